This design comes from an exercise in tuning for small area and a short achievable clock period on the open sky130 flow, not from production work.
RTL that was checked went through simulation tests only; none was proved equivalent to the original.
Runs are listed by start time; runs that overlapped did not see each other's results, and the first one shown may already differ from the original design.
Some runs may be left out. An edit can pass the tests and still lose a function that they never use.
For runs 2 to 5, 8 and 9, only the layout was checked, not whether the RTL still works.

===== design/flow/constraint.sdc =====
create_clock -name core_clock -period 380.0 [get_ports {clk}]
set_input_delay 76.0000 -clock core_clock [delete_from_list [all_inputs] [get_ports {clk}]]
set_output_delay 76.0000 -clock core_clock [all_outputs]
set_load 0.01 [all_outputs]

===== design/flow/config.mk =====
export PLATFORM = sky130hd
export DESIGN_NAME = alu_top
export DESIGN_NICKNAME = alu_top
export VERILOG_FILES = /design/flow/design.v
export SDC_FILE = /design/flow/constraint.sdc
export NUM_CORES = 8
export LEC_CHECK = 0
export CAP_MARGIN = 20
export CORE_MARGIN = 2
export CORE_UTILIZATION = 40
export SLEW_MARGIN = 20

===== design/flow/design.v =====
module alu  
#(parameter N=32)  
(
    input logic[N-1:0] operand1, operand2,
    input logic[3:0] operation,
    output logic[(2*N)-1:0] alu_out
);
    always@(operand1 or operand2 or operation) 
        begin
            case(operation)
                4'b0000: alu_out = operand1 + operand2;   
                4'b0001: alu_out = operand1 - operand2;   
                4'b0010: alu_out = operand1 * operand2;   
                4'b0011: alu_out = (operand2 != 0) ? (operand1 % operand2) : 1'bx;   
                4'b0100: alu_out = (operand2 != 0) ? (operand1 / operand2) : 1'bx;   
                4'b0101: alu_out = operand1 & operand2;   
                4'b0110: alu_out = operand1 | operand2;   
                4'b0111: alu_out = operand1 ^ operand2;   
                4'b1000: alu_out = operand1 && operand2;   
                4'b1001: alu_out = operand1 || operand2;   
                4'b1010: alu_out = operand1 << 1;   
                4'b1011: alu_out = operand1 >> 1;   
                4'b1100: alu_out = operand1 == operand2;   
                4'b1101: alu_out = operand1 != operand2;   
                4'b1110: alu_out = operand1 < operand2;   
                4'b1111: alu_out = operand1 > operand2;  
            endcase
        end
endmodule
module alu_top  
#(parameter N=32)  
    (  
    input logic clk, reset,
    input logic[N-1:0]operand1, operand2,
    input logic[3:0] select,
    output logic[(2*N)-1:0] result
    );
    logic[(2*N)-1:0] alu_out; 
    alu #(.N(N)) alu_inst(
        .operand1(operand1),
        .operand2(operand2),
        .operation(select),
        .alu_out(alu_out)
        );  
    always@(posedge clk or posedge reset) begin
        if(reset == 1) begin
        result <= 0;
    end
    else begin
        result <= alu_out;
    end
  end
endmodule 

===== design/flow/run.sh =====
#!/bin/bash
# synth_recipe.tcl (not shown) runs the flow's synth.tcl, then flattens the netlist and writes it again
# the make line also repeats each setting of config.mk as NAME=value (left out here)
make -C /OpenROAD-flow-scripts/flow DESIGN_CONFIG=/design/flow/config.mk WORK_HOME=/design/flow/orfs CLKGATE_MAP_FILE= SYNTH_SCRIPT=/design/flow/synth_recipe.tcl finish

==> results of run 1 <==
[cells in the mapped netlist, types with 53 or more instances]
library cell,instances,share of area
xor2_1,519,0.034
and2_1,125,0.0058
nor3_1,869,0.032
nand3_1,326,0.012
buf_4,79,0.0044
and4_1,57,0.0037
a21o_1,334,0.019
o21a_1,783,0.044
dfrtp_1,64,0.012
clkbuf_1,364,0.010
and3_1,122,0.0057
nand2b_1,141,0.0066
inv_1,1487,0.042
mux2_2,287,0.024
a21oi_1,1440,0.054
nor2_1,1798,0.050
or2_2,248,0.012
ha_1,1914,0.18
a221oi_1,76,0.0050
o21bai_1,129,0.0072
mux2i_1,86,0.0064
nand2_1,1868,0.052
nor4_1,101,0.0047
buf_6,95,0.0080
o221ai_1,53,0.0035
nor2b_1,145,0.0068
a31oi_1,138,0.0064
o31ai_1,348,0.020
xnor2_1,657,0.043
o21ai_0,562,0.021
fa_1,899,0.13
o21ai_1,78,0.0029
nand4_1,184,0.0086
a211oi_1,112,0.0063
or3_1,136,0.0064
o2111ai_1,57,0.0037
buf_1,100,0.0028
o211ai_1,134,0.0075
[metrics by stage]
step	setup TNS, ns	instance area (sq um)	hold slack (ns)	util
after CTS	0	142000	75.75	0.426
final	0	145000	75.75	0.435
after floorplan	0	134000	76.24	-
after global routing	-35.49	145000	75.76	0.435
after global placement	0	141000	76.18	0.424
after detailed placement	-143.77	141000	76.18	0.424
[kinds of logic (layout without fill, tap and decap cells)]
kind of cell | Yosys count | count (layout) | share of synthesized area
AND/OR/NAND/NOR | 6508 | 6516 | 0.235
XOR/XNOR | 1191 | 1191 | 0.0789
multiplexers | 421 | 421 | 0.0355
other | 1 | 60 | 0.0000280
AO/OA/AOI/OAI | 4977 | 4983 | 0.254
flip-flops | 64 | 64 | 0.0120
buffers and inverters | 2202 | 2349 | 0.0712
adder cells (fa/ha/maj) | 2820 | 2820 | 0.314
[final cells by class]
cell class	count	area [sq um]	area share
Timing Repair Buffer	836	6730	0.0464
Sequential cell	64	1600	0.0110
Clock inverter	7	128	0.000879
Antenna cell	28	70.1	0.000483
Multi-Input combinational cell	16000	125000	0.863
Clock buffer	9	225	0.00155
Inverter	1497	5690	0.0392
Tap cell	4387	5490	0.0378
[layer usage]
metal / part of all wire / global-route usage / wire length [microns]
met1: 0.40 / 0.416 / 235000
met2: 0.43 / 0.516 / 251000
met3: 0.087 / 0.0580 / 51300
met4: 0.083 / 0.221 / 48500
met5: 0.00029 / 0 / 172
[repair_timing]
item                                   CTS  global route
resized for setup                       18           438
gates cloned                             0            14
setup endpoints to repair               64            64
setup buffers                            2           142
endpoints found under the hold margin    0             0
pin swaps                                2            77
==> metrics.cfg, run 1 <==
[status]
status = finished clean

[synth]
avgSynthCellArea_sq_um = 7.37
ys_warn_count = 2
synth_flop_cell = dfrtp_1
ys_types = 186
ys_ff_latch = 64
synth-async-reset-ratio = 1.00
synth_cells = 18200
ys_seq_area_frac = 0.0120
netlist_area_sq_um = 134000
synth_edf_count = 0

[die]
rows = 212
dieHeight_microns = 583
dieArea_sq_um = 339000
initial_utilization = 0.402
io_pins = 134
fp.coreArea_sq_um = 333000
die_w_microns = 583

[setup_path]
worstSetupEndpoint = result[23]
path_depth = 1132
cp-end-kind = register
crit_buf_inv = 153
crit_top_cell = o21a_1
startpoint_type = input port
slowest_stage = clkdlybuf4s50_1
path_class = input port to register
crit_family = compound AO/OA/AOI/OAI gates
critPathLaunch = operand2[31]
cp_max_fo = 82
required_ns = 380.21
critPathMaxStageDelay_ns = 0.77
cp.arrival_ns = 360.07

[sta]
worst_pin_slew_ns = 1.34
min_period_over_period = 0.947
drv_slew = 0
relSlewSlack = 0.104
fin_ws_ns = 20.14
max_freq_mhz = 2.78
hold_viol = 0
setup_viol = 0
fin_crit_ns = 359.86

[routing]
dr.pass1.iters = 7
antenna_left = 0
vias = 141000
vias_per_cell = 6.20
wl_per_cell_microns = 25.7
post-route-drc-count = 0
drt_first_iter_violations = 14500
wl_microns = 587000

[final_layout]
syn_to_final_growth_pct = 8.39
finalNetCount = 21300
final_common_cell = ha_1
instances_no_fill = 22800
regMostFlops = result
largest_reg_flops = 64
fillerInstances = 34400
drive_gt1_frac = 0.111
biggestRegsByFlops = result x64
final_cell_mix = 1910 x ha_1, 1857 x nand2_1, 1771 x nor2_1

[placed_design]
dp.cells = 22600
numPortBuffers = 133
dp_hpwl_microns = 463000
pre_cts_ws_ns = -2.91
place_congestion = 1.07

[job]
cap_viol_max_count = 0

[clock_network]
root_buffer = clkbuf_16
hold_buffers = 0
clock_sinks = 64
cts_buffers = 9
tritoncts = done
htree_levels = 3
clock_path_buffers = 2
path_clk_slew_ns = 0.07

[global_routing]
grt_util_all_layers = 0.330
grt_pass1_wl_microns = 854000
grt_pass1_vias = 132000
grt_overflow_total = 0
grt_max_degree = 83
antenna_found_initial = 51

[worst_hold_path]
hold_path_class = input port to async pin

Power of run 1 is not shown: the default activity estimate is doubtful for this run.
## Run 2: large edit since run 1, in outline
design/flow/design.v: 53 -> 6204 lines; modules unchanged: 1
  alu: edited, 29 -> 6180 lines, shown in part
==> module alu, changes in run 2, first 45 of 6204 lines <==
@@ -1,4 +1,4 @@
-module alu  
-#(parameter N=32)  
+module alu
+#(parameter N=32)
 (
     input logic[N-1:0] operand1, operand2,
@@ -6,24 +6,6175 @@
     output logic[(2*N)-1:0] alu_out
 );
-    always@(operand1 or operand2 or operation) 
-        begin
-            case(operation)
-                4'b0000: alu_out = operand1 + operand2;   
-                4'b0001: alu_out = operand1 - operand2;   
-                4'b0010: alu_out = operand1 * operand2;   
-                4'b0011: alu_out = (operand2 != 0) ? (operand1 % operand2) : 1'bx;   
-                4'b0100: alu_out = (operand2 != 0) ? (operand1 / operand2) : 1'bx;   
-                4'b0101: alu_out = operand1 & operand2;   
-                4'b0110: alu_out = operand1 | operand2;   
-                4'b0111: alu_out = operand1 ^ operand2;   
-                4'b1000: alu_out = operand1 && operand2;   
-                4'b1001: alu_out = operand1 || operand2;   
-                4'b1010: alu_out = operand1 << 1;   
-                4'b1011: alu_out = operand1 >> 1;   
-                4'b1100: alu_out = operand1 == operand2;   
-                4'b1101: alu_out = operand1 != operand2;   
-                4'b1110: alu_out = operand1 < operand2;   
-                4'b1111: alu_out = operand1 > operand2;  
-            endcase
-        end
+  wire [31:0] a = operand1;
+  wire [31:0] b = operand2;
+  wire [3:0] op = operation;
+  wire op_add = (op == 4'd0);
+  wire op_sub = (op == 4'd1);
+  wire op_mul = (op == 4'd2);
+  wire op_div = (op == 4'd3) | (op == 4'd4);
+  wire op_cmp = (op == 4'd14) | (op == 4'd15);
+  wire inv = op_sub | op_div | op_cmp;
+  wire [31:0] bx = b ^ {32{inv}};
+  wire [31:0] r0 = a & {32{~op_mul}};
+  wire [31:0] bhz;
+  assign bhz[0] = 1'b1;
+  assign bhz[1] = bhz[0] & ~b[31];
==> metrics.cfg, run 2 <==
[status]
status = finished clean  ; unchanged

[clock_network]
clock_sinks = 64  ; unchanged
htree_levels = 3  ; unchanged
path_clk_slew_ns = 0.06  ; was 0.07 ns
post_cts_buffers = 0  ; was 2
tritoncts = done  ; unchanged
hold_buffers = 0  ; unchanged
cts_resized = 0  ; was 18
root_buffer = clkbuf_16  ; unchanged
cts_buffers = 9  ; unchanged
clock_path_buffers = 2  ; unchanged

[setup_path]
cp_max_fo = 42  ; was 82
slowest_stage = nor3_1  ; was clkdlybuf4s50_1
critPathLaunch = select[3]  ; was operand2[31]
worstSetupEndpoint = result[63]  ; was result[23]
cp.arrival_ns = 173.15  ; was 360.07 ns
critPathMaxStageDelay_ns = 1.00  ; was 0.77 ns
path_class = input port to register  ; unchanged
required_ns = 380.24  ; was 380.21 ns
path_depth = 325  ; was 1132
startpoint_type = input port  ; unchanged
crit_buf_inv = 23  ; was 153
crit_family = compound AO/OA/AOI/OAI gates  ; unchanged
cp-end-kind = register  ; unchanged

[routing]
antenna_left = 0  ; unchanged
vias = 51900  ; was 141000
vias_per_cell = 6.40  ; was 6.20
post-route-drc-count = 0  ; unchanged
drt_first_iter_violations = 6175  ; was 14500
dr.pass1.iters = 10  ; was 7
wl_per_cell_microns = 29.3  ; was 25.7 microns
wl_microns = 238000  ; was 587000 microns

[synth]
synth.most_common_cell = nor2_1  ; was ha_1
synth_cells = 6411  ; was 18200
ys_ff_latch = 64  ; unchanged
synth.largest_area_cell = fa_1  ; was ha_1
synth_area_leaders = fa_1 24%, ha_1 14%, nor2_1 5.4%  ; was ha_1 18%, fa_1 13%, a21oi_1 5.4%
synthSimpleGateAreaFrac = 0.187  ; was 0.235
synth_top_family_by_area = adder cells  ; unchanged
synth.cells.most_frequent = 712 x nor2_1, 711 x inv_1, 656 x nand2_1  ; was 1914 x ha_1, 1868 x nand2_1, 1798 x nor2_1
synth_flop_cell = dfrtp_1  ; unchanged
netlist_area_sq_um = 49100  ; was 134000 sq um
ys_seq_area_frac = 0.0326  ; was 0.0120
synth_edf_count = 0  ; unchanged
ys_types = 105  ; was 186
yosysTopAreaCellShare = 0.245  ; was 0.179
avgSynthCellArea_sq_um = 7.66  ; was 7.37 sq um
synth_compound_area_frac = 0.229  ; was 0.254
ys_warn_count = 2  ; unchanged
synth_fa_ha_area_frac = 0.386  ; was 0.314
synthXorXnorAreaFrac = 0.0664  ; was 0.0789
muxShareOfSynthArea = 0.0207  ; was 0.0355
synth-async-reset-ratio = 1.00  ; unchanged

[final_layout]
seqCellArea_sq_um = 1600  ; unchanged
biggestRegsByFlops = result x64  ; unchanged
regMostFlops = result  ; unchanged
drive_gt1_frac = 0.0636  ; was 0.111
fin_util = 0.439  ; was 0.435
multi_input_area_sq_um = 44000  ; was 125000 sq um
largest_reg_flops = 64  ; unchanged
final_cell_mix = 707 x inv_1, 698 x nor2_1, 656 x nand2_1  ; was 1910 x ha_1, 1857 x nand2_1, 1771 x nor2_1
final_common_cell = inv_1  ; was ha_1
finalNetCount = 7694  ; was 21300
syn_to_final_growth_pct = 8.78  ; was 8.39%
design_area_sq_um = 53400  ; was 145000 sq um
fillerInstances = 12500  ; was 34400

[placed_design]
dp_hpwl_microns = 184000  ; was 463000 microns
place_congestion = 1.09  ; was 1.07
numPortBuffers = 133  ; unchanged
placed_area_sq_um = 53100  ; was 141000 sq um

[sta]
worst_pin_slew_ns = 1.34  ; about the same
hold_viol = 0  ; unchanged
min_period_over_period = 0.455  ; was 0.947
max_freq_mhz = 5.78  ; was 2.78 MHz
relSlewSlack = 0.105  ; was 0.104
fin_crit_ns = 172.92  ; was 359.86 ns
drv_slew = 0  ; unchanged
rsz0062_at_grt = no
setup_viol = 0  ; unchanged
setup-tns-final_ns = 0  ; unchanged

[global_routing]
grt_util_all_layers = 0.371  ; was 0.330
grt_max_degree = 65  ; was 83
antenna_found_initial = 23  ; was 51
grt_pass1_vias = 51100  ; was 132000
grt_pass1_wl_microns = 344000  ; was 854000 microns
grt_overflow_total = 0  ; unchanged

[die]
dieArea_sq_um = 126000  ; was 339000 sq um
rows = 128  ; was 212
dieHeight_microns = 354  ; was 583 microns
io_pins = 134  ; unchanged
initial_utilization = 0.403  ; was 0.402
fp.coreArea_sq_um = 122000  ; was 333000 sq um
die_w_microns = 354  ; was 583 microns

[worst_hold_path]
hold_path_class = input port to async pin  ; unchanged

[job]
cap_viol_max_count = 0  ; unchanged

run 2: cell types whose count changed in the layout (fill, tap and decap cells not counted), sizes merged, moves of 314 or more:
cell,delta
o21a,-654
ha,-1360
buf,-545
xnor2,-419
inv,-763
nand2,-1220
xor2,-400
nor2,-1097
a21oi,-1053
o31ai,-314
nor3,-735
run 2: tightest hold or removal path, delay by kind of cell:
| family | cells | cell delay, ns |
|---|---|---|
| buffers and inverters | 3 | 1.09 |
run 2: metrics by stage:
step / std cells / hold slack, ns / setup slack, ns
after detailed placement: 8084 / 76.62 / 209.36
after CTS: 8099 / 76.22 / 209.47
after floorplan: 6411 / 76.12 / 224.19
after global placement: 8083 / 76.62 / 211.10
after global routing: 8099 / 76.28 / 201.47
final: 8106 / 76.18 / 207.09
run 2: how the worst min path moves through the flow:
stage	depth (start not counted)	end	slack [ns]	from
2_1_floorplan	2	result[32]	76.12	operand1[31]
3_3_place_gp	3	result[21]	76.62	reset
3_5_place_dp	3	result[21]	76.62	reset
4_1_cts	3	result[21]	76.22	reset
5_1_grt	3	result[21]	76.28	reset
6_report	3	result[21]	76.18	reset
run 2: kinds of logic (layout without fill, tap and decap cells):
logic type / count (synthesis) / after routing
DFF: 64 / 64
muxes: 96 / 96
buffers and inverters: 1008 / 1071
and+or+nand+nor: 2044 / 2044
adders and majority gates: 1155 / 1155
xor gates and xnor gates: 372 / 372
AOI/OAI and AO/OA: 1671 / 1671
other: 1 / 8
run 2: layout make-up:
class / instances / area share
clock inverters: 4 / 0.000586
clock buffers: 11 / 0.00455
flip-flops and latches: 64 / 0.0300
inverters: 731 / 0.0514
multi-input cells: 5339 / 0.823
diodes: 7 / 0.000328
repair buffers: 325 / 0.0518
well taps: 1625 / 0.0381
run 2: metal layers:
layer,up-vias,GRT usage,routed length [microns]
met5,-,0,324
met4,30,0.232,18900
met3,1027,0.112,30100
met2,3555,0.560,98900
met1,25000,0.463,89600
li1,22300,-,-
Power of run 2 is not shown: the default activity estimate is doubtful for this run.
## Run 3: large edit since run 2, in outline
design/flow/design.v: 6204 -> 5212 lines; modules unchanged: 1
  alu: edited, 6180 -> 5188 lines, shown in part
==> module alu, changes in run 3, first 51 of 11117 lines <==
@@ -54,6105 +54,5113 @@
   wire [31:0] q;
   wire [31:0] mc;
-  wire r31_p1 = r0[31] ^ bx[0];
+  wire r31_t1 = r0[31] | bx[0];
   wire r31_g2 = r0[31] & bx[0];
-  wire r31_g3 = r31_g2 | (r31_p1 & inv);
-  wire r31_s4 = r31_p1 ^ inv;
+  wire r31_g3 = r31_g2 | (r31_t1 & inv);
   wire co31 = r31_g3;
   wire sel31 = (co31 & dz[31]) | ma[31];
   assign q[31] = sel31;
   assign mc[31] = co31 & ma[31];
-  wire R31_5 = sel31 ? r31_s4 : r0[31];
-  wire r30_p6 = r0[30] ^ bx[0];
-  wire r30_p7 = R31_5 ^ bx[1];
-  wire r30_g8 = r0[30] & bx[0];
-  wire r30_g9 = R31_5 & bx[1];
-  wire r30_g10 = r30_g8 | (r30_p6 & inv);
-  wire r30_G11 = r30_g9 | (r30_p7 & r30_g10);
-  wire r30_P12 = r30_p7 & r30_p6;
-  wire r30_s13 = r30_p6 ^ inv;
-  wire r30_s14 = r30_p7 ^ r30_g10;
-  wire co30 = r30_G11;
+  wire R31_4 = r0[31] ^ (sel31 & (bx[0] ^ inv));
+  wire r30_t5 = r0[30] | bx[0];
+  wire r30_t6 = R31_4 | bx[1];
+  wire r30_g7 = r0[30] & bx[0];
+  wire r30_g8 = R31_4 & bx[1];
+  wire r30_g9 = r30_g7 | (r30_t5 & inv);
+  wire r30_G10 = r30_g8 | (r30_t6 & r30_g9);
+  wire r30_P11 = r30_t6 & r30_t5;
+  wire co30 = r30_G10;
   wire sel30 = (co30 & dz[30]) | ma[30];
   assign q[30] = sel30;
   assign mc[30] = co30 & ma[30];
-  wire R30_15 = sel30 ? r30_s13 : r0[30];
-  wire R30_16 = sel30 ? r30_s14 : R31_5;
-  wire r29_p17 = r0[29] ^ bx[0];
-  wire r29_p18 = R30_15 ^ bx[1];
-  wire r29_p19 = R30_16 ^ bx[2];
-  wire r29_g20 = r0[29] & bx[0];
-  wire r29_g21 = R30_15 & bx[1];
-  wire r29_g22 = R30_16 & bx[2];
-  wire r29_g23 = r29_g20 | (r29_p17 & inv);
-  wire r29_G24 = r29_g21 | (r29_p18 & r29_g23);
-  wire r29_P25 = r29_p18 & r29_p17;
-  wire r29_G26 = r29_g22 | (r29_p19 & r29_G24);
-  wire r29_P27 = r29_p19 & r29_P25;
-  wire r29_s28 = r29_p17 ^ inv;
-  wire r29_s29 = r29_p18 ^ r29_g23;
--- a/design/flow/config.mk
+++ b/design/flow/config.mk
@@ -6,4 +6,5 @@
 export NUM_CORES = 8
 export LEC_CHECK = 0
+export ABC_AREA = 1
 export CAP_MARGIN = 20
 export CORE_MARGIN = 2
==> metrics.cfg, run 3 <==
[status]
status = finished clean  ; unchanged

[clock_network]
clock_sinks = 64  ; unchanged
htree_levels = 3  ; unchanged
path_clk_slew_ns = 0.08  ; was 0.06 ns
root_buffer = clkbuf_16  ; unchanged
clock_path_buffers = 2  ; unchanged
cts_buffers = 9  ; unchanged
hold_buffers = 0  ; unchanged
cts_resized = 0  ; unchanged
post_cts_buffers = 0  ; unchanged
tritoncts = done  ; unchanged

[placed_design]
place_congestion = 1.07  ; was 1.09
dp_hpwl_microns = 175000  ; was 184000 microns
numPortBuffers = 133  ; unchanged

[final_layout]
largest_reg_flops = 64  ; unchanged
final_cell_mix = 2758 x nand2_1, 1376 x inv_1, 964 x nand3_1  ; was 707 x inv_1, 698 x nor2_1, 656 x nand2_1
syn_to_final_growth_pct = 2.59  ; was 8.78%
drive_gt1_frac = 0.133  ; was 0.0636
finalNetCount = 9714  ; was 7694
fin_util = 0.414  ; was 0.439
regMostFlops = result  ; unchanged
biggestRegsByFlops = result x64  ; unchanged
final_common_cell = nand2_1  ; was inv_1

[setup_path]
critPathMaxStageDelay_ns = 0.70  ; was 1.00 ns
cp_max_fo = 53  ; was 42
crit_buf_inv = 15  ; was 23
crit_top_cell = nand2_1
required_ns = 380.29  ; was 380.24 ns
cp-end-kind = register  ; unchanged
startpoint_type = input port  ; unchanged
slowest_stage = o21ai_0  ; was nor3_1
path_class = input port to register  ; unchanged
path_depth = 420  ; was 325
cp.arrival_ns = 130.93  ; was 173.15 ns
crit_family = simple AND/OR/NAND/NOR gates  ; was compound AO/OA/AOI/OAI gates

[routing]
vias = 58000  ; was 51900
vias_per_cell = 5.33  ; was 6.40
dr.pass1.iters = 8  ; was 10
wl_per_cell_microns = 20.7  ; was 29.3 microns
drt_first_iter_violations = 5005  ; was 6175
post-route-drc-count = 0  ; unchanged
wl_microns = 225000  ; was 238000 microns
antenna_left = 0  ; unchanged

[synth]
synth-async-reset-ratio = 1.00  ; unchanged
synth.most_common_cell = nand2_1  ; was nor2_1
synth.cells.most_frequent = 2758 x nand2_1, 1380 x inv_1, 964 x nand3_1  ; was 712 x nor2_1, 711 x inv_1, 656 x nand2_1
ys_ff_latch = 64  ; unchanged
synth_flop_cell = dfrtp_1  ; unchanged
ys_types = 83  ; was 105
avgSynthCellArea_sq_um = 6.09  ; was 7.66 sq um
ys_seq_area_frac = 0.0288  ; was 0.0326
ys_warn_count = 2  ; unchanged
synth.largest_area_cell = nand2_1  ; was fa_1
netlist_area_sq_um = 55600  ; was 49100 sq um
yosysTopAreaCellShare = 0.186  ; was 0.245
synth_edf_count = 0  ; unchanged
synth_cells = 9131  ; was 6411
synth_area_leaders = nand2_1 19%, fa_1 17%, inv_1 9.3%  ; was fa_1 24%, ha_1 14%, nor2_1 5.4%

[global_routing]
antenna_found_initial = 4  ; was 23
grt_overflow_total = 0  ; unchanged
grt_util_all_layers = 0.314  ; was 0.371
grt_pass1_wl_microns = 339000  ; was 344000 microns
grt_max_degree = 65  ; unchanged
grt_pass1_vias = 55400  ; was 51100

[sta]
relSlewSlack = 0.249  ; was 0.105
drv_slew = 0  ; unchanged
hold_viol = 0  ; unchanged
min_period_over_period = 0.344  ; was 0.455
setup-tns-final_ns = 0  ; unchanged
max_freq_mhz = 7.65  ; was 5.78 MHz
fin_crit_ns = 130.64  ; was 172.92 ns
rsz0062_at_grt = no  ; unchanged
setup_viol = 0  ; unchanged
worst_pin_slew_ns = 1.13  ; was 1.34 ns

[die]
io_pins = 134  ; unchanged
rows = 136  ; was 128
dieArea_sq_um = 142000  ; was 126000 sq um
fp.coreArea_sq_um = 138000  ; was 122000 sq um
initial_utilization = 0.404  ; was 0.403
die_w_microns = 377  ; was 354 microns
dieHeight_microns = 377  ; was 354 microns

[worst_hold_path]
hold_path_class = input port to async pin  ; unchanged

[job]
cap_viol_max_count = 0  ; unchanged

==> run 3: changes by cell type in the layout (fill, tap and decap cells not counted), moves of 129 or more <==
cell / previous run / this run
nand2_1: 656 / 2758
nand3_2: 2 / 165
xnor2_1: 222 / 31
nand2_2: 0 / 471
ha_1: 554 / 93
inv_1: 707 / 1376
a21oi_1: 393 / 173
xor2_1: 128 / 381
nand3_1: 118 / 964
fa_1: 600 / 471
a21o_1: 136 / 1
o21ai_0: 335 / 94
nor2_1: 698 / 897
==> run 3: cell families (layout without fill, tap and decap cells) <==
kind of cell | count (synthesis) | after routing | synth area share
other | 1 | 4 | 0.0000674
and+or+nand+nor | 5640 | 5640 | 0.467
buffers and inverters | 1909 | 1863 | 0.184
adders and majority gates | 564 | 564 | 0.190
AOI/OAI and AO/OA | 490 | 490 | 0.0533
DFF | 64 | 64 | 0.0288
xor gates and xnor gates | 463 | 463 | 0.0769
==> run 3: layout make-up <==
class                   instances  area, sq um
diodes                          3         7.51
clock inverters                 6         51.3
flip-flops and latches         64         1600
clock buffers                  10          239
fillers                     15000        80800
well taps                    1794         2240
multi-input cells            7158        44200
repair buffers                291         2510
inverters                    1556         6220
==> run 3: metal layers <==
| metal | routed length (microns) | vias to the layer above | GRT usage |
|---|---|---|---|
| met2 | 95600 | 2503 | 0.488 |
| met3 | 21800 | 640 | 0.0764 |
| li1 | - | 27700 | - |
| met5 | 39 | - | 0 |
| met4 | 16000 | 6 | 0.179 |
| met1 | 91800 | 27200 | 0.398 |
==> run 3: through the flow <==
step / cell area, sq um / hold slack (ns) / setup slack, ns / std cells
floorplan: 55600 / 76.15 / 264.84 / 9131
global placement: 56800 / 76.68 / 250.56 / 10900
detailed placement: 56800 / 76.69 / 249.50 / 10900
CTS: 57100 / 76.28 / 249.77 / 10900
global route: 57100 / 76.34 / 242.69 / 10900
finish: 57100 / 76.24 / 249.36 / 10900
==> run 3: how the worst max path moves through the flow <==
stage / from / endpoint / slack (ns)
after floorplan: select[0] / result[61] / 264.84
after global placement: select[0] / result[61] / 250.56
after detailed placement: select[3] / result[61] / 249.50
after CTS: select[3] / result[61] / 249.77
after global routing: select[0] / result[61] / 242.69
final: select[3] / result[61] / 249.36
==> run 3: tightest hold or removal path, cell delays in order <==
cell	delay, ns
clkdlybuf4s50_1	0.41
clkinv_2	0.04
buf_4	0.74
Power of run 3 is not shown: the default activity estimate is doubtful for this run.
==> run 4: changes to the inputs <==
--- a/design/flow/config.mk
+++ b/design/flow/config.mk
@@ -9,4 +9,5 @@
 export CAP_MARGIN = 20
 export CORE_MARGIN = 2
-export CORE_UTILIZATION = 40
+export CORE_UTILIZATION = 60
+export PLACE_DENSITY = 0.85
 export SLEW_MARGIN = 20
==> metrics.cfg, run 4 <==
[status]
status = finished clean  ; unchanged

[synth]
synthSimpleGateAreaFrac = 0.467  ; unchanged
synth_fa_ha_area_frac = 0.190  ; unchanged
synth_top_family_by_area = simple AND/OR/NAND/NOR gates  ; unchanged
synth-async-reset-ratio = 1.00  ; unchanged
ys_types = 83  ; unchanged
muxShareOfSynthArea = 0  ; unchanged
synth.cells.most_frequent = 2758 x nand2_1, 1380 x inv_1, 964 x nand3_1  ; unchanged
synth_edf_count = 0  ; unchanged
ys_seq_area_frac = 0.0288  ; unchanged
synth_compound_area_frac = 0.0533  ; unchanged
avgSynthCellArea_sq_um = 6.09  ; unchanged
synth_cells = 9131  ; unchanged
synth_area_leaders = nand2_1 19%, fa_1 17%, inv_1 9.3%  ; unchanged
ys_ff_latch = 64  ; unchanged
synthXorXnorAreaFrac = 0.0769  ; unchanged
ys_warn_count = 2  ; unchanged
synth.largest_area_cell = nand2_1  ; unchanged
netlist_area_sq_um = 55600  ; unchanged
synth.most_common_cell = nand2_1  ; unchanged
synth_flop_cell = dfrtp_1  ; unchanged
yosysTopAreaCellShare = 0.186  ; unchanged

[final_layout]
multi_input_area_sq_um = 44200  ; about the same
fillerInstances = 8938  ; was 15000
biggestRegsByFlops = result x64  ; unchanged
drive_gt1_frac = 0.133  ; about the same
regMostFlops = result  ; unchanged
syn_to_final_growth_pct = 1.37  ; was 2.59%
final_cell_mix = 2758 x nand2_1, 1377 x inv_1, 964 x nand3_1  ; was 2758 x nand2_1, 1376 x inv_1, 964 x nand3_1
design_area_sq_um = 56400  ; was 57100 sq um
largest_reg_flops = 64  ; unchanged
final_common_cell = nand2_1  ; unchanged
finalNetCount = 9712  ; was 9714
seqCellArea_sq_um = 1600  ; unchanged

[global_routing]
grt_util_all_layers = 0.464  ; was 0.314
grt_pass1_wl_microns = 333000  ; was 339000 microns
grt_max_degree = 65  ; unchanged
grt_overflow_total = 0  ; unchanged
antenna_found_initial = 9  ; was 4
grt_pass1_vias = 56800  ; was 55400

[worst_hold_path]
hold_path_class = input port to async pin  ; unchanged

[die]
die_w_microns = 309  ; was 377 microns
dieHeight_microns = 309  ; was 377 microns
fp.coreArea_sq_um = 91800  ; was 138000 sq um
initial_utilization = 0.606  ; was 0.404
io_pins = 134  ; unchanged
rows = 111  ; was 136
dieArea_sq_um = 95200  ; was 142000 sq um

[job]
cap_viol_max_count = 0  ; unchanged

[routing]
vias_per_cell = 5.81  ; was 5.33
vias = 60000  ; was 58000
antenna_left = 0  ; unchanged
dr.pass1.iters = 9  ; was 8
wl_microns = 221000  ; was 225000 microns
post-route-drc-count = 0  ; unchanged
wl_per_cell_microns = 21.4  ; was 20.7 microns
drt_first_iter_violations = 6396  ; was 5005

[placed_design]
numPortBuffers = 133  ; unchanged
placed_area_sq_um = 56100  ; was 56800 sq um
place_congestion = 1.10  ; was 1.07
dp_hpwl_microns = 170000  ; was 175000 microns

[sta]
drv_slew = 0  ; unchanged
relSlewSlack = 0.121  ; was 0.249
min_period_over_period = 0.347  ; was 0.344
worst_pin_slew_ns = 1.32  ; was 1.13 ns
hold_viol = 0  ; unchanged
fin_crit_ns = 131.96  ; was 130.64 ns
rsz0062_at_grt = no  ; unchanged
max_freq_mhz = 7.58  ; was 7.65 MHz
setup_viol = 0  ; unchanged
setup-tns-final_ns = 0  ; unchanged

[clock_network]
tritoncts = done  ; unchanged
hold_buffers = 0  ; unchanged
clock_path_buffers = 2  ; unchanged
path_clk_slew_ns = 0.06  ; was 0.08 ns
cts_resized = 0  ; unchanged
post_cts_buffers = 0  ; unchanged
clock_sinks = 64  ; unchanged
root_buffer = clkbuf_16  ; unchanged
htree_levels = 3  ; unchanged
cts_buffers = 9  ; unchanged

[setup_path]
critPathMaxStageDelay_ns = 0.89  ; was 0.70 ns
slowest_stage = nor2_4  ; was o21ai_0
cp-end-kind = register  ; unchanged
worstSetupEndpoint = result[61]  ; unchanged
required_ns = 380.29  ; about the same
cp.arrival_ns = 132.25  ; was 130.93 ns
critPathLaunch = select[3]  ; unchanged
startpoint_type = input port  ; unchanged
path_class = input port to register  ; unchanged
cp_max_fo = 53  ; unchanged
crit_buf_inv = 18  ; was 15
path_depth = 415  ; was 420
crit_top_cell = nand2_1  ; unchanged
crit_family = simple AND/OR/NAND/NOR gates  ; unchanged

-- run 4: cell count changes in the layout (fill, tap and decap cells not counted), sizes merged --
| cell | before | now |
|---|---|---|
| buf | 159 | 157 |
| bufinv | 3 | 4 |
| diode | 3 | 4 |
| clkinv | 62 | 60 |
| clkinvlp | 3 | 4 |
-- run 4: through the flow --
step	utilization	setup slack, ns	hold WS, ns	instances
finish	0.614	248.04	76.23	10300
global route	0.614	241.97	76.32	10300
CTS	0.614	249.90	76.25	10300
detailed placement	0.611	249.56	76.66	10300
global placement	0.611	251.41	76.64	10300
floorplan	-	264.84	76.15	9131
-- run 4: layer usage --
| layer | global-route usage | vias to the layer above | share of wire |
|---|---|---|---|
| met4 | 0.364 | 16 | 0.096 |
| met5 | 0.00253 | - | 0.00065 |
| met1 | 0.550 | 27700 | 0.36 |
| met3 | 0.157 | 1082 | 0.13 |
| met2 | 0.689 | 3563 | 0.41 |
| li1 | - | 27700 | - |
-- run 4: logic make-up after synthesis --
kind of cell               after synthesis
AOI/OAI and AO/OA                      490
xor gates and xnor gates               463
buffers and inverters                 1909
and+or+nand+nor                       5640
DFF                                     64
adders and majority gates              564
other                                    1
-- run 4: worst min-delay path by stage --
stage	slack, ns	cells after the start	to
2_1_floorplan	76.15	2	result[32]
3_3_place_gp	76.64	3	result[27]
3_5_place_dp	76.66	3	result[38]
4_1_cts	76.25	3	result[54]
5_1_grt	76.32	3	result[27]
6_report	76.23	3	result[27]
-- run 4: cell type report --
cell class / instances / area share
clock inverter: 6 / 0.00120
antenna: 4 / 0.000177
sequential: 64 / 0.0284
multi-input combinational: 7158 / 0.784
tap: 1243 / 0.0276
inverter: 1556 / 0.110
clock buffer: 10 / 0.00424
timing repair buffer: 289 / 0.0443
Power of run 4 is not shown: the default activity estimate is doubtful for this run.
## Run 5: large edit since run 4, in outline
design/flow/design.v: 5212 -> 5854 lines; modules unchanged: 1
  alu: edited, 5188 -> 5830 lines, shown in part
==> module alu, changes in run 5, first 60 of 10769 lines <==
@@ -54,5113 +54,5755 @@
   wire [31:0] q;
   wire [31:0] mc;
-  wire r31_t1 = r0[31] | bx[0];
-  wire r31_g2 = r0[31] & bx[0];
-  wire r31_g3 = r31_g2 | (r31_t1 & inv);
-  wire co31 = r31_g3;
+  wire pp1 = ma[1] & b[31];
+  wire pp2 = ma[2] & b[30];
+  wire pp3 = ma[2] & b[31];
+  wire pp4 = ma[3] & b[29];
+  wire pp5 = ma[3] & b[30];
+  wire pp6 = ma[3] & b[31];
+  wire pp7 = ma[4] & b[28];
+  wire pp8 = ma[4] & b[29];
+  wire pp9 = ma[4] & b[30];
+  wire pp10 = ma[4] & b[31];
+  wire pp11 = ma[5] & b[27];
+  wire pp12 = ma[5] & b[28];
+  wire pp13 = ma[5] & b[29];
+  wire pp14 = ma[5] & b[30];
+  wire pp15 = ma[5] & b[31];
+  wire pp16 = ma[6] & b[26];
+  wire pp17 = ma[6] & b[27];
+  wire pp18 = ma[6] & b[28];
+  wire pp19 = ma[6] & b[29];
+  wire pp20 = ma[6] & b[30];
+  wire pp21 = ma[6] & b[31];
+  wire pp22 = ma[7] & b[25];
+  wire pp23 = ma[7] & b[26];
+  wire pp24 = ma[7] & b[27];
+  wire pp25 = ma[7] & b[28];
+  wire pp26 = ma[7] & b[29];
+  wire pp27 = ma[7] & b[30];
+  wire pp28 = ma[7] & b[31];
+  wire pp29 = ma[8] & b[24];
+  wire pp30 = ma[8] & b[25];
+  wire pp31 = ma[8] & b[26];
+  wire pp32 = ma[8] & b[27];
+  wire pp33 = ma[8] & b[28];
+  wire pp34 = ma[8] & b[29];
+  wire pp35 = ma[8] & b[30];
+  wire pp36 = ma[8] & b[31];
+  wire pp37 = ma[9] & b[23];
+  wire pp38 = ma[9] & b[24];
+  wire pp39 = ma[9] & b[25];
+  wire pp40 = ma[9] & b[26];
+  wire pp41 = ma[9] & b[27];
+  wire pp42 = ma[9] & b[28];
+  wire pp43 = ma[9] & b[29];
+  wire pp44 = ma[9] & b[30];
+  wire pp45 = ma[9] & b[31];
+  wire pp46 = ma[10] & b[22];
+  wire pp47 = ma[10] & b[23];
+  wire pp48 = ma[10] & b[24];
+  wire pp49 = ma[10] & b[25];
+  wire pp50 = ma[10] & b[26];
+  wire pp51 = ma[10] & b[27];
+  wire pp52 = ma[10] & b[28];
+  wire pp53 = ma[10] & b[29];
--- a/design/flow/config.mk
+++ b/design/flow/config.mk
@@ -9,5 +9,4 @@
 export CAP_MARGIN = 20
 export CORE_MARGIN = 2
-export CORE_UTILIZATION = 60
-export PLACE_DENSITY = 0.85
+export CORE_UTILIZATION = 40
 export SLEW_MARGIN = 20
==> metrics.cfg, run 5 <==
[sta]
max_freq_mhz = 7.87  ; was 7.58 MHz
hold_viol = 0  ; unchanged
rsz0062_at_grt = no  ; unchanged
relSlewSlack = 0.144  ; was 0.121
min_period_over_period = 0.334  ; was 0.347
setup_viol = 0  ; unchanged
worst_pin_slew_ns = 1.28  ; was 1.32 ns
fin_crit_ns = 127.02  ; was 131.96 ns
drv_slew = 0  ; unchanged
setup-tns-final_ns = 0  ; unchanged
fin_ws_ns = 252.98  ; was 248.04 ns

[setup_path]
path_class = input port to register  ; unchanged
slowest_stage = clkdlybuf4s50_1  ; was nor2_4
critPathMaxStageDelay_ns = 0.78  ; was 0.89 ns
cp.arrival_ns = 127.31  ; was 132.25 ns
startpoint_type = input port  ; unchanged
cp_max_fo = 66  ; was 53
cp-end-kind = register  ; unchanged
crit_top_cell = nand2_1  ; unchanged
required_ns = 380.29  ; about the same

[synth]
ys_warn_count = 2  ; unchanged
ys_seq_area_frac = 0.0263  ; was 0.0288
synth_area_leaders = nand2_1 20%, fa_1 15%, inv_1 10%  ; was nand2_1 19%, fa_1 17%, inv_1 9.3%
synth.most_common_cell = nand2_1  ; unchanged
netlist_area_sq_um = 61000  ; was 55600 sq um
synth.largest_area_cell = nand2_1  ; unchanged
synth-async-reset-ratio = 1.00  ; unchanged
synth.cells.most_frequent = 3191 x nand2_1, 1632 x inv_1, 1125 x nand3_1  ; was 2758 x nand2_1, 1380 x inv_1, 964 x nand3_1
avgSynthCellArea_sq_um = 5.92  ; was 6.09 sq um
yosysTopAreaCellShare = 0.196  ; was 0.186
synth_cells = 10300  ; was 9131
synth_edf_count = 0  ; unchanged
ys_types = 82  ; was 83
synth_flop_cell = dfrtp_1  ; unchanged
ys_ff_latch = 64  ; unchanged

[clock_network]
tritoncts = done  ; unchanged
clock_path_buffers = 2  ; unchanged
htree_levels = 3  ; unchanged
hold_buffers = 0  ; unchanged
path_clk_slew_ns = 0.06  ; about the same
cts_resized = 0  ; unchanged
root_buffer = clkbuf_16  ; unchanged
clock_sinks = 64  ; unchanged
post_cts_buffers = 0  ; unchanged
cts_buffers = 9  ; unchanged

[placed_design]
dp_hpwl_microns = 189000  ; was 170000 microns
numPortBuffers = 133  ; unchanged
place_congestion = 1.02  ; was 1.10
pre_cts_ws_ns = 253.34  ; was 249.56 ns

[global_routing]
grt_pass1_wl_microns = 366000  ; was 333000 microns
grt_overflow_total = 0  ; unchanged
antenna_found_initial = 14  ; was 9
grt_max_degree = 67  ; was 65
grt_use_met2 = 0.473  ; was 0.689
grt_pass1_vias = 61000  ; was 56800
use_met3 = 0.0610  ; was 0.157
grt_util_all_layers = 0.304  ; was 0.464
busiest_layer = met2  ; unchanged
use_met1 = 0.404  ; was 0.550

[routing]
vias = 64700  ; was 60000
vias_per_cell = 5.27  ; was 5.81
dr.pass1.iters = 6  ; was 9
wl_per_cell_microns = 19.7  ; was 21.4 microns
antenna_left = 0  ; unchanged
post-route-drc-count = 0  ; unchanged
wl_microns = 241000  ; was 221000 microns
drt_first_iter_violations = 5590  ; was 6396

[final_layout]
regMostFlops = result  ; unchanged
final_cell_mix = 3191 x nand2_1, 1629 x inv_1, 1125 x nand3_1  ; was 2758 x nand2_1, 1377 x inv_1, 964 x nand3_1
finalNetCount = 10900  ; was 9712
syn_to_final_growth_pct = 2.53  ; was 1.37%
biggestRegsByFlops = result x64  ; unchanged
final_common_cell = nand2_1  ; unchanged
fillerInstances = 16700  ; was 8938
drive_gt1_frac = 0.143  ; was 0.133
largest_reg_flops = 64  ; unchanged

[status]
status = finished clean  ; unchanged

[job]
cap_viol_max_count = 0  ; unchanged

[die]
initial_utilization = 0.402  ; was 0.606
io_pins = 134  ; unchanged
dieHeight_microns = 394  ; was 309 microns
die_w_microns = 394  ; was 309 microns
rows = 143  ; was 111
fp.coreArea_sq_um = 152000  ; was 91800 sq um
dieArea_sq_um = 156000  ; was 95200 sq um

[worst_hold_path]
hold_path_class = input port to async pin  ; unchanged

-- run 5: changes by cell type after synthesis, sizes merged, moves of 44 or more --
cell | before | now
inv | 1493 | 1711
nand3 | 1135 | 1323
or2 | 49 | 5
a21oi | 189 | 270
nand2 | 3279 | 3981
xor2 | 424 | 370
nand4 | 94 | 40
-- run 5: metrics by stage --
step / utilization / cells / area (sq um) / hold slack, ns
after floorplan: - / 10300 / 61000 / 76.14
after global placement: 0.410 / 12200 / 62200 / 76.67
after detailed placement: 0.410 / 12200 / 62200 / 76.67
after CTS: 0.412 / 12300 / 62500 / 76.26
after global routing: 0.412 / 12300 / 62500 / 76.32
final: 0.412 / 12300 / 62500 / 76.23
-- run 5: worst max path at each step --
stage | startpoint | end | slack [ns] | cells past startpoint
final | select[0] | result[39] | 252.98 | 372
after global routing | select[1] | result[39] | 247.13 | 374
after floorplan | select[3] | result[39] | 269.47 | 394
after detailed placement | select[1] | result[39] | 253.34 | 376
after CTS | select[1] | result[39] | 253.64 | 377
after global placement | select[1] | result[39] | 254.58 | 364
-- run 5: kinds of logic after synthesis --
| kind of cell | after synthesis | share of synthesized area |
|---|---|---|
| AOI/OAI and AO/OA | 640 | 0.0627 |
| xor gates and xnor gates | 392 | 0.0575 |
| adders and majority gates | 562 | 0.173 |
| buffers and inverters | 2134 | 0.181 |
| DFF | 64 | 0.0263 |
| other | 1 | 0.0000615 |
| and+or+nand+nor | 6513 | 0.500 |
-- run 5: final cells by class --
cell class                      instances  area [sq um]  share of cell area
Multi-Input combinational cell       8108         48800               0.780
Inverter                             1756          6710               0.107
Tap cell                             2030          2540              0.0406
Timing Repair Buffer                  291          2520              0.0403
Sequential cell                        64          1600              0.0256
Clock buffer                           10           239             0.00382
Clock inverter                          6           115             0.00184
Antenna cell                            3          7.51            0.000120
-- run 5: worst max-delay path, delay by kind of cell --
kind,cells,cell delay [ns]
AO/OA/AOI/OAI,5,0.70
XOR/XNOR,2,0.32
adder cells (fa/ha/maj),1,0.44
buffers and inverters,19,4.79
AND/OR/NAND/NOR,345,44.33
-- run 5: layer usage --
layer	share of wire	vias to the layer above
met5	0.00033	-
met2	0.42	2690
met4	0.055	12
met1	0.42	30100
met3	0.097	638
li1	-	31200
Power of run 5 is not shown: the default activity estimate is doubtful for this run.
==> run 6: too many edits to list; what changed since run 5 <==
design/flow/design.v: 5854 -> 5390 lines; modules unchanged: 1
  alu: edited, 5830 -> 5366 lines, shown in part
==> module alu, changes in run 6, first 40 of 7317 lines <==
@@ -1813,9 +1813,9 @@
   wire r28_G1746 = r28_g1742 | (r28_t1738 & r28_g1741);
   wire r28_P1747 = r28_t1738 & r28_t1737;
-  wire r28_G1748 = r28_g1741 | (r28_t1737 & r28_G1744);
-  wire r28_P1749 = r28_t1737 & r28_P1745;
-  wire r28_G1750 = r28_G1746 | (r28_P1747 & r28_G1744);
-  wire r28_P1751 = r28_P1747 & r28_P1745;
-  wire co28 = r28_G1750;
+  wire r28_G1748 = r28_G1746 | (r28_P1747 & r28_G1744);
+  wire r28_P1749 = r28_P1747 & r28_P1745;
+  wire r28_G1750 = r28_g1741 | (r28_t1737 & r28_G1744);
+  wire r28_P1751 = r28_t1737 & r28_P1745;
+  wire co28 = r28_G1748;
   wire sel28 = (co28 & dz[28]) | ma[28];
   assign q[28] = sel28;
@@ -1824,5 +1824,5 @@
   wire R28_1753 = R29_1732 ^ (sel28 & (bx[1] ^ r28_g1743));
   wire R28_1754 = R29_1733 ^ (sel28 & (bx[2] ^ r28_G1744));
-  wire R28_1755 = R29_1734 ^ (sel28 & (bx[3] ^ r28_G1748));
+  wire R28_1755 = R29_1734 ^ (sel28 & (bx[3] ^ r28_G1750));
   wire r27_t1756 = r0[27] | bx[0];
   wire r27_t1757 = R28_1752 | bx[1];
@@ -1840,10 +1840,10 @@
   wire r27_G1769 = r27_g1764 | (r27_t1759 & r27_g1763);
   wire r27_P1770 = r27_t1759 & r27_t1758;
-  wire r27_G1771 = r27_g1763 | (r27_t1758 & r27_G1767);
-  wire r27_P1772 = r27_t1758 & r27_P1768;
-  wire r27_G1773 = r27_G1769 | (r27_P1770 & r27_G1767);
-  wire r27_P1774 = r27_P1770 & r27_P1768;
-  wire r27_G1775 = r27_g1765 | (r27_t1760 & r27_G1773);
-  wire r27_P1776 = r27_t1760 & r27_P1774;
+  wire r27_G1771 = r27_G1769 | (r27_P1770 & r27_G1767);
+  wire r27_P1772 = r27_P1770 & r27_P1768;
+  wire r27_G1773 = r27_g1763 | (r27_t1758 & r27_G1767);
+  wire r27_P1774 = r27_t1758 & r27_P1768;
+  wire r27_G1775 = r27_g1765 | (r27_t1760 & r27_G1771);
+  wire r27_P1776 = r27_t1760 & r27_P1772;
   wire co27 = r27_G1775;
   wire sel27 = (co27 & dz[27]) | ma[27];
@@ -1853,6 +1853,6 @@
--- a/design/flow/config.mk
+++ b/design/flow/config.mk
@@ -7,6 +7,6 @@
 export LEC_CHECK = 0
 export ABC_AREA = 1
-export CAP_MARGIN = 20
+export CAP_MARGIN = 70
 export CORE_MARGIN = 2
 export CORE_UTILIZATION = 40
-export SLEW_MARGIN = 20
+export SLEW_MARGIN = 70
==> metrics.cfg, run 6 <==
[placed_design]
placed_area_sq_um = 59100  ; was 62200 sq um
numPortBuffers = 133  ; unchanged
place_congestion = 1.01  ; was 1.02
dp_hpwl_microns = 183000  ; was 189000 microns

[final_layout]
syn_to_final_growth_pct = 5.09  ; was 2.53%
final_cell_mix = 2735 x nand2_1, 1433 x inv_1, 1012 x nand3_1  ; was 3191 x nand2_1, 1629 x inv_1, 1125 x nand3_1
regMostFlops = result  ; unchanged
final_common_cell = nand2_1  ; unchanged
finalNetCount = 9964  ; was 10900
multi_input_area_sq_um = 46400  ; was 48800 sq um
fin_util = 0.423  ; was 0.412
seqCellArea_sq_um = 1600  ; about the same
drive_gt1_frac = 0.165  ; was 0.143
fillerInstances = 15400  ; was 16700
largest_reg_flops = 64  ; unchanged
biggestRegsByFlops = result x64  ; unchanged
design_area_sq_um = 59700  ; was 62500 sq um

[sta]
rsz0062_at_grt = no  ; unchanged
hold_slack_ns = 75.86  ; was 76.23 ns
drv_slew = 0  ; unchanged
hold_viol = 0  ; unchanged
setup_viol = 0  ; unchanged
min_period_over_period = 0.324  ; was 0.334
setup-tns-final_ns = 0  ; unchanged
fin_crit_ns = 123.21  ; was 127.02 ns
max_freq_mhz = 8.12  ; was 7.87 MHz

[die]
dieArea_sq_um = 145000  ; was 156000 sq um
initial_utilization = 0.402  ; about the same
fp.coreArea_sq_um = 141000  ; was 152000 sq um
rows = 138  ; was 143
die_w_microns = 381  ; was 394 microns
dieHeight_microns = 381  ; was 394 microns
io_pins = 134  ; unchanged

[routing]
dr.pass1.iters = 6  ; unchanged
post-route-drc-count = 0  ; unchanged
vias = 59700  ; was 64700
antenna_left = 0  ; unchanged
wl_per_cell_microns = 20.6  ; was 19.7 microns
vias_per_cell = 5.31  ; was 5.27
wl_microns = 232000  ; was 241000 microns
drt_first_iter_violations = 5260  ; was 5590

[clock_network]
cts_buffers = 9  ; unchanged
post_cts_buffers = 0  ; unchanged
cts_resized = 0  ; unchanged
tritoncts = done  ; unchanged
hold_buffers = 0  ; unchanged
clock_sinks = 64  ; unchanged
root_buffer = clkbuf_16  ; unchanged
path_clk_slew_ns = 0.10  ; was 0.06 ns
clock_path_buffers = 2  ; unchanged
htree_levels = 3  ; unchanged

[synth]
ys_ff_latch = 64  ; unchanged
avgSynthCellArea_sq_um = 6.08  ; was 5.92 sq um
synth_flop_cell = dfrtp_1  ; unchanged
synth.largest_area_cell = nand2_1  ; unchanged
synth-async-reset-ratio = 1.00  ; unchanged
synth.cells.most_frequent = 2735 x nand2_1, 1455 x inv_1, 1013 x nand3_1  ; was 3191 x nand2_1, 1632 x inv_1, 1125 x nand3_1
synth_edf_count = 0  ; unchanged
ys_warn_count = 2  ; unchanged
netlist_area_sq_um = 56800  ; was 61000 sq um
ys_seq_area_frac = 0.0282  ; was 0.0263
synth.most_common_cell = nand2_1  ; unchanged
yosysTopAreaCellShare = 0.181  ; was 0.196
ys_types = 81  ; was 82
synth_cells = 9342  ; was 10300
synth_area_leaders = nand2_1 18%, fa_1 16%, inv_1 9.6%  ; was nand2_1 20%, fa_1 15%, inv_1 10%

[status]
status = finished clean  ; unchanged

[global_routing]
grt_util_all_layers = 0.314  ; was 0.304
grt_overflow_total = 0  ; unchanged
grt_pass1_wl_microns = 348000  ; was 366000 microns
antenna_found_initial = 10  ; was 14
grt_max_degree = 56  ; was 67
grt_pass1_vias = 56700  ; was 61000

[setup_path]
crit_top_cell = nand2_2  ; was nand2_1
startpoint_type = input port  ; unchanged
required_ns = 380.20  ; was 380.29 ns
cp.arrival_ns = 123.41  ; was 127.31 ns
cp-end-kind = register  ; unchanged
path_class = input port to register  ; unchanged
slowest_stage = clkdlybuf4s50_1  ; unchanged
cp_max_fo = 55  ; was 66
critPathMaxStageDelay_ns = 0.51  ; was 0.78 ns

[worst_hold_path]
hold_path_class = input port to async pin  ; unchanged

[job]
cap_viol_max_count = 0  ; unchanged

run 6: layer usage:
layer / vias to the layer above / global-route usage / wire [microns]
li1: 28400 / - / -
met1: 28000 / 0.412 / 97100
met2: 2601 / 0.490 / 99600
met3: 637 / 0.0651 / 21700
met4: 12 / 0.153 / 13200
met5: - / 0 / 78
run 6: per-stage QoR:
step / setup WS (ns) / instances
finish: 256.79 / 11200
CTS: 256.63 / 11200
floorplan: 268.55 / 9342
global route: 251.74 / 11200
detailed placement: 256.36 / 11200
global placement: 255.08 / 11200
run 6: worst max-delay path, delay by kind of cell:
kind / cells / cell delay (ns)
AO/OA/AOI/OAI: 4 / 0.96
XOR/XNOR: 3 / 0.83
buffers and inverters: 13 / 1.98
AND/OR/NAND/NOR: 383 / 43.01
run 6: layout make-up:
cell class              instances  area share
diodes                          3    0.000126
repair buffers                329      0.0511
clock buffers                   9     0.00377
well taps                    1890      0.0396
clock inverters                 7     0.00132
flip-flops and latches         64      0.0268
multi-input cells            7338       0.776
inverters                    1591       0.101
run 6: cell families (layout without fill, tap and decap cells):
| kind of cell | Yosys count | count (layout) | synth area share |
|---|---|---|---|
| AOI/OAI and AO/OA | 477 | 477 | 0.0506 |
| DFF | 64 | 64 | 0.0282 |
| xor gates and xnor gates | 466 | 466 | 0.0793 |
| adders and majority gates | 561 | 561 | 0.185 |
| and+or+nand+nor | 5833 | 5833 | 0.483 |
| other | 1 | 4 | 0.0000660 |
| buffers and inverters | 1940 | 1936 | 0.174 |
run 6: worst max path at each step:
stage	to	cells past startpoint	start	slack, ns
finish	result[30]	403	select[3]	256.79
global route	result[39]	411	select[2]	251.74
CTS	result[39]	400	select[1]	256.63
detailed placement	result[39]	400	select[1]	256.36
global placement	result[39]	395	select[1]	255.08
floorplan	result[39]	390	select[3]	268.55
Power of run 6 is not shown: the default activity estimate is doubtful for this run.
==> run 7: changes to the inputs <==
--- a/design/flow/config.mk
+++ b/design/flow/config.mk
@@ -7,6 +7,6 @@
 export LEC_CHECK = 0
 export ABC_AREA = 1
-export CAP_MARGIN = 70
+export CAP_MARGIN = 20
 export CORE_MARGIN = 2
 export CORE_UTILIZATION = 40
-export SLEW_MARGIN = 70
+export SLEW_MARGIN = 20
==> metrics.cfg, run 7 <==
[clock_network]
htree_levels = 3  ; unchanged
post_cts_buffers = 0  ; unchanged
cts_resized = 0  ; unchanged
path_clk_slew_ns = 0.09  ; was 0.10 ns
cts_buffers = 9  ; unchanged
root_buffer = clkbuf_16  ; unchanged
tritoncts = done  ; unchanged
clock_sinks = 64  ; unchanged
hold_buffers = 0  ; unchanged
clock_path_buffers = 2  ; unchanged

[routing]
vias = 59700  ; about the same
wl_per_cell_microns = 20.7  ; was 20.6 microns
antenna_left = 0  ; unchanged
post-route-drc-count = 0  ; unchanged
dr.pass1.iters = 6  ; unchanged
vias_per_cell = 5.33  ; was 5.31
wl_microns = 232000  ; about the same
drt_first_iter_violations = 5347  ; was 5260

[die]
die_w_microns = 381  ; unchanged
initial_utilization = 0.402  ; unchanged
dieHeight_microns = 381  ; unchanged
rows = 138  ; unchanged
dieArea_sq_um = 145000  ; unchanged
fp.coreArea_sq_um = 141000  ; unchanged
io_pins = 134  ; unchanged

[placed_design]
dp_hpwl_microns = 182000  ; was 183000 microns
numPortBuffers = 133  ; unchanged
place_congestion = 1.01  ; unchanged
pre_cts_ws_ns = 254.03  ; was 256.36 ns

[global_routing]
grt_max_degree = 56  ; unchanged
grt_overflow_total = 0  ; unchanged
grt_pass1_wl_microns = 346000  ; was 348000 microns
antenna_found_initial = 9  ; was 10
grt_util_all_layers = 0.313  ; was 0.314
grt_pass1_vias = 56200  ; was 56700

[synth]
synth.cells.most_frequent = 2735 x nand2_1, 1455 x inv_1, 1013 x nand3_1  ; unchanged
yosysTopAreaCellShare = 0.181  ; unchanged
netlist_area_sq_um = 56800  ; unchanged
synth_flop_cell = dfrtp_1  ; unchanged
ys_seq_area_frac = 0.0282  ; unchanged
avgSynthCellArea_sq_um = 6.08  ; unchanged
ys_warn_count = 2  ; unchanged
synth_area_leaders = nand2_1 18%, fa_1 16%, inv_1 9.6%  ; unchanged
ys_ff_latch = 64  ; unchanged
ys_types = 81  ; unchanged
synth_edf_count = 0  ; unchanged
synth-async-reset-ratio = 1.00  ; unchanged
synth.most_common_cell = nand2_1  ; unchanged
synth.largest_area_cell = nand2_1  ; unchanged
synth_cells = 9342  ; unchanged

[sta]
setup-tns-final_ns = 0  ; unchanged
drv_slew = 0  ; unchanged
min_period_over_period = 0.332  ; was 0.324
setup_viol = 0  ; unchanged
rsz0062_at_grt = no  ; unchanged
fin_crit_ns = 126.35  ; was 123.21 ns
hold_viol = 0  ; unchanged
relSlewSlack = 0.217
max_freq_mhz = 7.91  ; was 8.12 MHz
worst_pin_slew_ns = 1.17
fin_ws_ns = 253.65  ; was 256.79 ns

[setup_path]
worstSetupEndpoint = result[32]  ; was result[30]
cp-end-kind = register  ; unchanged
critPathLaunch = select[1]  ; was select[3]
slowest_stage = clkdlybuf4s50_1  ; unchanged
path_class = input port to register  ; unchanged
critPathMaxStageDelay_ns = 0.81  ; was 0.51 ns
cp_max_fo = 55  ; unchanged
cp.arrival_ns = 126.44  ; was 123.41 ns
required_ns = 380.09  ; was 380.20 ns
startpoint_type = input port  ; unchanged
crit_top_cell = nand2_2  ; unchanged

[final_layout]
syn_to_final_growth_pct = 3.18  ; was 5.09%
final_common_cell = nand2_1  ; unchanged
regMostFlops = result  ; unchanged
finalNetCount = 9930  ; was 9964
drive_gt1_frac = 0.151  ; was 0.165
largest_reg_flops = 64  ; unchanged
final_cell_mix = 2735 x nand2_1, 1451 x inv_1, 1013 x nand3_1  ; was 2735 x nand2_1, 1433 x inv_1, 1012 x nand3_1
biggestRegsByFlops = result x64  ; unchanged

[worst_hold_path]
hold_path_class = input port to async pin  ; unchanged

[job]
cap_viol_max_count = 0  ; unchanged

[status]
status = finished clean  ; unchanged

## run 7: metal layers
layer | wire length, microns | track usage | part of all wire | vias up
met1 | 96500 | 0.410 | 0.42 | 28000
met2 | 99100 | 0.490 | 0.43 | 2739
met4 | 13700 | 0.150 | 0.059 | 12
met3 | 22100 | 0.0645 | 0.096 | 672
li1 | - | - | - | 28300
met5 | 162 | 0 | 0.00070 | -
## run 7: area by class of cell
| type | count | area (sq um) |
|---|---|---|
| Antenna cell | 5 | 12.5 |
| Clock buffer | 9 | 225 |
| Clock inverter | 7 | 120 |
| Fill cell | 15500 | 82600 |
| Inverter | 1591 | 6000 |
| Multi-Input combinational cell | 7338 | 45800 |
| Sequential cell | 64 | 1600 |
| Tap cell | 1890 | 2360 |
| Timing Repair Buffer | 295 | 2570 |
## run 7: worst min path at each step
stage                      startpoint    endpoint  slack [ns]  cells after the start
after detailed placement        reset  result[62]       76.37                      2
final                           reset  result[62]       75.90                      2
after global placement          reset  result[61]       76.36                      2
after CTS                       reset  result[62]       75.93                      2
after global routing            reset  result[62]       75.96                      2
after floorplan           operand1[4]   result[5]       76.16                      2
## run 7: worst max-delay path, delay by kind of cell
kind	cells	cell delay, ns
simple gates	371	44.69
buf+inv	14	2.11
xor+xnor	5	2.04
compound gates	3	0.87
## run 7: logic make-up after synthesis
| family | count (synthesis) | synth area share |
|---|---|---|
| simple gates | 5833 | 0.483 |
| buf+inv | 1940 | 0.174 |
| fa+ha+maj | 561 | 0.185 |
| compound gates | 477 | 0.0506 |
| xor+xnor | 466 | 0.0793 |
| flops | 64 | 0.0282 |
| other cells | 1 | 0.0000660 |
## run 7: through the flow
step | hold WS (ns) | instances | area [sq um] | utilization
finish | 75.90 | 11200 | 58600 | 0.415
global route | 75.96 | 11200 | 58600 | 0.415
CTS | 75.93 | 11200 | 58600 | 0.415
detailed placement | 76.37 | 11200 | 58300 | 0.413
global placement | 76.36 | 11200 | 58300 | 0.412
floorplan | 76.16 | 9342 | 56800 | -
Power of run 7 is not shown: the default activity estimate is doubtful for this run.
## Run 8: large edit since run 7, in outline
design/flow/design.v: 5390 -> 5960 lines; modules unchanged: 1
  alu: edited, 5366 -> 5936 lines, shown in part
==> module alu, changes in run 8, first 40 of 7416 lines <==
@@ -1876,3469 +1876,4039 @@
   wire r26_G1801 = r26_G1797 | (r26_P1798 & r26_G1795);
   wire r26_P1802 = r26_P1798 & r26_P1796;
-  wire r26_G1803 = r26_G1799 | (r26_P1800 & r26_G1801);
-  wire r26_P1804 = r26_P1800 & r26_P1802;
-  wire r26_G1805 = r26_g1790 | (r26_t1784 & r26_G1795);
-  wire r26_P1806 = r26_t1784 & r26_P1796;
-  wire r26_G1807 = r26_g1792 | (r26_t1786 & r26_G1801);
-  wire r26_P1808 = r26_t1786 & r26_P1802;
-  wire co26 = r26_G1803;
+  wire r26_G1803 = r26_G1799 | (r26_P1800 & r26_G1797);
+  wire r26_P1804 = r26_P1800 & r26_P1798;
+  wire r26_G1805 = r26_G1803 | (r26_P1804 & r26_G1795);
+  wire r26_P1806 = r26_P1804 & r26_P1796;
+  wire r26_G1807 = r26_g1790 | (r26_t1784 & r26_G1795);
+  wire r26_P1808 = r26_t1784 & r26_P1796;
+  wire r26_G1809 = r26_g1792 | (r26_t1786 & r26_G1801);
+  wire r26_P1810 = r26_t1786 & r26_P1802;
+  wire co26 = r26_G1805;
   wire sel26 = (co26 & dz[26]) | ma[26];
   assign q[26] = sel26;
   assign mc[26] = co26 & ma[26];
-  wire R26_1809 = r0[26] ^ (sel26 & (bx[0] ^ inv));
-  wire R26_1810 = R27_1777 ^ (sel26 & (bx[1] ^ r26_g1794));
-  wire R26_1811 = R27_1778 ^ (sel26 & (bx[2] ^ r26_G1795));
-  wire R26_1812 = R27_1779 ^ (sel26 & (bx[3] ^ r26_G1805));
-  wire R26_1813 = R27_1780 ^ (sel26 & (bx[4] ^ r26_G1801));
-  wire R26_1814 = R27_1781 ^ (sel26 & (bx[5] ^ r26_G1807));
-  wire r25_t1815 = r0[25] | bx[0];
-  wire r25_t1816 = R26_1809 | bx[1];
-  wire r25_t1817 = R26_1810 | bx[2];
-  wire r25_t1818 = R26_1811 | bx[3];
-  wire r25_t1819 = R26_1812 | bx[4];
-  wire r25_t1820 = R26_1813 | bx[5];
-  wire r25_t1821 = R26_1814 | bx[6];
-  wire r25_g1822 = r0[25] & bx[0];
-  wire r25_g1823 = R26_1809 & bx[1];
-  wire r25_g1824 = R26_1810 & bx[2];
-  wire r25_g1825 = R26_1811 & bx[3];
-  wire r25_g1826 = R26_1812 & bx[4];
==> metrics.cfg, run 8 <==
[status]
status = finished clean  ; unchanged

[synth]
synth_cells = 10800  ; was 9342
ys_warn_count = 2  ; unchanged
synth_compound_area_frac = 0.0496  ; was 0.0506
synthSimpleGateAreaFrac = 0.528  ; was 0.483
synth_area_leaders = nand2_1 22%, fa_1 15%, nand3_1 10%  ; was nand2_1 18%, fa_1 16%, inv_1 9.6%
synth_top_family_by_area = simple AND/OR/NAND/NOR gates  ; unchanged
muxShareOfSynthArea = 0  ; unchanged
synthXorXnorAreaFrac = 0.0488  ; was 0.0793
ys_ff_latch = 64  ; unchanged
synth-async-reset-ratio = 1.00  ; unchanged
ys_types = 87  ; was 81
synth.largest_area_cell = nand2_1  ; unchanged
synth_edf_count = 0  ; unchanged
yosysTopAreaCellShare = 0.222  ; was 0.181
synth.most_common_cell = nand2_1  ; unchanged
netlist_area_sq_um = 62100  ; was 56800 sq um
ys_seq_area_frac = 0.0258  ; was 0.0282
synth_flop_cell = dfrtp_1  ; unchanged
synth_fa_ha_area_frac = 0.170  ; was 0.185
synth.cells.most_frequent = 3668 x nand2_1, 1692 x inv_1, 1279 x nand3_1  ; was 2735 x nand2_1, 1455 x inv_1, 1013 x nand3_1
avgSynthCellArea_sq_um = 5.75  ; was 6.08 sq um

[clock_network]
cts_resized = 0  ; unchanged
post_cts_buffers = 0  ; unchanged
hold_buffers = 0  ; unchanged
clock_path_buffers = 2  ; unchanged
cts_buffers = 9  ; unchanged
path_clk_slew_ns = 0.10  ; was 0.09 ns
tritoncts = done  ; unchanged
clock_sinks = 64  ; unchanged
htree_levels = 3  ; unchanged
root_buffer = clkbuf_16  ; unchanged

[setup_path]
crit_top_cell = nand2_1  ; was nand2_2
crit_buf_inv = 18  ; was 14
path_class = input port to register  ; unchanged
cp_max_fo = 71  ; was 55
crit_family = simple AND/OR/NAND/NOR gates  ; unchanged
critPathLaunch = select[2]  ; was select[1]
slowest_stage = buf_4  ; was clkdlybuf4s50_1
startpoint_type = input port  ; unchanged
cp-end-kind = register  ; unchanged
cp.arrival_ns = 127.85  ; was 126.44 ns
critPathMaxStageDelay_ns = 0.74  ; was 0.81 ns
required_ns = 380.22  ; was 380.09 ns

[die]
io_pins = 134  ; unchanged
rows = 144  ; was 138
dieHeight_microns = 398  ; was 381 microns
fp.coreArea_sq_um = 154000  ; was 141000 sq um
initial_utilization = 0.403  ; was 0.402
dieArea_sq_um = 158000  ; was 145000 sq um
die_w_microns = 398  ; was 381 microns

[routing]
wl_per_cell_microns = 22.2  ; was 20.7 microns
dr.pass1.iters = 8  ; was 6
antenna_left = 0  ; unchanged
drt_first_iter_violations = 6911  ; was 5347
wl_microns = 284000  ; was 232000 microns
vias_per_cell = 5.47  ; was 5.33
vias = 70000  ; was 59700
post-route-drc-count = 0  ; unchanged

[sta]
rsz0062_at_grt = no  ; unchanged
worst_pin_slew_ns = 1.21  ; was 1.17 ns
drv_slew = 0  ; unchanged
setup-tns-final_ns = 0  ; unchanged
setup_viol = 0  ; unchanged
fin_crit_ns = 127.63  ; was 126.35 ns
hold_viol = 0  ; unchanged
fin_ws_ns = 252.37  ; was 253.65 ns
min_period_over_period = 0.336  ; was 0.332
relSlewSlack = 0.194  ; was 0.217
max_freq_mhz = 7.84  ; was 7.91 MHz

[placed_design]
dp.cells = 12800  ; was 11200
pre_cts_ws_ns = 252.85  ; was 254.03 ns
numPortBuffers = 133  ; unchanged
place_congestion = 1.03  ; was 1.01
dp_hpwl_microns = 222000  ; was 182000 microns

[global_routing]
grt_pass1_vias = 65800  ; was 56200
grt_overflow_total = 0  ; unchanged
grt_util_all_layers = 0.350  ; was 0.313
grt_pass1_wl_microns = 416000  ; was 346000 microns
antenna_found_initial = 16  ; was 9
grt_max_degree = 72  ; was 56

[worst_hold_path]
hold_path_class = input port to async pin  ; unchanged

[final_layout]
final_common_cell = nand2_1  ; unchanged
largest_reg_flops = 64  ; unchanged
fin_util = 0.415  ; about the same
drive_gt1_frac = 0.123  ; was 0.151
finalNetCount = 11400  ; was 9930
biggestRegsByFlops = result x64  ; unchanged
fillerInstances = 17100  ; was 15500
instances_no_fill = 12800  ; was 11200
regMostFlops = result  ; unchanged
final_cell_mix = 3668 x nand2_1, 1685 x inv_1, 1279 x nand3_1  ; was 2735 x nand2_1, 1451 x inv_1, 1013 x nand3_1
syn_to_final_growth_pct = 2.93  ; was 3.18%

[job]
cap_viol_max_count = 0  ; unchanged

[run 8: final timing paths]
kind                         endpoint  slack [ns]  cells after the start
min in group core_clock    result[25]       76.57                      4
hold / removal             result[39]       76.25                      3
max in group asynchronous  result[12]      303.08                      3
setup / recovery           result[38]      252.37                    357
[run 8: per-layer routing]
layer / global-route usage / part of all wire / wire [microns] / vias up
met1: 0.442 / 0.40 / 115000 / 32800
met5: 0 / 0.00029 / 81 / -
met2: 0.560 / 0.44 / 124000 / 3391
met4: 0.185 / 0.063 / 17800 / 12
li1: - / - / - / 33000
met3: 0.0711 / 0.096 / 27300 / 808
[run 8: cell type report]
class | count | area (sq um) | share of cell area
Inverter | 1817 | 6940 | 0.109
Clock buffer | 11 | 253 | 0.00396
Tap cell | 2044 | 2560 | 0.0400
Antenna cell | 7 | 17.5 | 0.000274
Multi-Input combinational cell | 8531 | 49800 | 0.780
Timing Repair Buffer | 304 | 2610 | 0.0409
Sequential cell | 64 | 1600 | 0.0251
Clock inverter | 5 | 86.3 | 0.00135
[run 8: through the flow]
step	cell area [sq um]	hold WS, ns
floorplan	62100	76.15
global placement	63500	76.68
global route	63900	76.33
detailed placement	63500	76.68
finish	63900	76.25
CTS	63900	76.28
[run 8: cells by family (layout without fill, tap and decap cells)]
logic type                 count (synthesis)  after routing
buffers and inverters                   2194           2137
xor gates and xnor gates                 343            343
DFF                                       64             64
other                                      1              8
AOI/OAI and AO/OA                        517            517
adders and majority gates                561            561
and+or+nand+nor                         7109           7109
[run 8: worst min-delay path, cell delays in order]
cell and delay (ns):
clkdlybuf4s50_1 0.41, clkinv_2 0.04, buf_4 0.74
Power of run 8 is not shown: the default activity estimate is doubtful for this run.
## Run 9: large edit since run 8, in outline
design/flow/design.v: 5960 -> 4702 lines; modules unchanged: 1
  alu: edited, 5936 -> 4678 lines, shown in part
==> module alu, changes in run 9, first 39 of 6859 lines <==
@@ -1811,4104 +1811,2846 @@
   wire r28_G1744 = r28_g1740 | (r28_t1736 & r28_g1743);
   wire r28_P1745 = r28_t1736 & r28_t1735;
-  wire r28_G1746 = r28_g1742 | (r28_t1738 & r28_g1741);
-  wire r28_P1747 = r28_t1738 & r28_t1737;
-  wire r28_G1748 = r28_G1746 | (r28_P1747 & r28_G1744);
-  wire r28_P1749 = r28_P1747 & r28_P1745;
-  wire r28_G1750 = r28_g1741 | (r28_t1737 & r28_G1744);
-  wire r28_P1751 = r28_t1737 & r28_P1745;
+  wire r28_G1746 = r28_g1741 | (r28_t1737 & r28_G1744);
+  wire r28_P1747 = r28_t1737 & r28_P1745;
+  wire r28_G1748 = r28_g1742 | (r28_t1738 & r28_G1746);
+  wire r28_P1749 = r28_t1738 & r28_P1747;
   wire co28 = r28_G1748;
   wire sel28 = (co28 & dz[28]) | ma[28];
   assign q[28] = sel28;
   assign mc[28] = co28 & ma[28];
-  wire R28_1752 = r0[28] ^ (sel28 & (bx[0] ^ inv));
-  wire R28_1753 = R29_1732 ^ (sel28 & (bx[1] ^ r28_g1743));
-  wire R28_1754 = R29_1733 ^ (sel28 & (bx[2] ^ r28_G1744));
-  wire R28_1755 = R29_1734 ^ (sel28 & (bx[3] ^ r28_G1750));
-  wire r27_t1756 = r0[27] | bx[0];
-  wire r27_t1757 = R28_1752 | bx[1];
-  wire r27_t1758 = R28_1753 | bx[2];
-  wire r27_t1759 = R28_1754 | bx[3];
-  wire r27_t1760 = R28_1755 | bx[4];
-  wire r27_g1761 = r0[27] & bx[0];
-  wire r27_g1762 = R28_1752 & bx[1];
-  wire r27_g1763 = R28_1753 & bx[2];
-  wire r27_g1764 = R28_1754 & bx[3];
-  wire r27_g1765 = R28_1755 & bx[4];
-  wire r27_g1766 = r27_g1761 | (r27_t1756 & inv);
-  wire r27_G1767 = r27_g1762 | (r27_t1757 & r27_g1766);
-  wire r27_P1768 = r27_t1757 & r27_t1756;
-  wire r27_G1769 = r27_g1764 | (r27_t1759 & r27_g1763);
-  wire r27_P1770 = r27_t1759 & r27_t1758;
-  wire r27_G1771 = r27_G1769 | (r27_P1770 & r27_G1767);
-  wire r27_P1772 = r27_P1770 & r27_P1768;
-  wire r27_G1773 = r27_g1763 | (r27_t1758 & r27_G1767);
==> metrics.cfg, run 9 <==
[placed_design]
place_congestion = 1.06  ; was 1.03
numPortBuffers = 133  ; unchanged
dp.cells = 9316  ; was 12800
dp_hpwl_microns = 149000  ; was 222000 microns
placed_area_sq_um = 51500  ; was 63500 sq um

[clock_network]
htree_levels = 3  ; unchanged
clock_path_buffers = 2  ; unchanged
tritoncts = done  ; unchanged
hold_buffers = 0  ; unchanged
path_clk_slew_ns = 0.08  ; was 0.10 ns
cts_buffers = 9  ; unchanged
post_cts_buffers = 0  ; unchanged
root_buffer = clkbuf_16  ; unchanged
clock_sinks = 64  ; unchanged
cts_resized = 0  ; unchanged

[synth]
synth.cells.most_frequent = 1976 x nand2_1, 1304 x inv_1, 946 x nor2_1  ; was 3668 x nand2_1, 1692 x inv_1, 1279 x nand3_1
avgSynthCellArea_sq_um = 6.52  ; was 5.75 sq um
ys_warn_count = 2  ; unchanged
synth_flop_cell = dfrtp_1  ; unchanged
yosysTopAreaCellShare = 0.186  ; was 0.222
netlist_area_sq_um = 50300  ; was 62100 sq um
synth_area_leaders = fa_1 19%, nand2_1 15%, inv_1 9.7%  ; was nand2_1 22%, fa_1 15%, nand3_1 10%
synth_edf_count = 0  ; unchanged
synth.largest_area_cell = fa_1  ; was nand2_1
ys_ff_latch = 64  ; unchanged
synth-async-reset-ratio = 1.00  ; unchanged
synth_cells = 7709  ; was 10800
ys_seq_area_frac = 0.0318  ; was 0.0258
ys_types = 65  ; was 87
synth.most_common_cell = nand2_1  ; unchanged

[setup_path]
worstSetupEndpoint = result[23]  ; was result[38]
path_depth = 687  ; was 357
cp.arrival_ns = 149.48  ; was 127.85 ns
crit_family = simple AND/OR/NAND/NOR gates  ; unchanged
crit_buf_inv = 18  ; unchanged
startpoint_type = input port  ; unchanged
path_class = input port to register  ; unchanged
cp-end-kind = register  ; unchanged
cp_max_fo = 53  ; was 71
required_ns = 380.31  ; was 380.22 ns
critPathMaxStageDelay_ns = 0.95  ; was 0.74 ns
slowest_stage = a21oi_1  ; was buf_4
critPathLaunch = select[2]  ; unchanged
crit_top_cell = nand3_2  ; was nand2_1

[routing]
drt_first_iter_violations = 4624  ; was 6911
vias = 49400  ; was 70000
dr.pass1.iters = 6  ; was 8
antenna_left = 0  ; unchanged
wl_per_cell_microns = 21.0  ; was 22.2 microns
post-route-drc-count = 0  ; unchanged
wl_microns = 196000  ; was 284000 microns
vias_per_cell = 5.29  ; was 5.47

[status]
status = finished clean  ; unchanged

[final_layout]
instances_no_fill = 9337  ; was 12800
largest_reg_flops = 64  ; unchanged
fillerInstances = 13400  ; was 17100
final_cell_mix = 1976 x nand2_1, 1300 x inv_1, 944 x nor2_1  ; was 3668 x nand2_1, 1685 x inv_1, 1279 x nand3_1
final_common_cell = nand2_1  ; unchanged
biggestRegsByFlops = result x64  ; unchanged
design_area_sq_um = 51800  ; was 63900 sq um
finalNetCount = 8308  ; was 11400
drive_gt1_frac = 0.144  ; was 0.123
syn_to_final_growth_pct = 3.10  ; was 2.93%
regMostFlops = result  ; unchanged

[sta]
max_freq_mhz = 6.70  ; was 7.84 MHz
worst_pin_slew_ns = 1.17  ; was 1.21 ns
fin_crit_ns = 149.16  ; was 127.63 ns
drv_slew = 0  ; unchanged
min_period_over_period = 0.393  ; was 0.336
hold_viol = 0  ; unchanged
relSlewSlack = 0.218  ; was 0.194
rsz0062_at_grt = no  ; unchanged
setup-tns-final_ns = 0  ; unchanged
setup_viol = 0  ; unchanged

[die]
initial_utilization = 0.402  ; was 0.403
dieHeight_microns = 359  ; was 398 microns
io_pins = 134  ; unchanged
die_w_microns = 359  ; was 398 microns
rows = 130  ; was 144
fp.coreArea_sq_um = 125000  ; was 154000 sq um
dieArea_sq_um = 129000  ; was 158000 sq um

[global_routing]
grt_overflow_total = 0  ; unchanged
grt_pass1_wl_microns = 291000  ; was 416000 microns
grt_util_all_layers = 0.302  ; was 0.350
antenna_found_initial = 13  ; was 16
grt_pass1_vias = 46400  ; was 65800
grt_max_degree = 59  ; was 72

[worst_hold_path]
hold_path_class = input port to async pin  ; unchanged

[job]
cap_viol_max_count = 0  ; unchanged

[run 9: changes by cell type in the layout (fill, tap and decap cells not counted), moves of 84 or more]
cell,before,now
nand2_1,3668,1976
nand3_1,1279,701
inv_1,1685,1300
nand2_2,582,265
nand3_2,211,480
xnor2_1,16,167
xor2_1,301,437
nand4_1,162,29
a21oi_1,171,46
o21ai_0,115,31
[run 9: area by class of cell]
cell class                 count  area, sq um  share of cell area
inverter                    1391         5250               0.101
multi-input combinational   5930        40200               0.775
antenna                        6         15.0            0.000290
sequential                    64         1600              0.0309
clock inverter                 6         85.1             0.00164
tap                         1650         2060              0.0398
timing repair buffer         281         2450              0.0473
clock buffer                   9          225             0.00434
[run 9: metal layers]
metal	vias to the layer above	share of wire	global-route usage
met1	23300	0.40	0.378
met5	-	0.00029	0
li1	23100	-	-
met2	2324	0.43	0.466
met4	10	0.069	0.174
met3	656	0.10	0.0835
[run 9: logic make-up after synthesis]
family / Yosys count / share of synthesized area
flip-flops: 64 / 0.0318
XOR/XNOR: 648 / 0.117
adder cells (fa/ha/maj): 561 / 0.209
AO/OA/AOI/OAI: 200 / 0.0265
AND/OR/NAND/NOR: 4520 / 0.439
other: 1 / 0.0000746
buffers and inverters: 1715 / 0.176
[run 9: metrics by stage]
stage	hold WS, ns	setup WS, ns	utilization
after floorplan	76.15	247.69	-
after global placement	76.22	233.28	0.411
after detailed placement	76.22	231.38	0.411
after CTS	75.80	231.54	0.414
after global routing	75.85	222.10	0.414
final	75.81	230.84	0.414
Power of run 9 is not shown: the default activity estimate is doubtful for this run.
==> run 10: too many edits to list; what changed since run 9 <==
design/flow/design.v: 4702 -> 5393 lines; modules unchanged: 1
  alu: edited, 4678 -> 5369 lines, shown in part
==> module alu, changes in run 10, first 40 of 6312 lines <==
@@ -14,5 +14,5 @@
   wire op_div = (op == 4'd3) | (op == 4'd4);
   wire op_cmp = (op == 4'd14) | (op == 4'd15);
-  wire inv = op_sub | op_div | op_cmp;
+  wire inv = op_sub | op_div | op_cmp | (op == 4'd12) | (op == 4'd13);
   wire [31:0] bx = b ^ {32{inv}};
   wire [31:0] r0 = a & {32{~op_mul}};
@@ -1811,2847 +1811,3538 @@
   wire r28_G1744 = r28_g1740 | (r28_t1736 & r28_g1743);
   wire r28_P1745 = r28_t1736 & r28_t1735;
-  wire r28_G1746 = r28_g1741 | (r28_t1737 & r28_G1744);
-  wire r28_P1747 = r28_t1737 & r28_P1745;
-  wire r28_G1748 = r28_g1742 | (r28_t1738 & r28_G1746);
-  wire r28_P1749 = r28_t1738 & r28_P1747;
+  wire r28_G1746 = r28_g1742 | (r28_t1738 & r28_g1741);
+  wire r28_P1747 = r28_t1738 & r28_t1737;
+  wire r28_G1748 = r28_G1746 | (r28_P1747 & r28_G1744);
+  wire r28_P1749 = r28_P1747 & r28_P1745;
+  wire r28_G1750 = r28_g1741 | (r28_t1737 & r28_G1744);
+  wire r28_P1751 = r28_t1737 & r28_P1745;
   wire co28 = r28_G1748;
   wire sel28 = (co28 & dz[28]) | ma[28];
   assign q[28] = sel28;
   assign mc[28] = co28 & ma[28];
-  wire R28_1750 = r0[28] ^ (sel28 & (bx[0] ^ inv));
-  wire R28_1751 = R29_1732 ^ (sel28 & (bx[1] ^ r28_g1743));
-  wire R28_1752 = R29_1733 ^ (sel28 & (bx[2] ^ r28_G1744));
-  wire R28_1753 = R29_1734 ^ (sel28 & (bx[3] ^ r28_G1746));
-  wire r27_t1754 = r0[27] | bx[0];
-  wire r27_t1755 = R28_1750 | bx[1];
-  wire r27_t1756 = R28_1751 | bx[2];
-  wire r27_t1757 = R28_1752 | bx[3];
-  wire r27_t1758 = R28_1753 | bx[4];
-  wire r27_g1759 = r0[27] & bx[0];
-  wire r27_g1760 = R28_1750 & bx[1];
-  wire r27_g1761 = R28_1751 & bx[2];
-  wire r27_g1762 = R28_1752 & bx[3];
-  wire r27_g1763 = R28_1753 & bx[4];
-  wire r27_g1764 = r27_g1759 | (r27_t1754 & inv);
-  wire r27_G1765 = r27_g1760 | (r27_t1755 & r27_g1764);
--- a/design/flow/config.mk
+++ b/design/flow/config.mk
@@ -7,6 +7,6 @@
 export LEC_CHECK = 0
 export ABC_AREA = 1
-export CAP_MARGIN = 20
+export CAP_MARGIN = 70
 export CORE_MARGIN = 2
 export CORE_UTILIZATION = 40
-export SLEW_MARGIN = 20
+export SLEW_MARGIN = 70
==> metrics.cfg, run 10 <==
[synth]
synthXorXnorAreaFrac = 0.0765  ; was 0.117
ys_ff_latch = 64  ; unchanged
synth.cells.most_frequent = 2748 x nand2_1, 1487 x inv_1, 1011 x nand3_1  ; was 1976 x nand2_1, 1304 x inv_1, 946 x nor2_1
netlist_area_sq_um = 55600  ; was 50300 sq um
synth.most_common_cell = nand2_1  ; unchanged
avgSynthCellArea_sq_um = 6.02  ; was 6.52 sq um
synth_edf_count = 0  ; unchanged
synth_fa_ha_area_frac = 0.189  ; was 0.209
synth_flop_cell = dfrtp_1  ; unchanged
yosysTopAreaCellShare = 0.185  ; was 0.186
synth-async-reset-ratio = 1.00  ; unchanged
synth_top_family_by_area = simple AND/OR/NAND/NOR gates  ; unchanged
synthSimpleGateAreaFrac = 0.469  ; was 0.439
ys_seq_area_frac = 0.0288  ; was 0.0318
synth_area_leaders = nand2_1 19%, fa_1 17%, inv_1 10%  ; was fa_1 19%, nand2_1 15%, inv_1 9.7%
synth_compound_area_frac = 0.0565  ; was 0.0265
ys_types = 77  ; was 65
synth.largest_area_cell = nand2_1  ; was fa_1
synth_cells = 9241  ; was 7709
muxShareOfSynthArea = 0.000203  ; was 0
ys_warn_count = 2  ; unchanged

[global_routing]
grt_max_degree = 56  ; was 59
grt_overflow_total = 0  ; unchanged
antenna_found_initial = 10  ; was 13
grt_util_all_layers = 0.324  ; was 0.302
grt_pass1_vias = 55600  ; was 46400
grt_pass1_wl_microns = 348000  ; was 291000 microns

[final_layout]
design_area_sq_um = 58700  ; was 51800 sq um
drive_gt1_frac = 0.143  ; was 0.144
biggestRegsByFlops = result x64  ; unchanged
fillerInstances = 14800  ; was 13400
syn_to_final_growth_pct = 5.50  ; was 3.10%
final_cell_mix = 2743 x nand2_1, 1455 x inv_1, 1011 x nand3_1  ; was 1976 x nand2_1, 1300 x inv_1, 944 x nor2_1
finalNetCount = 9854  ; was 8308
final_common_cell = nand2_1  ; unchanged
regMostFlops = result  ; unchanged
largest_reg_flops = 64  ; unchanged

[routing]
dr.pass1.iters = 6  ; unchanged
wl_microns = 234000  ; was 196000 microns
wl_per_cell_microns = 21.2  ; was 21.0 microns
vias_per_cell = 5.37  ; was 5.29
vias = 59200  ; was 49400
post-route-drc-count = 0  ; unchanged
antenna_left = 0  ; unchanged
drt_first_iter_violations = 5835  ; was 4624

[sta]
worst_pin_slew_ns = 0.495  ; was 1.17 ns
fin_ws_ns = 254.85  ; was 230.84 ns
setup-tns-final_ns = 0  ; unchanged
min_period_over_period = 0.329  ; was 0.393
max_freq_mhz = 7.99  ; was 6.70 MHz
hold_slack_ns = 75.95  ; was 75.81 ns
relSlewSlack = 0.667  ; was 0.218
setup_viol = 0  ; unchanged
drv_slew = 0  ; unchanged
rsz0062_at_grt = no  ; unchanged
hold_viol = 0  ; unchanged
fin_crit_ns = 125.15  ; was 149.16 ns

[die]
fp.coreArea_sq_um = 138000  ; was 125000 sq um
io_pins = 134  ; unchanged
initial_utilization = 0.404  ; was 0.402
dieHeight_microns = 377  ; was 359 microns
dieArea_sq_um = 142000  ; was 129000 sq um
die_w_microns = 377  ; was 359 microns
rows = 136  ; was 130

[clock_network]
cts_buffers = 9  ; unchanged
hold_buffers = 0  ; unchanged
path_clk_slew_ns = 0.06  ; was 0.08 ns
post_cts_buffers = 0  ; unchanged
cts_resized = 0  ; unchanged
clock_sinks = 64  ; unchanged
htree_levels = 3  ; unchanged
tritoncts = done  ; unchanged
root_buffer = clkbuf_16  ; unchanged
clock_path_buffers = 2  ; unchanged

[setup_path]
startpoint_type = input port  ; unchanged
cp_max_fo = 52  ; was 53
path_class = input port to register  ; unchanged
cp.arrival_ns = 125.44  ; was 149.48 ns
critPathMaxStageDelay_ns = 0.57  ; was 0.95 ns
cp-end-kind = register  ; unchanged
required_ns = 380.29  ; was 380.31 ns
crit_top_cell = nand2_2  ; was nand3_2
slowest_stage = clkdlybuf4s50_1  ; was a21oi_1

[worst_hold_path]
hold_path_class = input port to async pin  ; unchanged

[placed_design]
dp_hpwl_microns = 186000  ; was 149000 microns
pre_cts_ws_ns = 254.61  ; was 231.38 ns
placed_area_sq_um = 57900  ; was 51500 sq um
numPortBuffers = 133  ; unchanged
place_congestion = 1.03  ; was 1.06

[job]
cap_viol_max_count = 0  ; unchanged

[status]
status = finished clean  ; unchanged

## run 10: changes by cell type in the layout (fill, tap and decap cells not counted), moves of 41 or more
cell	delta
nor2_2	+58
a21oi_1	+139
nand2_1	+767
nand3b_1	+46
nand4_1	+52
nand2_2	+191
o21ai_1	+41
xnor2_1	-140
xor2_1	-104
o21ai_0	+82
nand3_2	-301
inv_1	+155
nor2_1	-64
nand3_1	+310
## run 10: layer usage
layer	wire [microns]	part of all wire	global-route usage	up-vias
li1	-	-	-	28100
met1	96700	0.41	0.425	27800
met2	101000	0.43	0.506	2710
met3	23200	0.099	0.0712	559
met4	13300	0.057	0.152	8
met5	49	0.00021	0	-
## run 10: worst max path at each step
stage              start         end  slack [ns]  cells after the start
5_1_grt        select[2]  result[39]      249.72                    408
3_3_place_gp   select[1]  result[38]      251.50                    400
2_1_floorplan  select[0]  result[39]      267.63                    385
6_report       select[2]  result[39]      254.85                    407
3_5_place_dp   select[2]  result[39]      254.61                    407
4_1_cts        select[2]  result[39]      254.88                    407
## run 10: kinds of logic (layout without fill, tap and decap cells)
family | Yosys count | in the layout
AOI/OAI and AO/OA | 531 | 531
buffers and inverters | 1953 | 1941
adders and majority gates | 559 | 559
muxes | 1 | 1
other | 1 | 8
DFF | 64 | 64
and+or+nand+nor | 5672 | 5672
xor gates and xnor gates | 460 | 460
## run 10: cell type report
class	count	area, sq um	share of cell area
antenna	7	17.5	0.000299
clock buffer	11	253	0.00431
clock inverter	4	53.8	0.000917
inverter	1604	6080	0.104
multi-input combinational	7224	45300	0.772
sequential	64	1600	0.0273
tap	1794	2240	0.0383
timing repair buffer	322	3150	0.0536
## run 10: critical path, delay by kind of cell
kind	cells	cell delay (ns)
simple gates	377	42.06
fa+ha+maj	2	0.59
buf+inv	16	3.51
xor+xnor	5	1.25
compound gates	7	1.54
## run 10: through the flow
| stage | util | cells |
|---|---|---|
| after CTS | 0.423 | 11000 |
| final | 0.426 | 11000 |
| after global placement | 0.412 | 11000 |
| after global routing | 0.426 | 11000 |
| after detailed placement | 0.421 | 11000 |
| after floorplan | - | 9241 |
Power of run 10 is not shown: the default activity estimate is doubtful for this run.
==> run 11: changes to the inputs <==
==> design/flow/flow/run.sh (new file) <==
#!/bin/bash
# Own layout flow: the standard flow with two changes.
#  1. After the standard synthesis, flow/flip.py chooses the polarity of each full-adder
#     cell so that fewer inverters sit between adders (a full adder is self-dual), and the
#     layout continues from that netlist. Registers are untouched.
#  2. Ports are buffered with sky130_fd_sc_hd__buf_2 instead of the default buffer.
# Each tool's output goes to a log file of its own in this folder.
set -euo pipefail
R=orfs/results/${FLOW_PLATFORM}/alu_top/base
bash standard.sh synth > synth.log 2>&1
cp "$R/1_2_yosys.v" 1_2_yosys_standard.v
python3 flow/flip.py 1_2_yosys_standard.v "$R/1_2_yosys.v" > flip.log 2>&1
rm -f "$R/1_synth.odb" "$R/1_synth.sdc"
bash standard.sh "BUFFER_PORTS_ARGS=-buffer_cell sky130_fd_sc_hd__buf_2" finish > layout.log 2>&1
==> design/flow/flow/flip.py (new file) <==
#!/usr/bin/env python3
"""Remove inverters around full-adder cells in a mapped sky130 netlist.

A full adder is self-dual: FA(~a, ~b, ~c) = (~cout, ~sum). Yosys' extract_fa picks
the polarity of each adder it finds on its own, which leaves inverters between
adders (and between adders and other logic). This script chooses, for each
sky130_fd_sc_hd__fa_* cell, whether to complement all its pins, so that as few
inverters as possible are needed, then rewrites the netlist.

usage: flip.py IN.v OUT.v
"""
import re
import sys
from collections import defaultdict

src = open(sys.argv[1]).read()
INV_RE = re.compile(r'^sky130_fd_sc_hd__(clk)?inv_\d+$')
FA_RE = re.compile(r'^sky130_fd_sc_hd__fa_\d+$')
OUTPINS = {'X', 'Y', 'Q', 'Q_N', 'SUM', 'COUT', 'HI', 'LO'}

inst_re = re.compile(r'^(\s*)(sky130_fd_sc_hd__\w+)\s+(\S+)\s*\((.*?)\);\n', re.M | re.S)
pin_re = re.compile(r'\.(\w+)\((.*?)\)\s*(?:,|$)', re.S)

insts = []  # [type, name, {pin: net}, (start, end)]
for m in inst_re.finditer(src):
    body = m.group(4)
    pins = {}
    for pm in pin_re.finditer(body.strip()):
        pins[pm.group(1)] = pm.group(2).strip()
    insts.append([m.group(2), m.group(3), pins, (m.start(), m.end())])

driver = {}
loads = defaultdict(list)
for idx, (typ, name, pins, _) in enumerate(insts):
    for p, n in pins.items():
        if not n:
            continue
        if p in OUTPINS:
            driver[n] = (idx, p)
        else:
            loads[n].append((idx, p))

def is_inv(idx):
    return INV_RE.match(insts[idx][0]) is not None

def is_fa(idx):
    return FA_RE.match(insts[idx][0]) is not None

def root(net):
    """Walk back through inverters: (root net, parity)."""
    par = 0
    seen = 0
    while net in driver and is_inv(driver[net][0]) and seen < 64:
        net = insts[driver[net][0]][2]['A']
        par ^= 1
        seen += 1
    return net, par

fas = [i for i in range(len(insts)) if is_fa(i)]
fa_of_net = {}
for i in fas:
    for p in ('SUM', 'COUT'):
        n = insts[i][2].get(p)
        if n:
            fa_of_net[n] = i

# consumers: every non-inverter input pin; needed value = val(root) ^ par ^ (f_v if FA input)
cons = []  # (idx, pin, root, par, is_fa_input)
for idx, (typ, name, pins, _) in enumerate(insts):
    if is_inv(idx):
        continue
    for p, n in pins.items():
        if p in OUTPINS or not n or n.startswith(("1'", "0'")):
            continue
        r, par = root(n)
        cons.append((idx, p, r, par, is_fa(idx)))

by_root = defaultdict(list)
for k, c in enumerate(cons):
    by_root[c[2]].append(k)
fa_cons = defaultdict(list)  # fa idx -> consumer ids on its inputs
for k, c in enumerate(cons):
    if c[4]:
        fa_cons[c[0]].append(k)

f = defaultdict(int)

def need_inv(k):
    idx, p, r, par, isfa = cons[k]
    b = par
    if isfa:
        b ^= f[idx]
    u = fa_of_net.get(r)
    if u is not None:
        b ^= f[u]
    return b

def root_cost(r):
    return 1 if any(need_inv(k) for k in by_root[r]) else 0

def touched_roots(i):
    rs = set(cons[k][2] for k in fa_cons[i])
    for p in ('SUM', 'COUT'):
        n = insts[i][2].get(p)
        if n:
            rs.add(n)
    return rs

before = sum(root_cost(r) for r in by_root)
import random
rng = random.Random(1)
troots = {i: touched_roots(i) for i in fas}

def descend():
    improved = True
    passes = 0
    while improved and passes < 100:
        improved = False
        passes += 1
        order = list(fas)
        rng.shuffle(order)
        for i in order:
            rs = troots[i]
            c0 = sum(root_cost(r) for r in rs)
            f[i] ^= 1
            c1 = sum(root_cost(r) for r in rs)
            if c1 < c0:
                improved = True
            else:
                f[i] ^= 1

best = None
for trial in range(40):
    for i in fas:
        f[i] = 0 if trial == 0 else rng.randint(0, 1)
    descend()
    cost = sum(root_cost(r) for r in by_root)
    if best is None or cost < best[0]:
        best = (cost, {i: f[i] for i in fas})
for i in fas:
    f[i] = best[1][i]
after = sum(root_cost(r) for r in by_root)
nflip = sum(f[i] for i in fas)

# rewrite: each consumer connects to root net or to one shared inverted copy of it
def esc(n):
    return n + ' ' if n.startswith('\\') else n

inv_net = {}
new_insts = []
cnt = [0]

def inverted(r):
    if r not in inv_net:
        cnt[0] += 1
        n = 'flipn_%d' % cnt[0]
        inv_net[r] = n
        new_insts.append('  sky130_fd_sc_hd__inv_1 flipi_%d (\n    .A(%s),\n    .Y(%s)\n  );\n' % (cnt[0], esc(r), n))
    return inv_net[r]

for k, (idx, p, r, par, isfa) in enumerate(cons):
    insts[idx][2][p] = inverted(r) if need_inv(k) else r
# swap nothing on flipped adders: complementing all inputs complements both outputs, and
# the consumers of those outputs were charged above through f[u].

# drop all old inverters whose outputs now have no loads; keep the rest
used = set()
for idx, (typ, name, pins, _) in enumerate(insts):
    if is_inv(idx):
        continue
    for p, n in pins.items():
        if p not in OUTPINS:
            used.add(n)
# output ports must stay driven: find port nets
ports = set()
for m in re.finditer(r'^\s*output\s+(\[\d+:\d+\]\s*)?(\S+);', src, re.M):
    nm = m.group(2)
    if m.group(1):
        hi, lo = map(int, re.findall(r'\d+', m.group(1)))
        for b in range(min(hi, lo), max(hi, lo) + 1):
            ports.add('%s[%d]' % (nm, b))
    else:
        ports.add(nm)
# inverters feeding other kept inverters: iterate to a fixed point
keep_inv = set()
changed = True
while changed:
    changed = False
    for idx in range(len(insts)):
        if not is_inv(idx) or idx in keep_inv:
            continue
        y = insts[idx][2]['Y']
        if y in used or y in ports:
            keep_inv.add(idx)
            used.add(insts[idx][2]['A'])
            changed = True

out = []
pos = 0
for idx, (typ, name, pins, (s, e)) in enumerate(insts):
    out.append(src[pos:s])
    pos = e
    if is_inv(idx) and idx not in keep_inv:
        continue
    body = ',\n'.join('    .%s(%s)' % (p, esc(n)) for p, n in pins.items())
    out.append('  %s %s (\n%s\n  );\n' % (typ, name, body))
tail = src[pos:]
em = tail.rfind('endmodule')
out.append(tail[:em])
out.extend(new_insts)
out.append(tail[em:])
res = ''.join(out)
decl = ''.join('  wire %s;\n' % n for n in inv_net.values())
res = re.sub(r'(module alu_top\(.*?\);\n)', lambda m: m.group(1) + decl, res, count=1, flags=re.S)
open(sys.argv[2], 'w').write(res)
removed = sum(1 for i in range(len(insts)) if is_inv(i) and i not in keep_inv)
sys.stderr.write('flip: %d adders, %d flipped, inverted roots %d -> %d, inverters removed %d added %d\n'
                 % (len(fas), nflip, before, after, removed, len(new_insts)))
==> design/flow/standard.sh (new file) <==
#!/bin/bash
# synth_recipe.tcl (not shown) runs the flow's synth.tcl, then flattens the netlist and writes it again
# the make line also repeats each setting of config.mk as NAME=value (left out here)
make -C /OpenROAD-flow-scripts/flow DESIGN_CONFIG=/design/flow/config.mk WORK_HOME=/design/flow/orfs CLKGATE_MAP_FILE= SYNTH_SCRIPT=/design/flow/synth_recipe.tcl "${@:-finish}"
removed: design/flow/run.sh
==> metrics.cfg, run 11 <==
[global_routing]
grt_max_degree = 56  ; unchanged
grt_pass1_vias = 54700  ; was 55600
grt_util_all_layers = 0.323  ; was 0.324
antenna_found_initial = 18  ; was 10
grt_overflow_total = 0  ; unchanged
grt_pass1_wl_microns = 341000  ; was 348000 microns

[placed_design]
place_congestion = 1.02  ; was 1.03
dp_hpwl_microns = 178000  ; was 186000 microns
numPortBuffers = 133  ; unchanged

[sta]
hold_viol = 0  ; unchanged
rsz0062_at_grt = no  ; unchanged
setup_viol = 0  ; unchanged
fin_crit_ns = 124.16  ; was 125.15 ns
max_freq_mhz = 8.05  ; was 7.99 MHz
min_period_over_period = 0.327  ; was 0.329
setup-tns-final_ns = 0  ; unchanged
drv_slew = 0  ; unchanged

[die]
dieArea_sq_um = 139000  ; was 142000 sq um
rows = 135  ; was 136
fp.coreArea_sq_um = 135000  ; was 138000 sq um
io_pins = 134  ; unchanged
dieHeight_microns = 373  ; was 377 microns
initial_utilization = 0.402  ; was 0.404
die_w_microns = 373  ; was 377 microns

[clock_network]
cts_resized = 0  ; unchanged
path_clk_slew_ns = 0.09  ; was 0.06 ns
root_buffer = clkbuf_16  ; unchanged
clock_path_buffers = 2  ; unchanged
hold_buffers = 0  ; unchanged
tritoncts = done  ; unchanged
cts_buffers = 9  ; unchanged
post_cts_buffers = 0  ; unchanged
htree_levels = 3  ; unchanged
clock_sinks = 64  ; unchanged

[setup_path]
path_class = input port to register  ; unchanged
cp.arrival_ns = 124.45  ; was 125.44 ns
cp-end-kind = register  ; unchanged
crit_top_cell = nand2_1  ; was nand2_2
required_ns = 380.29  ; about the same
slowest_stage = inv_1  ; was clkdlybuf4s50_1
cp_max_fo = 55  ; was 52
startpoint_type = input port  ; unchanged
critPathMaxStageDelay_ns = 0.42  ; was 0.57 ns

[final_layout]
largest_reg_flops = 64  ; unchanged
drive_gt1_frac = 0.155  ; was 0.143
finalNetCount = 9531  ; was 9854
biggestRegsByFlops = result x64  ; unchanged
regMostFlops = result  ; unchanged
final_cell_mix = 2745 x nand2_1, 1239 x inv_1, 1011 x nand3_1  ; was 2743 x nand2_1, 1455 x inv_1, 1011 x nand3_1
final_common_cell = nand2_1  ; unchanged
syn_to_final_growth_pct = 4.21  ; was 5.50%

[routing]
post-route-drc-count = 0  ; unchanged
vias = 58500  ; was 59200
wl_microns = 230000  ; was 234000 microns
dr.pass1.iters = 8  ; was 6
drt_first_iter_violations = 6167  ; was 5835
antenna_left = 0  ; unchanged
wl_per_cell_microns = 21.5  ; was 21.2 microns
vias_per_cell = 5.46  ; was 5.37

[status]
status = finished clean  ; unchanged

[worst_hold_path]
hold_path_class = input port to async pin  ; unchanged

[synth]
ys_warn_count = 2  ; unchanged
avgSynthCellArea_sq_um = 6.09  ; was 6.02 sq um
synth_cells = 8936  ; was 9241
netlist_area_sq_um = 54400  ; was 55600 sq um

[job]
cap_viol_max_count = 0  ; unchanged

-- run 11: area by class of cell --
class | instances | area, sq um
well taps | 1781 | 2230
flip-flops and latches | 64 | 1600
multi-input cells | 7224 | 45400
repair buffers | 304 | 2340
clock buffers | 10 | 239
fillers | 14600 | 78600
diodes | 9 | 22.5
inverters | 1299 | 4900
clock inverters | 6 | 42.5
-- run 11: layer usage --
layer | track usage | wire length, microns
met1 | 0.418 | 92400
met3 | 0.0801 | 25900
met2 | 0.494 | 97400
met5 | 0 | 130
met4 | 0.169 | 14300
-- run 11: path summary, 6_finish.rpt --
path                       slack, ns  cells after the start    startpoint         end
min in group core_clock        76.03                      3  operand1[25]  result[26]
worst min-delay path           75.59                      3         reset  result[19]
max in group asynchronous     303.98                      4         reset  result[47]
worst max-delay path          255.84                    398  operand2[19]  result[39]
-- run 11: critical path, delay by kind of cell --
family	cells	cell delay, ns
compound gates	8	1.74
xor+xnor	5	1.22
fa+ha+maj	2	0.57
buf+inv	17	2.93
simple gates	366	41.57
-- run 11: through the flow --
step / hold WS, ns / utilization / setup slack (ns) / cell area (sq um) / cells
2_1_floorplan: 76.14 / - / 267.41 / 54400 / 8936
3_3_place_gp: 76.34 / 0.405 / 252.15 / 54800 / 10600
3_5_place_dp: 76.00 / 0.414 / 255.67 / 56100 / 10700
4_1_cts: 75.58 / 0.416 / 255.99 / 56300 / 10700
5_1_grt: 75.60 / 0.419 / 250.43 / 56700 / 10700
6_report: 75.59 / 0.419 / 255.84 / 56700 / 10700
Power of run 11 is not shown: the default activity estimate is doubtful for this run.
==> run 12: changes to the inputs <==
==> design/flow/flow/run.sh (replaced) <==
#!/bin/bash
# Own layout flow: the standard flow with these changes.
#  1. After the standard synthesis, flow/flip.py chooses the polarity of each full-adder
#     cell so that fewer inverters sit between adders (a full adder is self-dual), and the
#     layout continues from that netlist. Registers are untouched.
#  2. Ports are buffered with sky130_fd_sc_hd__buf_1 instead of the default buffer.
# Each tool's output goes to a log file of its own in this folder.
set -euo pipefail
R=orfs/results/${FLOW_PLATFORM}/alu_top/base
bash standard.sh synth > synth.log 2>&1
cp "$R/1_2_yosys.v" 1_2_yosys_standard.v
python3 flow/flip.py 1_2_yosys_standard.v "$R/1_2_yosys.v" > flip.log 2>&1
rm -f "$R/1_synth.odb" "$R/1_synth.sdc"
bash standard.sh "BUFFER_PORTS_ARGS=-buffer_cell sky130_fd_sc_hd__buf_1" finish > layout.log 2>&1
==> metrics.cfg, run 12 <==
[status]
status = finished clean  ; unchanged

[final_layout]
multi_input_area_sq_um = 45400  ; about the same
design_area_sq_um = 56700  ; about the same
final_common_cell = nand2_1  ; unchanged
regMostFlops = result  ; unchanged
fillerInstances = 14600  ; about the same
finalNetCount = 9542  ; was 9531
biggestRegsByFlops = result x64  ; unchanged
largest_reg_flops = 64  ; unchanged
fin_util = 0.419  ; about the same
syn_to_final_growth_pct = 4.13  ; was 4.21%
seqCellArea_sq_um = 1600  ; unchanged
drive_gt1_frac = 0.142  ; was 0.155
final_cell_mix = 2745 x nand2_1, 1247 x inv_1, 1011 x nand3_1  ; was 2745 x nand2_1, 1239 x inv_1, 1011 x nand3_1

[global_routing]
grt_pass1_vias = 54300  ; was 54700
grt_max_degree = 56  ; unchanged
antenna_found_initial = 15  ; was 18
grt_util_all_layers = 0.317  ; was 0.323
grt_pass1_wl_microns = 337000  ; was 341000 microns
grt_overflow_total = 0  ; unchanged

[setup_path]
path_class = input port to register  ; unchanged
required_ns = 380.28  ; was 380.29 ns
cp.arrival_ns = 124.89  ; was 124.45 ns
cp_max_fo = 55  ; unchanged
critPathMaxStageDelay_ns = 0.40  ; was 0.42 ns
slowest_stage = buf_8  ; was inv_1
startpoint_type = input port  ; unchanged
cp-end-kind = register  ; unchanged
crit_top_cell = nand2_1  ; unchanged

[routing]
vias_per_cell = 5.44  ; was 5.46
drt_first_iter_violations = 6044  ; was 6167
wl_per_cell_microns = 21.3  ; was 21.5 microns
wl_microns = 228000  ; was 230000 microns
vias = 58200  ; was 58500
dr.pass1.iters = 9  ; was 8
antenna_left = 0  ; unchanged
post-route-drc-count = 0  ; unchanged

[clock_network]
path_clk_slew_ns = 0.09  ; about the same
clock_path_buffers = 2  ; unchanged
root_buffer = clkbuf_16  ; unchanged
cts_buffers = 9  ; unchanged
cts_resized = 0  ; unchanged
clock_sinks = 64  ; unchanged
htree_levels = 3  ; unchanged
tritoncts = done  ; unchanged
hold_buffers = 0  ; unchanged
post_cts_buffers = 0  ; unchanged

[sta]
max_freq_mhz = 8.03  ; was 8.05 MHz
hold_viol = 0  ; unchanged
fin_crit_ns = 124.60  ; was 124.16 ns
relSlewSlack = 0.651
setup_viol = 0  ; unchanged
rsz0062_at_grt = no  ; unchanged
hold_slack_ns = 75.62  ; was 75.59 ns
min_period_over_period = 0.328  ; was 0.327
setup-tns-final_ns = 0  ; unchanged
worst_pin_slew_ns = 0.523
drv_slew = 0  ; unchanged

[placed_design]
placed_area_sq_um = 56000  ; was 56100 sq um
dp_hpwl_microns = 179000  ; was 178000 microns
numPortBuffers = 133  ; unchanged
place_congestion = 1.02  ; about the same

[synth]
avgSynthCellArea_sq_um = 6.09  ; unchanged
netlist_area_sq_um = 54400  ; unchanged
synth_cells = 8936  ; unchanged
ys_warn_count = 2  ; unchanged

[die]
io_pins = 134  ; unchanged
die_w_microns = 373  ; unchanged
initial_utilization = 0.402  ; unchanged
fp.coreArea_sq_um = 135000  ; unchanged
dieHeight_microns = 373  ; unchanged
dieArea_sq_um = 139000  ; unchanged
rows = 135  ; unchanged

[job]
cap_viol_max_count = 0  ; unchanged

[worst_hold_path]
hold_path_class = input port to async pin  ; unchanged

[run 12: critical path: cells and delay by family]
kind	cells	cell delay, ns
simple gates	359	41.22
buf+inv	18	2.90
xor+xnor	7	2.00
compound gates	9	1.68
fa+ha+maj	2	0.59
[run 12: layout make-up]
| type | count | area share |
|---|---|---|
| multi-input combinational | 7224 | 0.800 |
| timing repair buffer | 315 | 0.0393 |
| sequential | 64 | 0.0282 |
| antenna | 10 | 0.000441 |
| clock buffer | 9 | 0.00397 |
| tap | 1781 | 0.0393 |
| inverter | 1299 | 0.0864 |
| clock inverter | 7 | 0.00225 |
[run 12: routing by layer]
layer | wire [microns] | up-vias | GRT usage
met5 | 146 | - | 0
met2 | 97100 | 2904 | 0.491
met4 | 13800 | 18 | 0.161
met1 | 93000 | 27100 | 0.414
met3 | 23600 | 660 | 0.0721
li1 | - | 27500 | -
[run 12: worst max path at each step]
stage / from / endpoint / cells past startpoint
global route: select[2] / result[39] / 408
global placement: select[2] / result[39] / 377
CTS: select[2] / result[39] / 398
detailed placement: select[2] / result[39] / 404
floorplan: select[0] / result[39] / 384
finish: select[2] / result[39] / 395
[run 12: through the flow]
stage / std cells / setup slack [ns]
2_1_floorplan: 8936 / 267.41
3_3_place_gp: 10700 / 252.04
3_5_place_dp: 10700 / 255.13
4_1_cts: 10700 / 255.43
5_1_grt: 10700 / 250.25
6_report: 10700 / 255.40
Power of run 12 is not shown: the default activity estimate is doubtful for this run.

## re-timing with driven ports
How much do the figures lean on ideal ports? The routed layouts below were timed once more, with nothing changed but the port constraints.
Step 1, drivers: a clkbuf_16 drives clk and a buf_2 each remaining input, both assumed.
Step 2 adds t to the input delays and takes it off the output delays; t is the mean of the earliest and latest rising clock arrival at the registers after step 1. Input paths then give back, and output paths get back, about the clock's delay inside the block.
Three values: ideal, step 1, step 2; two values: the first two.
| run | t (ns) | slack for setup (ns) | latest minus earliest clock arrival (ns) |
|---|---|---|---|
| run 1 | 0.462 | 20.145 / 20.150 / 19.688 | 0.015 / 0.015 |
| run 2 | 0.448 | 207.085 / 207.065 / 206.617 | 0.009 / 0.008 |
| run 3 | 0.446 | 249.356 / 249.391 / 248.945 | 0.021 / 0.021 |
| run 4 | 0.447 | 248.043 / 248.074 / 247.627 | 0.012 / 0.012 |
| run 5 | 0.432 | 252.982 / 253.002 / 252.570 | 0.033 / 0.032 |
| run 6 | 0.473 | 256.791 / 256.807 / 256.334 | 0.028 / 0.028 |
| run 7 | 0.461 | 253.654 / 253.698 / 253.237 | 0.029 / 0.029 |
| run 8 | 0.412 | 252.373 / 252.306 / 251.894 | 0.034 / 0.033 |
| run 9 | 0.445 | 230.838 / 230.864 / 230.419 | 0.028 / 0.028 |
| run 10 | 0.419 | 254.850 / 254.871 / 254.451 | 0.012 / 0.013 |
| run 11 | 0.428 | 255.843 / 255.865 / 255.437 | 0.026 / 0.026 |
| run 12 | 0.417 | 255.395 / 255.407 / 254.990 | 0.027 / 0.027 |
After both steps every run listed still meets setup and hold. For run 8, which loses most, drivers alone change the setup slack by -0.067 ns; drivers and shift together by -0.479 ns.
